Background: an optimization exercise with open tools, aiming at small area. Do not read the settings as production practice. In this exercise RTL edits were held to simulation tests only and were not proved equivalent to the original. Runs are listed by start time; runs that overlapped did not see each other's results, and the first one shown may already differ from the original design. Some runs may be left out. An edit can pass the tests and still lose a function that they never use. The flow treats the clock pin as an ideal source, which a real chip does not have. No activity file was given, so power comes from the tool's default toggle rates.

===== flow/run.sh =====
#!/bin/bash
# synth_recipe.tcl (not shown) runs the flow's synth.tcl, then flattens the netlist and writes it again
# the make line also repeats each setting of config.mk as NAME=value (left out here)
make -C /OpenROAD-flow-scripts/flow DESIGN_CONFIG=/design/flow/config.mk WORK_HOME=/design/flow/orfs CLKGATE_MAP_FILE= SYNTH_SCRIPT=/design/flow/synth_recipe.tcl finish

===== flow/config.mk =====
export PLATFORM = sky130hd
export DESIGN_NAME = mig_controller
export DESIGN_NICKNAME = mig_controller
export VERILOG_FILES = /design/flow/design.v
export SDC_FILE = /design/flow/constraint.sdc
export NUM_CORES = 4
export LEC_CHECK = 0
export CAP_MARGIN = 20
export CORE_AREA = 5 5 345 345
export DIE_AREA = 0 0 350 350
export SLEW_MARGIN = 20

===== flow/constraint.sdc =====
create_clock -name core_clock -period 5.0 [get_ports {sys_clk}]
set_input_delay 1.0000 -clock core_clock [delete_from_list [all_inputs] [get_ports {sys_clk}]]
set_output_delay 1.0000 -clock core_clock [all_outputs]
set_load 0.01 [all_outputs]

===== flow/design.v =====
module mig_controller(
    input                   sys_clk,
    input                   rst,
    input                   calib_done,
    output reg              ib_re,
    input       [256 - 1:0] ib_data,
    input       [7 - 1:0]   ib_count,
    input                   ib_valid,
    input                   ib_empty,
    output reg              ob_we,
    output reg  [128 - 1:0] ob_data,
    input       [7 - 1:0]   ob_count,
    input                   ob_full,
    input                   app_rdy,
    output reg              app_en,
    output reg  [3 - 1:0]   app_cmd,
    output reg  [30 - 1:0]  app_addr,
    input       [256 - 1:0] app_rd_data,
    input                   app_rd_data_end,
    input                   app_rd_data_valid,
    input                   app_wdf_rdy,
    output reg              app_wdf_wren,
    output reg  [256 - 1:0] app_wdf_data,
    output reg              app_wdf_end,
    output reg  [32 - 1:0]  app_wdf_mask
);
localparam  OUT_FIFO_SIZE   = 128;
localparam  DRAM_READ       = 3'b001,
            DRAM_WRITE      = 3'b000;
localparam  s_idle          = 2'b00,
            s_read          = 2'b01,
            s_decode        = 2'b11,
            s_cmd           = 2'b10;
reg     [2 - 1:0]   state;
reg     [256 - 1:0] ib_data_buf;
wire                is_dram;
wire                is_read;
wire    [26 - 1:0]  dram_addr;
wire    [128 - 1:0] dram_wr_data;
reg                 prev_valid; 
reg     [26 - 1:0]  prev_dram_rd_addr;
reg     [256 - 1:0] prev_dram_rd_data;
wire                skip_read;
assign skip_read = (state == s_decode) && (is_dram == 1'b1) && (is_read == 1'b1) && (prev_valid == 1'b1) && (dram_addr[26 - 1:1] == prev_dram_rd_addr[26 - 1:1]);
always @(posedge sys_clk) begin
    if(rst) begin
        ib_data_buf <= 256'b0;
    end
    else if(ib_valid) begin
        ib_data_buf <= ib_data;
    end
end
assign {is_dram, is_read, dram_addr, dram_wr_data} = ib_data_buf[156 - 1:0];
always @(posedge sys_clk) begin
    if(rst) begin
        state <= s_idle;
        ib_re <= 1'b0;
        app_en <= 1'b0;
        app_cmd <= 3'b0;
        app_addr <= 30'b0;
        app_wdf_wren <= 1'b0;
        app_wdf_data <= 256'b0;
        app_wdf_end <= 1'b0;
        app_wdf_mask <= 32'b0;
    end
    else begin
        case(state)
            s_idle: begin
                if((calib_done == 1'b1) && (!ib_empty)) begin
                    state <= s_read;
                    ib_re <= 1'b1;
                end
                else begin
                    ib_re <= 1'b0;
                end
                app_en <= 1'b0;
                app_cmd <= 3'b0;
                app_addr <= 30'b0;
                app_wdf_wren <= 1'b0;
                app_wdf_data <= 256'b0;
                app_wdf_end <= 1'b0;
                app_wdf_mask <= 32'b0;
            end
            s_read: begin
                ib_re <= 1'b0;
                if(ib_valid == 1'b1) begin
                    state <= s_decode;
                end
                app_en <= 1'b0;
                app_cmd <= 3'b0;
                app_addr <= 30'b0;
                app_wdf_wren <= 1'b0;
                app_wdf_data <= 256'b0;
                app_wdf_end <= 1'b0;
                app_wdf_mask <= 32'b0;
            end
            s_decode: begin
                ib_re <= 1'b0;
                if(is_dram == 1'b1) begin
                    if(is_read == 1'b1) begin
                        app_cmd <= DRAM_READ;
                        app_addr <= {1'b0, dram_addr[26 - 1:1], 3'b0};   
                        app_wdf_wren <= 1'b0;
                        app_wdf_data <= 256'b0;
                        app_wdf_end <= 1'b0;
                        app_wdf_mask <= 32'b0;
                        if(ob_count < (OUT_FIFO_SIZE - 2)) begin
                            if((prev_valid == 1'b1) && (dram_addr[26 - 1:1] == prev_dram_rd_addr[26 - 1:1])) begin
                                state <= s_idle;
                                app_en <= 1'b0;
                            end
                            else begin
                                state <= s_cmd;
                                app_en <= 1'b1;
                            end
                        end
                        else begin
                            app_en <= 1'b0;
                        end
                    end
                    else begin
                        app_cmd <= DRAM_WRITE;
                        app_addr <= {1'b0, dram_addr[26 - 1:1], 3'b0};   
                        app_wdf_wren <= 1'b1;
                        app_wdf_data <= (dram_addr[0] == 1'b1) ? {dram_wr_data, 128'b0} : {128'b0, dram_wr_data};
                        app_wdf_end <= 1'b1;
                        app_wdf_mask <= (dram_addr[0] == 1'b1) ? {{16{1'b0}}, {16{1'b1}}} : {{16{1'b1}}, {16{1'b0}}};
                        if(app_wdf_rdy == 1'b1) begin
                            state <= s_cmd;
                            app_en <= 1'b1;
                        end
                        else begin
                            app_en <= 1'b0;
                        end
                    end
                end
                else begin
                    state <= s_idle;
                    ib_re <= 1'b0;
                    app_en <= 1'b0;
                    app_cmd <= 3'b0;
                    app_addr <= 30'b0;
                    app_wdf_wren <= 1'b0;
                    app_wdf_data <= 256'b0;
                    app_wdf_end <= 1'b0;
                    app_wdf_mask <= 32'b0;
                end
            end
            s_cmd: begin
                ib_re <= 1'b0;
                if(is_read == 1'b1) begin
                    app_wdf_wren <= 1'b0;
                    app_wdf_data <= 256'b0;
                    app_wdf_end <= 1'b0;
                    app_wdf_mask <= 32'b0;
                    if(app_rdy == 1'b1) begin
                        state <= s_idle;
                        app_en <= 1'b0;
                        app_cmd <= 3'b0;
                        app_addr <= 30'b0;
                    end
                    else begin
                        app_en <= 1'b1;
                        app_cmd <= app_cmd;
                        app_addr <= app_addr;
                    end
                end
                else begin
                    app_wdf_wren <= 1'b0;
                    app_wdf_end <= 1'b0;
                    if(app_rdy == 1'b1) begin
                        state <= s_idle;
                        app_en <= 1'b0;
                        app_cmd <= 3'b0;
                        app_addr <= 30'b0;
                        app_wdf_data <= 256'b0;
                        app_wdf_mask <= 32'b0;
                    end
                    else begin
                        app_en <= 1'b1;
                        app_cmd <= app_cmd;
                        app_addr <= app_addr;
                        app_wdf_data <= app_wdf_data;
                        app_wdf_mask <= app_wdf_mask;
                    end
                end
            end
        endcase
    end
end
always @(posedge sys_clk) begin
    if(rst) begin
        prev_valid <= 1'b0;
        prev_dram_rd_addr <= 26'b0;
        prev_dram_rd_data <= 256'b0;
    end
    else if(app_rd_data_valid) begin
        prev_valid <= 1'b1;
        prev_dram_rd_addr <= dram_addr;
        prev_dram_rd_data <= app_rd_data;
    end
end
always @(posedge sys_clk) begin
    if(rst) begin
        ob_we <= 1'b0;
        ob_data <= 128'b0;
    end
    else begin
        if(app_rd_data_valid == 1'b1) begin
            ob_we <= 1'b1;
            ob_data <= (dram_addr[0] == 1'b1) ? app_rd_data[256 - 1 -: 128] : app_rd_data[128 - 1:0];
        end
        else if(skip_read) begin
            ob_we <= 1'b1;
            ob_data <= (dram_addr[0] == 1'b1) ? prev_dram_rd_data[256 - 1 -: 128] : prev_dram_rd_data[128 - 1:0];
        end
        else if(ob_we == 1'b1) begin
            ob_we <= 1'b0;
            ob_data <= 128'b0;
        end
        else begin
            ob_we <= 1'b0;
            ob_data <= 128'b0;
        end
    end
end
endmodule

==> results of run 1 <==
==> metrics by stage <==
stage / std cells / instance area, um2
3_3_place_gp: 5079 / 42500
3_5_place_dp: 5079 / 42500
4_1_cts: 5254 / 45700
6_report: 5267 / 45700
2_1_floorplan: 2925 / 32800
5_1_grt: 5260 / 45700
==> worst min-delay path, stage by stage, from the launching register on <==
cell	delay (ps)
sky130_fd_sc_hd__dfxtp_1	320
sky130_fd_sc_hd__mux2i_1	60
sky130_fd_sc_hd__nor2_1	70
==> routing by layer <==
layer,wire (um),GRT usage (%),share of wire (%)
met3,11300,7.24,11
met2,50600,27.5,47
met5,99,0,0.092
met4,2290,4.44,2.1
met1,43100,19.6,40
==> layout by cell type, fill, tap and decap left out, types with 2 or more instances in the layout <==
| cell type | netlist | routed |
|---|---|---|
| sky130_fd_sc_hd__nor2b_4 | 80 | 80 |
| sky130_fd_sc_hd__nor4_1 | 12 | 11 |
| sky130_fd_sc_hd__o22ai_1 | 2 | 2 |
| sky130_fd_sc_hd__clkbuf_1 | 138 | 26 |
| sky130_fd_sc_hd__nor2b_2 | 30 | 31 |
| sky130_fd_sc_hd__nor3_1 | 4 | 4 |
| sky130_fd_sc_hd__clkbuf_8 | 0 | 28 |
| sky130_fd_sc_hd__clkinv_2 | 0 | 13 |
| sky130_fd_sc_hd__inv_6 | 0 | 4 |
| sky130_fd_sc_hd__nor4_2 | 2 | 3 |
| sky130_fd_sc_hd__nand4_1 | 3 | 3 |
| sky130_fd_sc_hd__clkbuf_16 | 0 | 98 |
| sky130_fd_sc_hd__clkdlybuf4s50_1 | 0 | 869 |
| sky130_fd_sc_hd__inv_1 | 5 | 5 |
| sky130_fd_sc_hd__conb_1 | 1 | 7 |
| sky130_fd_sc_hd__a22oi_1 | 282 | 282 |
| sky130_fd_sc_hd__inv_16 | 0 | 2 |
| sky130_fd_sc_hd__nand2_1 | 4 | 4 |
| sky130_fd_sc_hd__nor2_1 | 731 | 729 |
| sky130_fd_sc_hd__buf_12 | 9 | 15 |
| sky130_fd_sc_hd__dfxtp_1 | 856 | 855 |
| sky130_fd_sc_hd__mux2i_1 | 438 | 438 |
| sky130_fd_sc_hd__a21oi_1 | 2 | 2 |
| sky130_fd_sc_hd__mux4_2 | 128 | 128 |
| sky130_fd_sc_hd__xor2_1 | 20 | 20 |
| sky130_fd_sc_hd__buf_4 | 39 | 28 |
| sky130_fd_sc_hd__nand3_1 | 3 | 3 |
| sky130_fd_sc_hd__nor2b_1 | 29 | 28 |
| sky130_fd_sc_hd__ha_1 | 4 | 4 |
| sky130_fd_sc_hd__diode_2 | 0 | 13 |
| sky130_fd_sc_hd__buf_8 | 0 | 3 |
| sky130_fd_sc_hd__nand2b_1 | 2 | 2 |
==> final cells by class <==
class | count | area, um2
Antenna cell | 13 | 32.5
Clock buffer | 152 | 2940
Clock inverter | 23 | 216
Fill cell | 11251 | 68900
Inverter | 5 | 18.8
Multi-Input combinational cell | 1791 | 14200
Sequential cell | 856 | 17100
Tap cell | 1512 | 1890
Timing Repair Buffer | 915 | 9250
==> kinds of logic after synthesis <==
logic type	synth area share [%]
multiplexers	22.2
XOR/XNOR	0.534
buffers and inverters	4.44
adder cells (fa/ha/maj)	0.153
AO/OA/AOI/OAI	6.72
flip-flops	52.3
AND/OR/NAND/NOR	13.7
other	0.0114
==> flip-flops by register name (all words and copies together) (netlist names) <==
signal and flops:
ob_we 1, app_wdf_data 256, ob_data 128, app_addr 25
app_cmd 1, prev_dram_rd_addr 25, prev_valid 1, prev_dram_rd_data 256
app_wdf_mask 2, state 2, app_wdf_wren 1, ib_data_buf 156
app_en 1, ib_re 1
==> worst min-delay path by stage <==
stage	startpoint	to	cells after the start
final	prev_dram_rd_data[233]	prev_dram_rd_data[233]	2
after global routing	prev_dram_rd_data[134]	prev_dram_rd_data[134]	2
after CTS	prev_dram_rd_data[130]	prev_dram_rd_data[130]	2
after detailed placement	prev_dram_rd_data[233]	prev_dram_rd_data[233]	2
after global placement	prev_dram_rd_data[0]	prev_dram_rd_data[0]	2
after floorplan	ib_data_buf[155]	app_wdf_wren	2
==> power by group through the flow <==
stage          Combinational [W]  Sequential [W]  Clock (W)
3_3_place_gp             0.00165         0.00740          0
4_1_cts                  0.00168         0.00726    0.00723
3_5_place_dp             0.00167         0.00740          0
2_1_floorplan           0.000972         0.00736          0
5_1_grt                  0.00179         0.00728    0.00750
6_report                 0.00166         0.00726    0.00700
==> impl_table.tex, run 1 <==
\begin{tabular}{lr}
\hline
Metric & Value \\
\hline
\multicolumn{2}{l}{\textbf{Logic synthesis}} \\
Number of flops mapped to enable cells by yosys & 0 \\
Area share of the largest cell type after synthesis & 52.3\% \\
Netlist area before placement & 0.0328 mm2 \\
Ys flop type & sky130\_fd\_sc\_hd\_\_dfxtp\_1 \\
Largest cells by area after synthesis & sky130\_fd\_sc\_hd\_\_dfxtp\_1 52\%, sky130\_fd\_sc\_hd\_\_mux2i\_1 13\%, sky130\_fd\_sc\_hd\_\_mux4\_2 8.8\% \\
Post-synth cell types & 35 \\
Async set-reset flop share out of synthesis & 0\% \\
Count of mapped cells out of synthesis & 2,919 \\
Share of synthesized area occupied by flip-flops and latches & 52.3\% \\
Most common library cells after synthesis & 856 x sky130\_fd\_sc\_hd\_\_dfxtp\_1, 731 x sky130\_fd\_sc\_hd\_\_nor2\_1, 438 x sky130\_fd\_sc\_hd\_\_mux2i\_1 \\
Mean post-synth cell area & 11.2 um2 \\
Cell with the most instances after synthesis & sky130\_fd\_sc\_hd\_\_dfxtp\_1 \\
Largest area contributor in the synthesized netlist & sky130\_fd\_sc\_hd\_\_dfxtp\_1 \\
\#FFs+latches synth & 856 \\
Count of yosys warnings during synthesis & 1 \\
\multicolumn{2}{l}{\textbf{Clock network}} \\
TritonCTS clock tree & built \\
CTS Hold Buffers Added & 0 \\
Clk pin slew, worst setup/hold paths & 60 ps \\
Number of buffers on the longest clock path & 3 \\
Number of buffers created by CTS & 96 \\
Quantity of gates resized following cts & 0 \\
Clk Tree Root Cell & sky130\_fd\_sc\_hd\_\_clkbuf\_16 \\
Clock insertion delay at the later pin of the skew report & 660 ps \\
Setup bufs post-CTS & 0 \\
Clk sink count & 856 \\
\# H-tree levels & 3 \\
\multicolumn{2}{l}{\textbf{Critical path}} \\
Start point of the critical path & app\_wdf\_mask[15] \\
Flop2flop setup slack & 2290 ps \\
Critical path arrival & 1960 ps \\
Crit-path slowest cell & sky130\_fd\_sc\_hd\_\_dfxtp\_1 \\
Number of buffers and inverters on the critical path & 1 \\
Crit Path Class & reg -> out \\
Crit-path max cell delay & 650 ps \\
Worst-path cell chain & clkdlybuf4s50\_1 \\
Critical path endpoint category & primary output \\
Critical Path Start Type & register \\
Endpoint of the worst setup timing path & app\_wdf\_mask[15] \\
Maximum fanout count along the critical path & 17 \\
Register-to-Register Path Depth & 6 \\
Cell family with most CP delay & flip-flops \\
Worst flop-to-flop path endpoint & ob\_data[87] \\
Critical Path Stages & 1 \\
Origin of the critical flop-to-flop path & ib\_data\_buf[132] \\
Required arrival time at the worst endpoint & 4000 ps \\
\multicolumn{2}{l}{\textbf{Floorplan}} \\
Total core area & 0.115 mm2 \\
Count of boundary I/O pins & 990 \\
DIE AREA & 0.123 mm2 \\
Initial standard-cell utilization of the core & 28.6\% \\
Die height & 350 um \\
Die X & 350 um \\
Standard-cell row count & 124 \\
\multicolumn{2}{l}{\textbf{Routing}} \\
Detailed-routing iteration count for the pre-antenna-repair pass & 5 \\
Wirelength, routed & 107,000 um \\
Vias/cell & 4.60 \\
Drt drc & 0 \\
Total number of vias & 24.2k \\
Remaining antenna violation count after routing & 0 \\
Detailed router's first-iteration violation count & 1,445 \\
Wire length per cell after detailed routing & 20.4 um \\
\multicolumn{2}{l}{\textbf{Final layout}} \\
Area delta synth->final & 39.5\% \\
Total number of nets in the final design & 4,205 \\
Layout cell share with drive strength beyond 1 & 11.8\% \\
Final core occ & 39.9\% \\
\multicolumn{2}{l}{\textbf{Pwr}} \\
Leakage power & 17.7 nW \\
Internal power & 0.0121 W \\
Tot Pwr & 0.0159 W \\
Share of power burned in combinational logic & 10.4\% \\
Part of the power in registers & 45.6\% \\
Worst vdd rail ir drop & 0.258 mV \\
Net switching component of the power & 0.00383 W \\
Clock share of power & 44.0\% \\
Power Density & 348 mW/mm2 \\
Proportion of total power due to net switching & 24.1\% \\
\multicolumn{2}{l}{\textbf{Place}} \\
Port-buffer cells & 872 \\
Routability congestion estimate & 0.791 \\
Worst Setup Slack post-DPL & 1790 ps \\
Post-DP HPWL & 75,600 um \\
\multicolumn{2}{l}{\textbf{STA}} \\
Worst clock skew & 18.9 ps \\
Transition at the pin with the smallest max-transition slack & 1090 ps \\
Final period utilization & 59.3\% \\
Final critical delay including setup and external delays & 2960 ps \\
Fin. max-slew vios & 0 \\
Final number of setup-violating endpoints & 0 \\
Setup total negative slack & 0 ps \\
Worst rel slew slack & 27.2\% \\
Number of hold violations in the final report & 0 \\
RSZ-0062 raised after global routing & false \\
Post-layout worst setup margin & 2040 ps \\
F\_max & 0.337 GHz \\
Final Hold Slack & 485 ps \\
\multicolumn{2}{l}{\textbf{Global route}} \\
Global-route usage over all layers & 16.5\% \\
Largest net degree at the start of global routing & 186 \\
Initial antenna violation count & 41 \\
Number of global-route vias before repair & 23.9k \\
First-pass GRT wire length & 156,000 um \\
Global-route congestion overflow total & 0 \\
\multicolumn{2}{l}{\textbf{Flow run}} \\
Max capacitance violation total & 0 \\
\multicolumn{2}{l}{\textbf{Outcome}} \\
Status & complete, no violations \\
\multicolumn{2}{l}{\textbf{Min path}} \\
Class of the worst hold path & reg -> reg \\
\hline
\end{tabular}
==> inputs of run 2 (changes only) <==
==> flow/design.v (replaced) <==
module mig_controller(
    input                   sys_clk,
    input                   rst,
    input                   calib_done,
    output reg              ib_re,
    input       [256 - 1:0] ib_data,
    input       [7 - 1:0]   ib_count,
    input                   ib_valid,
    input                   ib_empty,
    output reg              ob_we,
    output      [128 - 1:0] ob_data,
    input       [7 - 1:0]   ob_count,
    input                   ob_full,
    input                   app_rdy,
    output                  app_en,
    output      [3 - 1:0]   app_cmd,
    output      [30 - 1:0]  app_addr,
    input       [256 - 1:0] app_rd_data,
    input                   app_rd_data_end,
    input                   app_rd_data_valid,
    input                   app_wdf_rdy,
    output reg              app_wdf_wren,
    output      [256 - 1:0] app_wdf_data,
    output                  app_wdf_end,
    output      [32 - 1:0]  app_wdf_mask
);
reg                 st_read;
reg                 st_dec;
reg                 st_cmd;
reg     [156 - 1:0] ib_data_buf;
wire                is_dram   = ib_data_buf[155];
wire                is_read   = ib_data_buf[154];
wire    [26 - 1:0]  dram_addr = ib_data_buf[153:128];
wire    [128 - 1:0] dram_wr_data = ib_data_buf[127:0];
reg                 addr_on;
reg                 prev_valid;
reg     [25 - 1:0]  prev_dram_rd_addr;
reg     [256 - 1:0] prev_dram_rd_data;
reg                 ob_sel;
wire dec_dram  = st_dec & is_dram;
wire dec_rd    = dec_dram & is_read;
wire dec_wr    = dec_dram & ~is_read;
wire addr_hit  = prev_valid & (dram_addr[25:1] == prev_dram_rd_addr);
wire ob_ok     = (ob_count < 7'd126);
wire skip_read = dec_rd & addr_hit;
always @(posedge sys_clk) begin
    if (ib_valid)
        ib_data_buf <= ib_data[155:0];
end
always @(posedge sys_clk) begin
    if (rst) begin
        st_read      <= 1'b0;
        st_dec       <= 1'b0;
        st_cmd       <= 1'b0;
        ib_re        <= 1'b0;
        addr_on      <= 1'b0;
        app_wdf_wren <= 1'b0;
    end
    else begin
        ib_re        <= ~st_read & ~st_dec & ~st_cmd & calib_done & ~ib_empty;
        st_read      <= (~st_read & ~st_dec & ~st_cmd & calib_done & ~ib_empty) | (st_read & ~ib_valid);
        st_dec       <= (st_read & ib_valid) | (dec_rd & ~ob_ok) | (dec_wr & ~app_wdf_rdy);
        st_cmd       <= (dec_rd & ob_ok & ~addr_hit) | (dec_wr & app_wdf_rdy) | (st_cmd & ~app_rdy);
        addr_on      <= dec_dram | (st_cmd & ~app_rdy);
        app_wdf_wren <= dec_wr;
    end
end
always @(posedge sys_clk) begin
    if (rst)
        prev_valid <= 1'b0;
    else if (app_rd_data_valid)
        prev_valid <= 1'b1;
end
always @(posedge sys_clk) begin
    if (app_rd_data_valid) begin
        prev_dram_rd_addr <= dram_addr[25:1];
        prev_dram_rd_data <= app_rd_data;
    end
end
always @(posedge sys_clk) begin
    if (rst)
        ob_we <= 1'b0;
    else
        ob_we <= app_rd_data_valid | skip_read;
    ob_sel <= dram_addr[0];
end
assign ob_data = ob_we ? (ob_sel ? prev_dram_rd_data[255:128] : prev_dram_rd_data[127:0]) : 128'b0;
assign app_en  = st_cmd;
assign app_cmd = {2'b00, addr_on & is_read};
assign app_addr = {2'b00, dram_addr[25:1] & {25{addr_on}}, 3'b000};
wire wd_on = app_wdf_wren | (st_cmd & ~is_read);
wire wd_hi = wd_on & dram_addr[0];
wire wd_lo = wd_on & ~dram_addr[0];
assign app_wdf_end  = app_wdf_wren;
assign app_wdf_data = {dram_wr_data & {128{wd_hi}}, dram_wr_data & {128{wd_lo}}};
assign app_wdf_mask = {{16{wd_lo}}, {16{wd_hi}}};
endmodule
==> impl_table.tex, run 2 <==
\begin{tabular}{lr}
\hline
Metric & Value \\
\hline
\multicolumn{2}{l}{\textbf{Floorplan}} \\
DIE AREA & 0.123 mm2 \\
Die height & 350 um \\
Total core area & 0.115 mm2 \\
Initial standard-cell utilization of the core & 15.8\% \\
Standard-cell row count & 124 \\
Count of boundary I/O pins & 990 \\
Die X & 350 um \\
\multicolumn{2}{l}{\textbf{Routing}} \\
Drt drc & 0 \\
Detailed-routing iteration count for the pre-antenna-repair pass & 5 \\
Vias/cell & 3.60 \\
Detailed router's first-iteration violation count & 882 \\
Remaining antenna violation count after routing & 0 \\
Wirelength, routed & 87,000 um \\
Wire length per cell after detailed routing & 24.4 um \\
Total number of vias & 12.8k \\
\multicolumn{2}{l}{\textbf{Final layout}} \\
FILL cells & 11.8k \\
Final core occ & 26.5\% \\
Multi-input combinational cell area & 0.00432 mm2 \\
Leading cell type in the layout, fill and taps excluded & sky130\_fd\_sc\_hd\_\_clkdlybuf4s50\_1 \\
Area occupied by registers & 0.0133 mm2 \\
Number of flip-flops under the largest register name & 256 \\
Top reg by flops & prev\_dram\_rd\_data \\
Registers with the highest flip-flop counts & prev\_dram\_rd\_data x256, ib\_data\_buf x156, prev\_dram\_rd\_addr x25 \\
Number of non-filler instances in the completed layout & 3,569 \\
Total number of nets in the final design & 2,532 \\
Area delta synth->final & 67.0\% \\
Commonest cells after routing, fill and taps aside & 870 x sky130\_fd\_sc\_hd\_\_clkdlybuf4s50\_1, 437 x sky130\_fd\_sc\_hd\_\_edfxtp\_1, 282 x sky130\_fd\_sc\_hd\_\_and2\_1, 128 x sky130\_fd\_sc\_hd\_\_mux2i\_1, 128 x sky130\_fd\_sc\_hd\_\_nor2b\_1 \\
Layout cell share with drive strength beyond 1 & 5.53\% \\
\multicolumn{2}{l}{\textbf{Clock network}} \\
Clk Tree Root Cell & sky130\_fd\_sc\_hd\_\_clkbuf\_16 \\
Number of buffers on the longest clock path & 3 \\
Number of buffers created by CTS & 54 \\
\# H-tree levels & 2 \\
Clock insertion delay at the later pin of the skew report & 630 ps \\
Quantity of gates resized following cts & 0 \\
Setup bufs post-CTS & 0 \\
Clk sink count & 446 \\
Clk pin slew, worst setup/hold paths & 60 ps \\
CTS Hold Buffers Added & 0 \\
TritonCTS clock tree & built \\
\multicolumn{2}{l}{\textbf{Global route}} \\
Number of global-route vias before repair & 13.1k \\
Global-route usage over all layers & 13.4\% \\
Largest net degree at the start of global routing & 145 \\
First-pass GRT wire length & 112,000 um \\
Global-route congestion overflow total & 0 \\
Initial antenna violation count & 56 \\
\multicolumn{2}{l}{\textbf{STA}} \\
Transition at the pin with the smallest max-transition slack & 965 ps \\
RSZ-0062 raised after global routing & false \\
Worst rel slew slack & 33.9\% \\
Setup total negative slack & 0 ps \\
Number of hold violations in the final report & 0 \\
Worst clock skew & 21.1 ps \\
Final number of setup-violating endpoints & 0 \\
F\_max & 0.239 GHz \\
Final period utilization & 83.7\% \\
Fin. max-slew vios & 0 \\
Final critical delay including setup and external delays & 4180 ps \\
\multicolumn{2}{l}{\textbf{Logic synthesis}} \\
Ys flop type & sky130\_fd\_sc\_hd\_\_edfxtp\_1 \\
Largest cells by area after synthesis & sky130\_fd\_sc\_hd\_\_edfxtp\_1 72\%, sky130\_fd\_sc\_hd\_\_and2\_1 9.7\%, sky130\_fd\_sc\_hd\_\_mux2i\_1 7.1\% \\
Post-synth cell types & 33 \\
\#FFs+latches synth & 446 \\
Number of flops mapped to enable cells by yosys & 437 \\
Netlist area before placement & 0.0182 mm2 \\
Area share of the largest cell type after synthesis & 72.2\% \\
Share of synthesized area occupied by flip-flops and latches & 73.2\% \\
Count of mapped cells out of synthesis & 1,145 \\
Count of yosys warnings during synthesis & 1 \\
Mean post-synth cell area & 15.9 um2 \\
Most common library cells after synthesis & 437 x sky130\_fd\_sc\_hd\_\_edfxtp\_1, 282 x sky130\_fd\_sc\_hd\_\_and2\_1, 129 x sky130\_fd\_sc\_hd\_\_nor2b\_1 \\
Async set-reset flop share out of synthesis & 0\% \\
Largest area contributor in the synthesized netlist & sky130\_fd\_sc\_hd\_\_edfxtp\_1 \\
Cell with the most instances after synthesis & sky130\_fd\_sc\_hd\_\_edfxtp\_1 \\
\multicolumn{2}{l}{\textbf{Critical path}} \\
Crit Path Class & reg -> out \\
Critical path endpoint category & primary output \\
Critical Path Start Type & register \\
Critical path arrival & 3180 ps \\
Maximum fanout count along the critical path & 78 \\
Flop2flop setup slack & 3120 ps \\
Required arrival time at the worst endpoint & 4000 ps \\
\multicolumn{2}{l}{\textbf{Flow run}} \\
Max capacitance violation total & 0 \\
\multicolumn{2}{l}{\textbf{Place}} \\
Placed insts & 3,452 \\
Port-buffer cells & 872 \\
Routability congestion estimate & 0.859 \\
Post-DP HPWL & 69,000 um \\
\multicolumn{2}{l}{\textbf{Pwr}} \\
Worst vdd rail ir drop & 0.249 mV \\
Power Density & 315 mW/mm2 \\
Leakage power & 10.6 nW \\
\multicolumn{2}{l}{\textbf{Min path}} \\
Class of the worst hold path & reg -> reg \\
\multicolumn{2}{l}{\textbf{Outcome}} \\
Status & complete, no violations \\
\hline
\end{tabular}
-- run 2: cell types whose count changed in the layout (fill, tap and decap cells not counted), moves of 128 or more --
cell / before / now
sky130_fd_sc_hd__mux4_2: 128 / 0
sky130_fd_sc_hd__edfxtp_1: 0 / 437
sky130_fd_sc_hd__mux2i_1: 438 / 128
sky130_fd_sc_hd__a22oi_1: 282 / 0
sky130_fd_sc_hd__dfxtp_1: 855 / 7
sky130_fd_sc_hd__nor2_1: 729 / 4
sky130_fd_sc_hd__and2_1: 0 / 282
-- run 2: routing by layer --
metal | share of wire, % | vias to the layer above | wire (um) | track usage (%)
met2 | 46 | 735 | 40300 | 21.2
met5 | 0.083 | - | 72 | 0
li1 | - | 5729 | - | -
met3 | 12 | 153 | 10100 | 5.92
met1 | 38 | 6220 | 33300 | 15.8
met4 | 3.6 | 10 | 3140 | 5.78
-- run 2: logic make-up after synthesis --
kind of cell / after synthesis / synth area share (%)
AO/OA/AOI/OAI: 9 / 0.358
XOR/XNOR: 25 / 1.20
buffers and inverters: 101 / 3.26
flip-flops: 446 / 73.2
multiplexers: 128 / 7.05
other: 1 / 0.0206
AND/OR/NAND/NOR: 435 / 14.9
-- run 2: area by class of cell --
cell class,count,area share (%)
flip-flops and latches,446,43.9
well taps,1512,6.23
inverters,2,0.0247
diodes,15,0.124
clock inverters,37,1.33
clock buffers,65,4.65
repair buffers,888,29.6
multi-input cells,604,14.2
-- run 2: power breakdown --
part | switching (W) | leakage [nW] | internal [W] | total (W)
Clock | 0.00164 | 0.882 | 0.00239 | 0.00403
Combinational | 0.000371 | 5.35 | 0.000540 | 0.000911
Sequential | 0.000185 | 4.35 | 0.00444 | 0.00462
Total | 0.00220 | 10.6 | 0.00737 | 0.00956
-- run 2: metrics by stage --
stage / setup slack [ps] / cell area (um2) / hold slack (ps) / power, W
3_3_place_gp: 1280 / 28500 / 457 / 0.00562
6_report: 815 / 30300 / 472 / 0.00956
5_1_grt: 580 / 30300 / 492 / 0.00995
4_1_cts: 565 / 30300 / 469 / 0.00973
3_5_place_dp: 1290 / 28500 / 467 / 0.00563
2_1_floorplan: 2530 / 18200 / 363 / 0.00484
-- run 2: worst max-delay path: stages, from the launching register on --
cell and delay [ps]:
sky130_fd_sc_hd__edfxtp_1 540, sky130_fd_sc_hd__inv_2 110, sky130_fd_sc_hd__a21oi_2 110, sky130_fd_sc_hd__nor2_4 590, sky130_fd_sc_hd__buf_12 320, sky130_fd_sc_hd__and2_1 230, sky130_fd_sc_hd__clkdlybuf4s50_1 560
-- run 2: worst paths after layout --
kind                                     endpoint  cells past startpoint        startpoint
worst max-delay path            app_wdf_data[113]                      6  ib_data_buf[154]
worst min-delay path                        ib_re                      1           st_read
worst max register to register             st_cmd                      4  ib_data_buf[130]
worst min register to register              ib_re                      1           st_read
==> inputs of run 3 (changes only) <==
--- a/flow/design.v
+++ b/flow/design.v
@@ -36,7 +36,8 @@
 reg                 prev_valid;
 reg     [25 - 1:0]  prev_dram_rd_addr;
 reg     [256 - 1:0] prev_dram_rd_data;
-reg                 ob_sel;
+reg                 ob_hi;
+reg                 ob_lo;
 wire dec_dram  = st_dec & is_dram;
 wire dec_rd    = dec_dram & is_read;
 wire dec_wr    = dec_dram & ~is_read;
@@ -77,14 +78,20 @@
         prev_dram_rd_data <= app_rd_data;
     end
 end
+wire ob_set = app_rd_data_valid | skip_read;
 always @(posedge sys_clk) begin
-    if (rst)
+    if (rst) begin
         ob_we <= 1'b0;
-    else
-        ob_we <= app_rd_data_valid | skip_read;
-    ob_sel <= dram_addr[0];
+        ob_hi <= 1'b0;
+        ob_lo <= 1'b0;
+    end
+    else begin
+        ob_we <= ob_set;
+        ob_hi <= ob_set & dram_addr[0];
+        ob_lo <= ob_set & ~dram_addr[0];
+    end
 end
-assign ob_data = ob_we ? (ob_sel ? prev_dram_rd_data[255:128] : prev_dram_rd_data[127:0]) : 128'b0;
+assign ob_data = (prev_dram_rd_data[255:128] & {128{ob_hi}}) | (prev_dram_rd_data[127:0] & {128{ob_lo}});
 assign app_en  = st_cmd;
 assign app_cmd = {2'b00, addr_on & is_read};
 assign app_addr = {2'b00, dram_addr[25:1] & {25{addr_on}}, 3'b000};
==> flow/flow/run.sh (new file) <==
#!/bin/bash
# Standard ORFS layout with three changes:
#  - port buffers are sky130_fd_sc_hd__buf_1 (every port still gets one),
#  - clock tree built from clkbuf_8 with larger sink clusters, no dummy loads.
set -euo pipefail
export BUFFER_PORTS_ARGS="-buffer_cell sky130_fd_sc_hd__buf_1"
export CTS_ARGS="-sink_clustering_enable -repair_clock_nets -buf_list sky130_fd_sc_hd__clkbuf_8 -dont_use_dummy_load -sink_clustering_size 16 -sink_clustering_max_diameter 80"
bash standard.sh > standard.log 2>&1
==> flow/standard.sh (new file) <==
#!/bin/bash
# synth_recipe.tcl (not shown) runs the flow's synth.tcl, then flattens the netlist and writes it again
# the make line also repeats each setting of config.mk as NAME=value (left out here)
make -C /OpenROAD-flow-scripts/flow DESIGN_CONFIG=/design/flow/config.mk WORK_HOME=/design/flow/orfs CLKGATE_MAP_FILE= SYNTH_SCRIPT=/design/flow/synth_recipe.tcl "${@:-finish}"
removed: flow/run.sh
==> impl_table.tex, run 3 <==
\begin{tabular}{lr}
\hline
Metric & Value \\
\hline
\multicolumn{2}{l}{\textbf{Outcome}} \\
Status & complete, no violations \\
\multicolumn{2}{l}{\textbf{Critical path}} \\
Critical Path Start Type & register \\
Critical path arrival & 2860 ps \\
Required arrival time at the worst endpoint & 4000 ps \\
Maximum fanout count along the critical path & 144 \\
Crit Path Class & reg -> out \\
Critical path endpoint category & primary output \\
\multicolumn{2}{l}{\textbf{STA}} \\
Setup total negative slack & 0 ps \\
Worst clock skew & 53.2 ps \\
Worst rel slew slack & 32.2\% \\
Fin. max-slew vios & 0 \\
Number of hold violations in the final report & 0 \\
Final period utilization & 77.3\% \\
RSZ-0062 raised after global routing & false \\
Transition at the pin with the smallest max-transition slack & 1010 ps \\
Final critical delay including setup and external delays & 3860 ps \\
Final Hold Slack & 479 ps \\
F\_max & 0.259 GHz \\
Final number of setup-violating endpoints & 0 \\
\multicolumn{2}{l}{\textbf{Pwr}} \\
Leakage power & 7.24 nW \\
Worst vdd rail ir drop & 0.215 mV \\
Power Density & 312 mW/mm2 \\
\multicolumn{2}{l}{\textbf{Final layout}} \\
Registers with the highest flip-flop counts & prev\_dram\_rd\_data x256, ib\_data\_buf x156, prev\_dram\_rd\_addr x25 \\
Area delta synth->final & 31.8\% \\
Final instance area & 0.0227 mm2 \\
Leading cell type in the layout, fill and taps excluded & sky130\_fd\_sc\_hd\_\_buf\_1 \\
Commonest cells after routing, fill and taps aside & 870 x sky130\_fd\_sc\_hd\_\_buf\_1, 437 x sky130\_fd\_sc\_hd\_\_edfxtp\_1, 281 x sky130\_fd\_sc\_hd\_\_and2\_1, 128 x sky130\_fd\_sc\_hd\_\_a22o\_1, 38 x sky130\_fd\_sc\_hd\_\_clkbuf\_8 \\
Number of flip-flops under the largest register name & 256 \\
Total number of nets in the final design & 2,395 \\
Top reg by flops & prev\_dram\_rd\_data \\
Final core occ & 19.8\% \\
Layout cell share with drive strength beyond 1 & 3.39\% \\
\multicolumn{2}{l}{\textbf{Routing}} \\
Total number of vias & 12.3k \\
Detailed-routing iteration count for the pre-antenna-repair pass & 7 \\
Remaining antenna violation count after routing & 0 \\
Wire length per cell after detailed routing & 25.0 um \\
Drt drc & 0 \\
Vias/cell & 3.64 \\
Detailed router's first-iteration violation count & 942 \\
Wirelength, routed & 84,600 um \\
\multicolumn{2}{l}{\textbf{Place}} \\
Routability congestion estimate & 0.834 \\
Port-buffer cells & 872 \\
Post-DP HPWL & 69,200 um \\
Post-DP Area & 0.0221 mm2 \\
\multicolumn{2}{l}{\textbf{Global route}} \\
Largest net degree at the start of global routing & 145 \\
Number of global-route vias before repair & 12.6k \\
Initial antenna violation count & 48 \\
Global-route congestion overflow total & 0 \\
Global-route usage over all layers & 12.9\% \\
First-pass GRT wire length & 108,000 um \\
\multicolumn{2}{l}{\textbf{Logic synthesis}} \\
Mean post-synth cell area & 16.8 um2 \\
Count of yosys warnings during synthesis & 1 \\
Count of mapped cells out of synthesis & 1,026 \\
Largest cells by area after synthesis & sky130\_fd\_sc\_hd\_\_edfxtp\_1 76\%, sky130\_fd\_sc\_hd\_\_and2\_1 10\%, sky130\_fd\_sc\_hd\_\_a22o\_1 6.5\% \\
Largest area contributor in the synthesized netlist & sky130\_fd\_sc\_hd\_\_edfxtp\_1 \\
Post-synth cell types & 30 \\
Async set-reset flop share out of synthesis & 0\% \\
Share of synthesized area occupied by flip-flops and latches & 77.4\% \\
Most common library cells after synthesis & 437 x sky130\_fd\_sc\_hd\_\_edfxtp\_1, 281 x sky130\_fd\_sc\_hd\_\_and2\_1, 128 x sky130\_fd\_sc\_hd\_\_a22o\_1 \\
Cell with the most instances after synthesis & sky130\_fd\_sc\_hd\_\_edfxtp\_1 \\
Ys flop type & sky130\_fd\_sc\_hd\_\_edfxtp\_1 \\
Number of flops mapped to enable cells by yosys & 437 \\
Area share of the largest cell type after synthesis & 76.2\% \\
\#FFs+latches synth & 447 \\
Netlist area before placement & 0.0172 mm2 \\
\multicolumn{2}{l}{\textbf{Clock network}} \\
\# H-tree levels & 2 \\
Clk pin slew, worst setup/hold paths & 100 ps \\
Number of buffers on the longest clock path & 3 \\
CTS Hold Buffers Added & 0 \\
Quantity of gates resized following cts & 0 \\
Clock insertion delay at the later pin of the skew report & 650 ps \\
Clk sink count & 447 \\
Setup bufs post-CTS & 0 \\
TritonCTS clock tree & built \\
Number of buffers created by CTS & 38 \\
Clk Tree Root Cell & sky130\_fd\_sc\_hd\_\_clkbuf\_8 \\
\multicolumn{2}{l}{\textbf{Flow run}} \\
Max capacitance violation total & 0 \\
\multicolumn{2}{l}{\textbf{Floorplan}} \\
Total core area & 0.115 mm2 \\
Initial standard-cell utilization of the core & 15.0\% \\
Die height & 350 um \\
Standard-cell row count & 124 \\
Die X & 350 um \\
Count of boundary I/O pins & 990 \\
DIE AREA & 0.123 mm2 \\
\multicolumn{2}{l}{\textbf{Min path}} \\
Class of the worst hold path & reg -> reg \\
\hline
\end{tabular}
run 3: cell types whose count changed after synthesis, sizes merged, moves of 24 or more:
cell / previous run / this run
clkbuf: 29 / 53
a22o: 1 / 128
nor2b: 129 / 0
buf: 70 / 46
mux2i: 128 / 0
run 3: where the power goes:
| part | switching, W | internal, W |
|---|---|---|
| combinational | 0.000347 | 0.000188 |
| sequential | 0.000196 | 0.00444 |
| clock | 0.00122 | 0.000681 |
| total | 0.00176 | 0.00531 |
run 3: cell families (layout without fill, tap and decap cells):
kind of cell           count (synthesis)  in the layout  synth area share [%]
XOR/XNOR                              25             25                  1.27
AND/OR/NAND/NOR                      313            313                  11.2
AO/OA/AOI/OAI                        139            139                  6.97
flip-flops                           447            447                  77.4
buffers and inverters                101            926                  3.10
other                                  1             24                0.0218
run 3: layer usage:
metal	global-route usage, %	vias to the layer above	routed length [um]
met1	15.6	6032	33200
met2	21.2	764	40300
li1	-	5402	-
met5	0	-	13
met4	4.56	2	2450
met3	4.76	123	8630
run 3: critical path: stages, from the launching register on:
cell                       delay (ps)
sky130_fd_sc_hd__edfxtp_1         400
sky130_fd_sc_hd__inv_1            110
sky130_fd_sc_hd__a21oi_1          550
sky130_fd_sc_hd__nor2_4            60
sky130_fd_sc_hd__buf_12           180
sky130_fd_sc_hd__and2_1           380
sky130_fd_sc_hd__buf_1            250
run 3: worst paths after layout:
check / to / start / cells after the start / slack, ps
worst max-delay path: app_wdf_data[220] / ib_data_buf[154] / 6 / 1140
worst max register to register: ob_hi / ib_data_buf[149] / 4 / 2920
worst min-delay path: ib_re / st_read / 1 / 480
worst min register to register: ib_re / st_read / 1 / 480
run 3: final cells by class:
class,count,area [um2]
Fill cell,12507,92000
Sequential cell,447,13300
Timing Repair Buffer,886,3490
Multi-Input combinational cell,484,3400
Tap cell,1512,1890
Clock buffer,38,523
Antenna cell,17,42.5
Inverter,2,7.51
run 3: metrics by stage:
step           power (W)  cells  worst slack (ps)
2_1_floorplan    0.00476   1032              2510
3_3_place_gp     0.00526   3331              1940
3_5_place_dp     0.00528   3331              1910
4_1_cts          0.00723   3369              1140
5_1_grt          0.00740   3375               962
6_report         0.00707   3386              1140
==> inputs of run 4 (changes only) <==
--- a/flow/design.v
+++ b/flow/design.v
@@ -27,11 +27,11 @@
 reg                 st_read;
 reg                 st_dec;
 reg                 st_cmd;
-reg     [156 - 1:0] ib_data_buf;
-wire                is_dram   = ib_data_buf[155];
-wire                is_read   = ib_data_buf[154];
-wire    [26 - 1:0]  dram_addr = ib_data_buf[153:128];
-wire    [128 - 1:0] dram_wr_data = ib_data_buf[127:0];
+reg     [28 - 1:0]  ib_data_buf;
+reg     [128 - 1:0] wr_data_n;
+wire                is_dram   = ib_data_buf[27];
+wire                is_read   = ib_data_buf[26];
+wire    [26 - 1:0]  dram_addr = ib_data_buf[25:0];
 reg                 addr_on;
 reg                 prev_valid;
 reg     [25 - 1:0]  prev_dram_rd_addr;
@@ -45,8 +45,10 @@
 wire ob_ok     = (ob_count < 7'd126);
 wire skip_read = dec_rd & addr_hit;
 always @(posedge sys_clk) begin
-    if (ib_valid)
-        ib_data_buf <= ib_data[155:0];
+    if (ib_valid) begin
+        ib_data_buf <= ib_data[155:128];
+        wr_data_n   <= ~ib_data[127:0];
+    end
 end
 always @(posedge sys_clk) begin
     if (rst) begin
@@ -96,9 +98,9 @@
 assign app_cmd = {2'b00, addr_on & is_read};
 assign app_addr = {2'b00, dram_addr[25:1] & {25{addr_on}}, 3'b000};
 wire wd_on = app_wdf_wren | (st_cmd & ~is_read);
-wire wd_hi = wd_on & dram_addr[0];
-wire wd_lo = wd_on & ~dram_addr[0];
+wire wd_hi_n = ~(wd_on & dram_addr[0]);
+wire wd_lo_n = ~(wd_on & ~dram_addr[0]);
 assign app_wdf_end  = app_wdf_wren;
-assign app_wdf_data = {dram_wr_data & {128{wd_hi}}, dram_wr_data & {128{wd_lo}}};
-assign app_wdf_mask = {{16{wd_lo}}, {16{wd_hi}}};
+assign app_wdf_data = {~(wr_data_n | {128{wd_hi_n}}), ~(wr_data_n | {128{wd_lo_n}})};
+assign app_wdf_mask = {{16{~wd_lo_n}}, {16{~wd_hi_n}}};
 endmodule
==> impl_table.tex, run 4 <==
\begin{tabular}{lr}
\hline
Metric & Value \\
\hline
\multicolumn{2}{l}{\textbf{Critical path}} \\
Flop2flop setup slack & 3150 ps \\
Required arrival time at the worst endpoint & 4000 ps \\
Critical Path Start Type & register \\
Crit-path slowest cell & sky130\_fd\_sc\_hd\_\_or2\_4 \\
Critical path endpoint category & primary output \\
Register-to-Register Path Depth & 5 \\
Worst-path cell chain & inv\_2 -> a21oi\_1 -> or2\_4 -> inv\_1 -> buf\_1 \\
Maximum fanout count along the critical path & 49 \\
Crit Path Class & reg -> out \\
Worst flop-to-flop path endpoint & ob\_lo \\
Origin of the critical flop-to-flop path & ib\_data\_buf[7] \\
Crit-path max cell delay & 730 ps \\
Critical path arrival & 3040 ps \\
\multicolumn{2}{l}{\textbf{Global route}} \\
Global-route congestion overflow total & 0 \\
First-pass GRT wire length & 106,000 um \\
Initial antenna violation count & 45 \\
Number of global-route vias before repair & 12.9k \\
Largest net degree at the start of global routing & 79 \\
Global-route usage over all layers & 12.6\% \\
\multicolumn{2}{l}{\textbf{Final layout}} \\
Area occupied by registers & 0.0133 mm2 \\
FILL cells & 12.6k \\
Area delta synth->final & 32.2\% \\
Multi-input combinational cell area & 0.00275 mm2 \\
Registers with the highest flip-flop counts & prev\_dram\_rd\_data x256, wr\_data\_n x128, ib\_data\_buf x28 \\
Number of flip-flops under the largest register name & 256 \\
Layout cell share with drive strength beyond 1 & 3.80\% \\
Total number of nets in the final design & 2,539 \\
Top reg by flops & prev\_dram\_rd\_data \\
Leading cell type in the layout, fill and taps excluded & sky130\_fd\_sc\_hd\_\_buf\_1 \\
Commonest cells after routing, fill and taps aside & 870 x sky130\_fd\_sc\_hd\_\_buf\_1, 437 x sky130\_fd\_sc\_hd\_\_edfxtp\_1, 261 x sky130\_fd\_sc\_hd\_\_nor2\_1, 133 x sky130\_fd\_sc\_hd\_\_inv\_1, 128 x sky130\_fd\_sc\_hd\_\_a22o\_1 \\
\multicolumn{2}{l}{\textbf{Logic synthesis}} \\
Netlist area before placement & 0.0171 mm2 \\
Largest cells by area after synthesis & sky130\_fd\_sc\_hd\_\_edfxtp\_1 77\%, sky130\_fd\_sc\_hd\_\_a22o\_1 6.6\%, sky130\_fd\_sc\_hd\_\_nor2\_1 5.7\% \\
Count of yosys warnings during synthesis & 1 \\
Largest area contributor in the synthesized netlist & sky130\_fd\_sc\_hd\_\_edfxtp\_1 \\
Most common library cells after synthesis & 437 x sky130\_fd\_sc\_hd\_\_edfxtp\_1, 261 x sky130\_fd\_sc\_hd\_\_nor2\_1, 133 x sky130\_fd\_sc\_hd\_\_inv\_1 \\
Cell with the most instances after synthesis & sky130\_fd\_sc\_hd\_\_edfxtp\_1 \\
Area share of the largest cell type after synthesis & 76.8\% \\
Count of mapped cells out of synthesis & 1,155 \\
\#FFs+latches synth & 447 \\
Post-synth cell types & 37 \\
Ys flop type & sky130\_fd\_sc\_hd\_\_edfxtp\_1 \\
Mean post-synth cell area & 14.8 um2 \\
Number of flops mapped to enable cells by yosys & 437 \\
Share of synthesized area occupied by flip-flops and latches & 78.0\% \\
Async set-reset flop share out of synthesis & 0\% \\
\multicolumn{2}{l}{\textbf{Pwr}} \\
Leakage power & 7.84 nW \\
Worst vdd rail ir drop & 0.184 mV \\
Net switching component of the power & 0.00176 W \\
Proportion of total power due to net switching & 24.8\% \\
Share of power burned in combinational logic & 7.5\% \\
Clock share of power & 27.3\% \\
Part of the power in registers & 65.2\% \\
Internal power & 0.00533 W \\
Power Density & 314 mW/mm2 \\
\multicolumn{2}{l}{\textbf{STA}} \\
Number of hold violations in the final report & 0 \\
RSZ-0062 raised after global routing & false \\
Worst rel slew slack & 37.8\% \\
Fin. max-slew vios & 0 \\
Worst clock skew & 60.1 ps \\
Final number of setup-violating endpoints & 0 \\
Final Hold Slack & 478 ps \\
Transition at the pin with the smallest max-transition slack & 932 ps \\
Final critical delay including setup and external delays & 4040 ps \\
F\_max & 0.247 GHz \\
Setup total negative slack & 0 ps \\
Final period utilization & 80.9\% \\
\multicolumn{2}{l}{\textbf{Min path}} \\
Start point of the worst min-delay path & prev\_valid \\
Hold path depth & 2 \\
Hold Path Sink & prev\_valid \\
Class of the worst hold path & reg -> reg \\
\multicolumn{2}{l}{\textbf{Routing}} \\
Wire length per cell after detailed routing & 23.5 um \\
Total number of vias & 12.8k \\
Wirelength, routed & 82,700 um \\
Drt drc & 0 \\
Vias/cell & 3.63 \\
Detailed-routing iteration count for the pre-antenna-repair pass & 5 \\
Detailed router's first-iteration violation count & 1,029 \\
Remaining antenna violation count after routing & 0 \\
\multicolumn{2}{l}{\textbf{Outcome}} \\
Status & complete, no violations \\
\multicolumn{2}{l}{\textbf{Floorplan}} \\
Die height & 350 um \\
Count of boundary I/O pins & 990 \\
Initial standard-cell utilization of the core & 14.9\% \\
Total core area & 0.115 mm2 \\
DIE AREA & 0.123 mm2 \\
Standard-cell row count & 124 \\
Die X & 350 um \\
\multicolumn{2}{l}{\textbf{Flow run}} \\
Max capacitance violation total & 0 \\
\multicolumn{2}{l}{\textbf{Clock network}} \\
CTS Hold Buffers Added & 0 \\
Quantity of gates resized following cts & 0 \\
\# H-tree levels & 2 \\
Clock insertion delay at the later pin of the skew report & 650 ps \\
Clk sink count & 447 \\
Number of buffers on the longest clock path & 3 \\
Clk pin slew, worst setup/hold paths & 100 ps \\
TritonCTS clock tree & built \\
Clk Tree Root Cell & sky130\_fd\_sc\_hd\_\_clkbuf\_8 \\
Setup bufs post-CTS & 0 \\
Number of buffers created by CTS & 39 \\
\multicolumn{2}{l}{\textbf{Place}} \\
Routability congestion estimate & 0.850 \\
Port-buffer cells & 872 \\
Post-DP HPWL & 67,300 um \\
\hline
\end{tabular}
-- run 4: cell count changes after synthesis, moves of 5 or more --
cell | before | now
sky130_fd_sc_hd__xor2_1 | 12 | 2
sky130_fd_sc_hd__clkbuf_1 | 53 | 31
sky130_fd_sc_hd__inv_1 | 2 | 133
sky130_fd_sc_hd__nor2_1 | 6 | 261
sky130_fd_sc_hd__and2_1 | 281 | 25
sky130_fd_sc_hd__xnor2_1 | 13 | 19
sky130_fd_sc_hd__buf_2 | 3 | 26
sky130_fd_sc_hd__nand2_1 | 7 | 2
-- run 4: worst max-delay path by stage --
stage | depth (start not counted) | slack [ps] | startpoint | to
after global routing | 5 | 640 | ib_data_buf[26] | app_wdf_mask[20]
after detailed placement | 5 | 1510 | ib_data_buf[26] | app_wdf_mask[20]
final | 5 | 960 | ib_data_buf[26] | app_wdf_mask[20]
after CTS | 5 | 750 | ib_data_buf[26] | app_wdf_mask[20]
after floorplan | 7 | 2400 | ib_data_buf[26] | app_wdf_mask[17]
after global placement | 5 | 1560 | ib_data_buf[26] | app_wdf_mask[20]
-- run 4: layer usage --
metal  GRT usage (%)  share of wire [%]  wire (um)  vias to the layer above
met5               0              0.050         41                        -
met4            5.29                3.6       2990                        6
met3            5.52                 12       9790                      149
met2            20.6                 47      38900                      721
met1            14.5                 38      31000                     6249
li1                -                  -          -                     5684
-- run 4: power by group through the flow --
stage / Sequential [W] / Clock [W] / Combinational [W]
global placement: 0.00470 / 0 / 0.000537
finish: 0.00463 / 0.00193 / 0.000534
CTS: 0.00463 / 0.00209 / 0.000551
global route: 0.00465 / 0.00219 / 0.000585
detailed placement: 0.00471 / 0 / 0.000545
floorplan: 0.00460 / 0 / 0.000192
-- run 4: kinds of logic (layout without fill, tap and decap cells) --
family	count (synthesis)	count (layout)	synth area share [%]
buffers and inverters	231	1071	6.14
XOR/XNOR	22	22	1.17
AND/OR/NAND/NOR	315	315	7.72
flip-flops	447	447	78.0
other	1	20	0.0219
AO/OA/AOI/OAI	139	139	6.99
-- run 4: area by class of cell --
class | count | area share [%]
Sequential cell | 447 | 59.0
Timing Repair Buffer | 898 | 15.7
Clock buffer | 39 | 2.38
Tap cell | 1512 | 8.37
Multi-Input combinational cell | 483 | 12.2
Inverter | 134 | 2.23
Antenna cell | 13 | 0.144
-- run 4: per-stage QoR --
step | std cells | total power, W | instance area [um2] | util, % | worst slack, ps
2_1_floorplan | 1161 | 0.00479 | 17100 | - | 2400
3_3_place_gp | 3474 | 0.00524 | 22000 | 19.2 | 1560
3_5_place_dp | 3474 | 0.00526 | 22000 | 19.2 | 1510
4_1_cts | 3513 | 0.00727 | 22600 | 19.7 | 754
5_1_grt | 3523 | 0.00743 | 22600 | 19.7 | 637
6_report | 3526 | 0.00709 | 22600 | 19.7 | 956
-- run 4: critical path: cells and delay by family (launching register included) --
family | cells | cell delay, ps
DFF | 1 | 550
buffers and inverters | 3 | 750
and+or+nand+nor | 1 | 730
AOI/OAI and AO/OA | 1 | 380
==> inputs of run 5 (changes only) <==
==> flow/flow/run.sh (replaced) <==
#!/bin/bash
# Standard ORFS layout with these changes:
#  - port buffers are sky130_fd_sc_hd__buf_1 (every port still gets one),
#  - clock tree built from clkbuf_8 with larger sink clusters, no dummy loads,
#  - after CTS, leaf clock buffers with a slow sink slew become clkbuf_16.
set -euo pipefail
export BUFFER_PORTS_ARGS="-buffer_cell sky130_fd_sc_hd__buf_1"
export CTS_ARGS="-sink_clustering_enable -repair_clock_nets -buf_list sky130_fd_sc_hd__clkbuf_8 -dont_use_dummy_load -sink_clustering_size 16 -sink_clustering_max_diameter 80"
export POST_CTS_TCL="$PWD/flow/post_cts.tcl"
export CLK_LEAF_SLEW_LIMIT=0.112
bash standard.sh > standard.log 2>&1
==> flow/flow/post_cts.tcl (new file) <==
# Upsize clock-tree leaf buffers whose flip-flop clock pins see a slow slew,
# then legalize the placement again.
estimate_parasitics -placement
set upsized 0
foreach inst [get_cells -hierarchical clkbuf_leaf_*] {
  if {[get_property $inst ref_name] ne "sky130_fd_sc_hd__clkbuf_8"} { continue }
  set out [get_pins -of_objects $inst -filter "direction==output"]
  set net [get_nets -of_objects $out]
  set worst 0
  foreach p [get_pins -of_objects $net -filter "direction==input"] {
    set s [get_property $p slew_max]
    if {$s > $worst} { set worst $s }
  }
  if {$worst > $::env(CLK_LEAF_SLEW_LIMIT)} {
    replace_cell $inst sky130_fd_sc_hd__clkbuf_16
    incr upsized
  }
}
puts "post_cts: upsized $upsized leaf clock buffers"
if {$upsized > 0} {
  detailed_placement
  check_placement -verbose
  estimate_parasitics -placement
}
--- a/flow/config.mk
+++ b/flow/config.mk
@@ -6,6 +6,6 @@
 export NUM_CORES = 4
 export LEC_CHECK = 0
 export CAP_MARGIN = 20
-export CORE_AREA = 5 5 345 345
-export DIE_AREA = 0 0 350 350
+export CORE_AREA = 5 5 455 125
+export DIE_AREA = 0 0 460 130
 export SLEW_MARGIN = 20
==> impl_table.tex, run 5 <==
\begin{tabular}{lr}
\hline
Metric & Value \\
\hline
\multicolumn{2}{l}{\textbf{Outcome}} \\
Status & complete, no violations \\
\multicolumn{2}{l}{\textbf{Place}} \\
Port-buffer cells & 872 \\
Routability congestion estimate & 0.971 \\
Post-DP Area & 0.0209 mm2 \\
Post-DP HPWL & 63,200 um \\
\multicolumn{2}{l}{\textbf{Logic synthesis}} \\
Ys flop type & sky130\_fd\_sc\_hd\_\_edfxtp\_1 \\
Share of synthesized area occupied by flip-flops and latches & 78.0\% \\
Mean post-synth cell area & 14.8 um2 \\
Largest area contributor in the synthesized netlist & sky130\_fd\_sc\_hd\_\_edfxtp\_1 \\
Largest cells by area after synthesis & sky130\_fd\_sc\_hd\_\_edfxtp\_1 77\%, sky130\_fd\_sc\_hd\_\_a22o\_1 6.6\%, sky130\_fd\_sc\_hd\_\_nor2\_1 5.7\% \\
Async set-reset flop share out of synthesis & 0\% \\
Count of mapped cells out of synthesis & 1,155 \\
Most common library cells after synthesis & 437 x sky130\_fd\_sc\_hd\_\_edfxtp\_1, 261 x sky130\_fd\_sc\_hd\_\_nor2\_1, 133 x sky130\_fd\_sc\_hd\_\_inv\_1 \\
Post-synth cell types & 37 \\
Area share of the largest cell type after synthesis & 76.8\% \\
Netlist area before placement & 0.0171 mm2 \\
Number of flops mapped to enable cells by yosys & 437 \\
Cell with the most instances after synthesis & sky130\_fd\_sc\_hd\_\_edfxtp\_1 \\
\#FFs+latches synth & 447 \\
Count of yosys warnings during synthesis & 1 \\
\multicolumn{2}{l}{\textbf{STA}} \\
Final number of setup-violating endpoints & 0 \\
F\_max & 0.261 GHz \\
Fin. max-slew vios & 0 \\
Number of hold violations in the final report & 0 \\
Final critical delay including setup and external delays & 3820 ps \\
Setup total negative slack & 0 ps \\
Worst clock skew & 22.5 ps \\
Worst rel slew slack & 34.6\% \\
Transition at the pin with the smallest max-transition slack & 980 ps \\
Final period utilization & 76.5\% \\
RSZ-0062 raised after global routing & false \\
\multicolumn{2}{l}{\textbf{Critical path}} \\
Crit Path Class & reg -> out \\
Required arrival time at the worst endpoint & 4000 ps \\
Critical path endpoint category & primary output \\
Maximum fanout count along the critical path & 94 \\
Critical path arrival & 2820 ps \\
Critical Path Start Type & register \\
\multicolumn{2}{l}{\textbf{Clock network}} \\
Clk sink count & 447 \\
TritonCTS clock tree & built \\
Clock insertion delay at the later pin of the skew report & 700 ps \\
Clk pin slew, worst setup/hold paths & 110 ps \\
\multicolumn{2}{l}{\textbf{Final layout}} \\
Leading cell type in the layout, fill and taps excluded & sky130\_fd\_sc\_hd\_\_buf\_1 \\
Layout cell share with drive strength beyond 1 & 2.83\% \\
Top reg by flops & prev\_dram\_rd\_data \\
Final instance area & 0.0215 mm2 \\
Area delta synth->final & 25.5\% \\
FILL cells & 5,182 \\
Total number of nets in the final design & 2,519 \\
Number of flip-flops under the largest register name & 256 \\
Commonest cells after routing, fill and taps aside & 870 x sky130\_fd\_sc\_hd\_\_buf\_1, 437 x sky130\_fd\_sc\_hd\_\_edfxtp\_1, 261 x sky130\_fd\_sc\_hd\_\_nor2\_1, 133 x sky130\_fd\_sc\_hd\_\_inv\_1, 128 x sky130\_fd\_sc\_hd\_\_a22o\_1 \\
Registers with the highest flip-flop counts & prev\_dram\_rd\_data x256, wr\_data\_n x128, ib\_data\_buf x28 \\
\multicolumn{2}{l}{\textbf{Global route}} \\
Global-route congestion overflow total & 0 \\
Initial antenna violation count & 12 \\
Largest net degree at the start of global routing & 108 \\
Global-route usage over all layers & 24.2\% \\
First-pass GRT wire length & 98,300 um \\
Number of global-route vias before repair & 11.9k \\
\multicolumn{2}{l}{\textbf{Routing}} \\
Vias/cell & 4.69 \\
Remaining antenna violation count after routing & 0 \\
Detailed router's first-iteration violation count & 1,515 \\
Wire length per cell after detailed routing & 28.6 um \\
Total number of vias & 12.7k \\
Drt drc & 0 \\
Wirelength, routed & 77,400 um \\
Detailed-routing iteration count for the pre-antenna-repair pass & 5 \\
\multicolumn{2}{l}{\textbf{Floorplan}} \\
DIE AREA & 0.0598 mm2 \\
Count of boundary I/O pins & 990 \\
Total core area & 0.0526 mm2 \\
Initial standard-cell utilization of the core & 32.5\% \\
Standard-cell row count & 43 \\
Die X & 460 um \\
Die height & 130 um \\
\multicolumn{2}{l}{\textbf{Pwr}} \\
Leakage power & 7.75 nW \\
Power Density & 331 mW/mm2 \\
Worst vdd rail ir drop & 0.199 mV \\
\multicolumn{2}{l}{\textbf{Min path}} \\
Class of the worst hold path & in -> reg \\
\multicolumn{2}{l}{\textbf{Flow run}} \\
Max capacitance violation total & 0 \\
\hline
\end{tabular}
==> run 5: cell counts after synthesis <==
No cell type changed its count.
==> run 5: worst paths after layout <==
kind	start	to	slack, ps	cells after the start
hold reg to reg	st_dec	ib_re	470	1
hold / removal	app_rd_data[203]	prev_dram_rd_data[203]	450	1
setup reg to reg	ib_data_buf[16]	ob_lo	3200	5
setup / recovery	ib_data_buf[26]	app_wdf_data[30]	1180	6
==> run 5: per-layer routing <==
layer	up-vias	GRT usage [%]	wire, um
li1	5632	-	-
met4	4	2.80	874
met3	60	11.2	9040
met1	6421	35.0	34400
met5	-	0	24
met2	564	34.2	33100
==> run 5: worst max-delay path: stages, from the launching register on <==
cell and delay, ps:
sky130_fd_sc_hd__edfxtp_1 460, sky130_fd_sc_hd__inv_2 50, sky130_fd_sc_hd__a21oi_1 190, sky130_fd_sc_hd__or2_4 540
sky130_fd_sc_hd__buf_12 400, sky130_fd_sc_hd__nor2_1 210, sky130_fd_sc_hd__buf_1 180
==> run 5: kinds of logic after synthesis <==
logic type,synth area share [%]
DFF,78.0
buffers and inverters,6.14
AOI/OAI and AO/OA,6.99
xor gates and xnor gates,1.17
and+or+nand+nor,7.72
other,0.0219
==> run 5: area by class of cell <==
class | count | area (um2) | share of cell area, %
antenna | 1 | 2.50 | 0.0117
clock buffer | 31 | 505 | 2.36
inverter | 134 | 503 | 2.34
multi-input combinational | 483 | 2750 | 12.8
sequential | 447 | 13300 | 62.1
tap | 720 | 901 | 4.20
timing repair buffer | 886 | 3460 | 16.1
==> run 5: where the power goes <==
part           switching [W]  total [W]  internal, W
Clock                0.00122    0.00189     0.000673
Sequential          0.000194    0.00463      0.00444
Combinational       0.000383   0.000575     0.000192
==> run 5: metrics by stage <==
step / util, % / setup WS [ps] / std cells / power [W] / hold slack [ps]
after floorplan: - / 2400 / 1161 / 0.00479 / 437
after global placement: 39.8 / 2010 / 2670 / 0.00527 / 458
after detailed placement: 39.8 / 2000 / 2670 / 0.00528 / 457
after global routing: 40.8 / 1050 / 2701 / 0.00736 / 389
final: 40.8 / 1180 / 2702 / 0.00710 / 454
==> inputs of run 6 (changes only) <==
--- a/flow/config.mk
+++ b/flow/config.mk
@@ -6,6 +6,6 @@
 export NUM_CORES = 4
 export LEC_CHECK = 0
 export CAP_MARGIN = 20
-export CORE_AREA = 5 5 455 125
-export DIE_AREA = 0 0 460 130
+export CORE_AREA = 5 5 395 145
+export DIE_AREA = 0 0 400 150
 export SLEW_MARGIN = 20
==> impl_table.tex, run 6 <==
\begin{tabular}{lr}
\hline
Metric & Value \\
\hline
\multicolumn{2}{l}{\textbf{Min path}} \\
Start point of the worst min-delay path & st\_read \\
Hold path depth & 1 \\
Hold Path Sink & ib\_re \\
Class of the worst hold path & reg -> reg \\
\multicolumn{2}{l}{\textbf{Clock network}} \\
Clock insertion delay at the later pin of the skew report & 680 ps \\
TritonCTS clock tree & built \\
Clk sink count & 447 \\
Clk pin slew, worst setup/hold paths & 100 ps \\
\multicolumn{2}{l}{\textbf{STA}} \\
Final number of setup-violating endpoints & 0 \\
Final period utilization & 76.5\% \\
F\_max & 0.261 GHz \\
Setup total negative slack & 0 ps \\
Worst rel slew slack & 31.1\% \\
Number of hold violations in the final report & 0 \\
Final critical delay including setup and external delays & 3820 ps \\
RSZ-0062 raised after global routing & false \\
Fin. max-slew vios & 0 \\
Worst clock skew & 54.9 ps \\
Transition at the pin with the smallest max-transition slack & 1030 ps \\
Post-layout worst setup margin & 1180 ps \\
\multicolumn{2}{l}{\textbf{Logic synthesis}} \\
Count of mapped cells out of synthesis & 1,155 \\
Count of yosys warnings during synthesis & 1 \\
Ys flop type & sky130\_fd\_sc\_hd\_\_edfxtp\_1 \\
Share of synthesized area occupied by flip-flops and latches & 78.0\% \\
Mean post-synth cell area & 14.8 um2 \\
Async set-reset flop share out of synthesis & 0\% \\
Largest cells by area after synthesis & sky130\_fd\_sc\_hd\_\_edfxtp\_1 77\%, sky130\_fd\_sc\_hd\_\_a22o\_1 6.6\%, sky130\_fd\_sc\_hd\_\_nor2\_1 5.7\% \\
Post-synth cell types & 37 \\
Cell with the most instances after synthesis & sky130\_fd\_sc\_hd\_\_edfxtp\_1 \\
Largest area contributor in the synthesized netlist & sky130\_fd\_sc\_hd\_\_edfxtp\_1 \\
\#FFs+latches synth & 447 \\
Most common library cells after synthesis & 437 x sky130\_fd\_sc\_hd\_\_edfxtp\_1, 261 x sky130\_fd\_sc\_hd\_\_nor2\_1, 133 x sky130\_fd\_sc\_hd\_\_inv\_1 \\
Netlist area before placement & 0.0171 mm2 \\
Number of flops mapped to enable cells by yosys & 437 \\
Area share of the largest cell type after synthesis & 76.8\% \\
\multicolumn{2}{l}{\textbf{Critical path}} \\
Crit-path max cell delay & 640 ps \\
Register-to-Register Path Depth & 5 \\
Origin of the critical flop-to-flop path & ib\_data\_buf[9] \\
Critical path arrival & 2820 ps \\
Maximum fanout count along the critical path & 61 \\
Required arrival time at the worst endpoint & 4000 ps \\
Crit Path Class & reg -> out \\
Cell family with most CP delay & simple AND/OR/NAND/NOR gates \\
Worst-path cell chain & inv\_2 -> a21oi\_1 -> or2\_4 -> buf\_4 -> nor2\_1 -> buf\_1 \\
Worst flop-to-flop path endpoint & ob\_hi \\
Critical path endpoint category & primary output \\
Number of buffers and inverters on the critical path & 3 \\
Critical Path Start Type & register \\
Crit-path slowest cell & sky130\_fd\_sc\_hd\_\_or2\_4 \\
Flop2flop setup slack & 3350 ps \\
\multicolumn{2}{l}{\textbf{Final layout}} \\
Commonest cells after routing, fill and taps aside & 870 x sky130\_fd\_sc\_hd\_\_buf\_1, 437 x sky130\_fd\_sc\_hd\_\_edfxtp\_1, 261 x sky130\_fd\_sc\_hd\_\_nor2\_1, 133 x sky130\_fd\_sc\_hd\_\_inv\_1, 128 x sky130\_fd\_sc\_hd\_\_a22o\_1 \\
Top reg by flops & prev\_dram\_rd\_data \\
FILL cells & 5,293 \\
Final core occ & 39.7\% \\
Area delta synth->final & 25.7\% \\
Layout cell share with drive strength beyond 1 & 2.83\% \\
Registers with the highest flip-flop counts & prev\_dram\_rd\_data x256, wr\_data\_n x128, ib\_data\_buf x28 \\
Number of flip-flops under the largest register name & 256 \\
Leading cell type in the layout, fill and taps excluded & sky130\_fd\_sc\_hd\_\_buf\_1 \\
Total number of nets in the final design & 2,519 \\
\multicolumn{2}{l}{\textbf{Floorplan}} \\
Initial standard-cell utilization of the core & 31.6\% \\
Die height & 150 um \\
DIE AREA & 0.0600 mm2 \\
Count of boundary I/O pins & 990 \\
Total core area & 0.0540 mm2 \\
Standard-cell row count & 51 \\
Die X & 400 um \\
\multicolumn{2}{l}{\textbf{Pwr}} \\
Internal power & 0.00528 W \\
Proportion of total power due to net switching & 24.0\% \\
Leakage power & 7.74 nW \\
Part of the power in registers & 66.0\% \\
Share of power burned in combinational logic & 7.6\% \\
Net switching component of the power & 0.00167 W \\
Worst vdd rail ir drop & 0.173 mV \\
Power Density & 324 mW/mm2 \\
Clock share of power & 26.4\% \\
\multicolumn{2}{l}{\textbf{Global route}} \\
Global-route usage over all layers & 20.0\% \\
Global-route congestion overflow total & 0 \\
Largest net degree at the start of global routing & 85 \\
Number of global-route vias before repair & 11.9k \\
Initial antenna violation count & 12 \\
First-pass GRT wire length & 83,700 um \\
\multicolumn{2}{l}{\textbf{Outcome}} \\
Status & complete, no violations \\
\multicolumn{2}{l}{\textbf{Routing}} \\
Remaining antenna violation count after routing & 0 \\
Detailed-routing iteration count for the pre-antenna-repair pass & 5 \\
Wirelength, routed & 64,400 um \\
Vias/cell & 4.50 \\
Wire length per cell after detailed routing & 23.6 um \\
Drt drc & 0 \\
Detailed router's first-iteration violation count & 982 \\
Total number of vias & 12.3k \\
\multicolumn{2}{l}{\textbf{Flow run}} \\
Max capacitance violation total & 0 \\
\multicolumn{2}{l}{\textbf{Place}} \\
Worst Setup Slack post-DPL & 1890 ps \\
Routability congestion estimate & 0.885 \\
Port-buffer cells & 872 \\
Post-DP HPWL & 50,800 um \\
\hline
\end{tabular}
[run 6: cell counts after synthesis]
No cell type changed its count.
[run 6: power by group through the flow]
stage,Clock (W),Combinational [W],Sequential (W)
floorplan,0,0.000192,0.00460
global placement,0,0.000528,0.00466
detailed placement,0,0.000535,0.00467
global route,0.00208,0.000572,0.00461
finish,0.00184,0.000530,0.00459
[run 6: worst max-delay path by stage]
stage / from / cells past startpoint / end / slack [ps]
2_1_floorplan: ib_data_buf[26] / 7 / app_wdf_mask[17] / 2400
3_3_place_gp: ib_data_buf[26] / 6 / app_wdf_data[49] / 1900
3_5_place_dp: ib_data_buf[26] / 6 / app_wdf_data[49] / 1890
5_1_grt: ib_data_buf[26] / 6 / app_wdf_data[49] / 940
6_report: ib_data_buf[26] / 6 / app_wdf_data[49] / 1180
[run 6: area by class of cell]
cell class | instances | area [um2] | area share, %
well taps | 742 | 928 | 4.32
diodes | 9 | 22.5 | 0.105
multi-input cells | 483 | 2750 | 12.8
flip-flops and latches | 447 | 13300 | 62.1
repair buffers | 886 | 3450 | 16.1
clock buffers | 31 | 494 | 2.30
inverters | 134 | 503 | 2.34
[run 6: through the flow]
stage               area (um2)  instances  total power (W)  hold slack (ps)
global route             21500       2731          0.00726              397
floorplan                17100       1161          0.00479              437
global placement         21000       2692          0.00519              459
finish                   21500       2732          0.00695              458
detailed placement       21000       2692          0.00521              462
[run 6: routing by layer]
metal | track usage (%) | vias to the layer above | part of all wire [%]
met5 | 0 | - | 0
met4 | 8.64 | 0 | 4.4
met3 | 5.06 | 102 | 6.9
met2 | 36.0 | 442 | 53
met1 | 22.7 | 6116 | 36
li1 | - | 5643 | -
[run 6: cell families after synthesis]
logic type      after synthesis  synth area share (%)
xor+xnor                     22                  1.17
flops                       447                  78.0
compound gates              139                  6.99
other cells                   1                0.0219
simple gates                315                  7.72
buf+inv                     231                  6.14
==> inputs of run 7 (changes only) <==
--- a/flow/design.v
+++ b/flow/design.v
@@ -7,7 +7,7 @@
     input       [7 - 1:0]   ib_count,
     input                   ib_valid,
     input                   ib_empty,
-    output reg              ob_we,
+    output                  ob_we,
     output      [128 - 1:0] ob_data,
     input       [7 - 1:0]   ob_count,
     input                   ob_full,
@@ -83,16 +83,15 @@
 wire ob_set = app_rd_data_valid | skip_read;
 always @(posedge sys_clk) begin
     if (rst) begin
-        ob_we <= 1'b0;
         ob_hi <= 1'b0;
         ob_lo <= 1'b0;
     end
     else begin
-        ob_we <= ob_set;
         ob_hi <= ob_set & dram_addr[0];
         ob_lo <= ob_set & ~dram_addr[0];
     end
 end
+assign ob_we   = ob_hi | ob_lo;
 assign ob_data = (prev_dram_rd_data[255:128] & {128{ob_hi}}) | (prev_dram_rd_data[127:0] & {128{ob_lo}});
 assign app_en  = st_cmd;
 assign app_cmd = {2'b00, addr_on & is_read};
==> impl_table.tex, run 7 <==
\begin{tabular}{lr}
\hline
Metric & Value \\
\hline
\multicolumn{2}{l}{\textbf{Critical path}} \\
Critical path arrival & 2860 ps \\
Flop2flop setup slack & 3250 ps \\
Crit Path Class & reg -> out \\
Critical Path Start Type & register \\
Critical path endpoint category & primary output \\
Required arrival time at the worst endpoint & 4000 ps \\
Maximum fanout count along the critical path & 72 \\
\multicolumn{2}{l}{\textbf{Floorplan}} \\
Die X & 400 um \\
Initial standard-cell utilization of the core & 31.6\% \\
DIE AREA & 0.0600 mm2 \\
Standard-cell row count & 51 \\
Die height & 150 um \\
Total core area & 0.0540 mm2 \\
Count of boundary I/O pins & 990 \\
\multicolumn{2}{l}{\textbf{Global route}} \\
Number of global-route vias before repair & 11.8k \\
First-pass GRT wire length & 85,200 um \\
Global-route usage over all layers & 20.3\% \\
Global Route met2 Usage & 34.6\% \\
Initial antenna violation count & 19 \\
Met1 routing resource usage after global routing & 25.6\% \\
Global-route congestion overflow total & 0 \\
Largest net degree at the start of global routing & 95 \\
Met3 global-route usage & 5.38\% \\
Most used routing layer & met2 \\
\multicolumn{2}{l}{\textbf{Logic synthesis}} \\
Most common library cells after synthesis & 437 x sky130\_fd\_sc\_hd\_\_edfxtp\_1, 260 x sky130\_fd\_sc\_hd\_\_nor2\_1, 132 x sky130\_fd\_sc\_hd\_\_inv\_1 \\
Count of yosys warnings during synthesis & 1 \\
Area share of the largest cell type after synthesis & 76.9\% \\
Post-synth cell types & 32 \\
Count of mapped cells out of synthesis & 1,152 \\
Largest cells by area after synthesis & sky130\_fd\_sc\_hd\_\_edfxtp\_1 77\%, sky130\_fd\_sc\_hd\_\_a22o\_1 6.6\%, sky130\_fd\_sc\_hd\_\_nor2\_1 5.7\% \\
Share of synthesized area occupied by flip-flops and latches & 78.0\% \\
Cell with the most instances after synthesis & sky130\_fd\_sc\_hd\_\_edfxtp\_1 \\
Netlist area before placement & 0.0171 mm2 \\
Number of flops mapped to enable cells by yosys & 437 \\
\#FFs+latches synth & 446 \\
Async set-reset flop share out of synthesis & 0\% \\
Largest area contributor in the synthesized netlist & sky130\_fd\_sc\_hd\_\_edfxtp\_1 \\
Mean post-synth cell area & 14.8 um2 \\
Ys flop type & sky130\_fd\_sc\_hd\_\_edfxtp\_1 \\
\multicolumn{2}{l}{\textbf{STA}} \\
Worst rel slew slack & 40.8\% \\
Final period utilization & 77.2\% \\
Setup total negative slack & 0 ps \\
RSZ-0062 raised after global routing & false \\
F\_max & 0.259 GHz \\
Post-layout worst setup margin & 1140 ps \\
Fin. max-slew vios & 0 \\
Transition at the pin with the smallest max-transition slack & 888 ps \\
Number of hold violations in the final report & 0 \\
Final critical delay including setup and external delays & 3860 ps \\
Worst clock skew & 83.6 ps \\
Final number of setup-violating endpoints & 0 \\
\multicolumn{2}{l}{\textbf{Routing}} \\
Wirelength, routed & 65,600 um \\
Vias/cell & 4.48 \\
Drt drc & 0 \\
Wire length per cell after detailed routing & 24.1 um \\
Detailed router's first-iteration violation count & 1,194 \\
Total number of vias & 12.2k \\
Detailed-routing iteration count for the pre-antenna-repair pass & 8 \\
Remaining antenna violation count after routing & 0 \\
\multicolumn{2}{l}{\textbf{Final layout}} \\
Layout cell share with drive strength beyond 1 & 2.58\% \\
Number of flip-flops under the largest register name & 256 \\
Leading cell type in the layout, fill and taps excluded & sky130\_fd\_sc\_hd\_\_buf\_1 \\
Commonest cells after routing, fill and taps aside & 870 x sky130\_fd\_sc\_hd\_\_buf\_1, 437 x sky130\_fd\_sc\_hd\_\_edfxtp\_1, 260 x sky130\_fd\_sc\_hd\_\_nor2\_1, 132 x sky130\_fd\_sc\_hd\_\_inv\_1, 128 x sky130\_fd\_sc\_hd\_\_a22o\_1 \\
Final core occ & 39.6\% \\
Registers with the highest flip-flop counts & prev\_dram\_rd\_data x256, wr\_data\_n x128, ib\_data\_buf x28 \\
Top reg by flops & prev\_dram\_rd\_data \\
Area delta synth->final & 25.6\% \\
Total number of nets in the final design & 2,512 \\
\multicolumn{2}{l}{\textbf{Place}} \\
Port-buffer cells & 872 \\
Routability congestion estimate & 0.891 \\
Worst Setup Slack post-DPL & 1810 ps \\
Post-DP HPWL & 51,700 um \\
\multicolumn{2}{l}{\textbf{Clock network}} \\
Clk pin slew, worst setup/hold paths & 100 ps \\
TritonCTS clock tree & built \\
Clock insertion delay at the later pin of the skew report & 700 ps \\
Clk sink count & 446 \\
\multicolumn{2}{l}{\textbf{Pwr}} \\
Worst vdd rail ir drop & 0.159 mV \\
Tot Pwr & 0.00691 W \\
Power Density & 323 mW/mm2 \\
Leakage power & 7.71 nW \\
\multicolumn{2}{l}{\textbf{Min path}} \\
Class of the worst hold path & reg -> reg \\
\multicolumn{2}{l}{\textbf{Flow run}} \\
Max capacitance violation total & 0 \\
\multicolumn{2}{l}{\textbf{Outcome}} \\
Status & complete, no violations \\
\hline
\end{tabular}
[run 7: cell families (layout without fill, tap and decap cells)]
family / count (synthesis) / after routing / synth area share (%)
AND/OR/NAND/NOR: 313 / 313 / 7.60
flip-flops: 446 / 446 / 78.0
XOR/XNOR: 25 / 25 / 1.28
AO/OA/AOI/OAI: 138 / 138 / 7.01
buffers and inverters: 229 / 1045 / 6.08
other: 1 / 19 / 0.0220
[run 7: metrics by stage]
step / cells / instance area, um2 / hold slack, ps
after global placement: 2685 / 20900 / 454
after detailed placement: 2685 / 20900 / 454
after floorplan: 1158 / 17100 / 429
final: 2728 / 21400 / 389
after global routing: 2724 / 21400 / 390
[run 7: layout make-up]
cell class	instances	area, um2
diodes	12	30.0
clock buffers	31	472
fillers	5321	32600
inverters	132	495
multi-input cells	483	2750
flip-flops and latches	446	13300
well taps	742	928
repair buffers	882	3440
[run 7: power breakdown]
part           switching, W  internal (W)
clock               0.00118      0.000622
sequential         0.000158       0.00443
combinational      0.000338      0.000189
total               0.00167       0.00524
[run 7: metal layers]
layer	up-vias	routed length [um]
met3	103	4490
met5	-	74
met1	5985	25800
li1	5626	-
met4	10	1870
met2	484	33400
[run 7: final timing paths]
kind	from	endpoint	cells after the start
max	ib_data_buf[26]	app_wdf_mask[2]	5
min	st_read	ib_re	1
max reg2reg	ib_data_buf[12]	ob_hi	4
min reg2reg	st_read	ib_re	1
[run 7: worst max-delay path, cell delays in order, from the launching register on]
cell	delay (ps)
sky130_fd_sc_hd__edfxtp_1	390
sky130_fd_sc_hd__inv_1	110
sky130_fd_sc_hd__a21oi_1	230
sky130_fd_sc_hd__nand2b_4	680
sky130_fd_sc_hd__inv_1	520
sky130_fd_sc_hd__buf_1	250

[separate check: timing with driven ports]
The flow's constraints put no driver on any port. The routed layouts listed below were extracted and timed again, unchanged, in two steps.
Step 1: set_driving_cell puts a clkbuf_16 on sys_clk and a buf_2 on each other input, an assumption about the parent block.
Step 2, shift: input delay + t, output delay - t, t = (earliest + latest rising clock arrival at the registers) / 2. This alone moves slack from input paths to output paths.
Slacks: no drivers / after step 1 / after step 2; pairs: no drivers / after step 1.
run	t, ns	slack for setup (ns)	slew at the worst register clock pin (ns)
run 1	0.719	2.037 / 1.969 / 1.779	0.06 / 0.06
run 2	0.673	0.815 / 0.755 / 1.428	0.06 / 0.06
run 3	0.678	1.136 / 1.082 / 1.760	0.12 / 0.12
run 4	0.660	0.956 / 0.907 / 1.567	0.11 / 0.11
run 5	0.718	1.175 / 1.123 / 1.841	0.12 / 0.12
run 6	0.708	1.175 / 1.121 / 1.829	0.11 / 0.11
run 7	0.706	1.142 / 1.089 / 1.794	0.11 / 0.11
After both steps every run listed still meets setup and hold. For run 1, which loses most, drivers alone change the setup slack by -0.068 ns; drivers and shift together by -0.258 ns.
